Context: an optimization exercise on an open-source flow, tuned for small area, a short achievable clock period and few clock cycles per item. The choices shown serve that exercise and are no tape-out recipe. Where RTL was checked, it was by simulation tests only, not by an equivalence proof against the original. Runs are listed by start time; runs that overlapped did not see each other's results, and the first one shown may already differ from the original design. The series may have gaps, and a smaller design here may also do less where the tests do not look. Function not checked in runs 1 to 4: the RTL went through the layout flow alone. Power figures rest on the tool's default switching activity, not on a simulated workload.

===== config.mk =====
export PLATFORM = sky130hd
export DESIGN_NAME = y86_cpu
export DESIGN_NICKNAME = y86_cpu
export VERILOG_FILES = /design/flow/design.v
export SDC_FILE = /design/flow/constraint.sdc
export NUM_CORES = 8
export LEC_CHECK = 0
export ABC_CLOCK_PERIOD_IN_PS = 30000
export CAP_MARGIN = 20
export CORE_MARGIN = 2
export CORE_UTILIZATION = 30
export SETUP_SLACK_MARGIN = 3
export SLEW_MARGIN = 20
export SYNTH_HIERARCHICAL = 1

===== constraint.sdc =====
create_clock -name core_clock -period 50.0 [get_ports {clk}]
set_input_delay 10.0000 -clock core_clock [delete_from_list [all_inputs] [get_ports {clk}]]
set_output_delay 10.0000 -clock core_clock [all_outputs]
set_load 0.01 [all_outputs]

===== design.v =====
module rf_ao222n(input a, b, c, d, e, f, output y);
  assign y = ~((a & b) | (c & d) | (e & f));
endmodule
module rf_read(input [14:0] sel, input [959:0] r, output [63:0] q);
  genvar b, g;
  for (b = 0; b < 64; b = b + 1) begin : bits
    wire [4:0] t;
    for (g = 0; g < 5; g = g + 1) begin : grp
      rf_ao222n u(.a(sel[3*g]),   .b(r[64*(3*g)+b]),
                  .c(sel[3*g+1]), .d(r[64*(3*g+1)+b]),
                  .e(sel[3*g+2]), .f(r[64*(3*g+2)+b]), .y(t[g]));
    end
    assign q[b] = ~(&t);
  end
endmodule
module y86_cpu(
    input         clk,
    input         rst,
    output [63:0] imem_addr,
    input  [79:0] imem_data,
    output [63:0] dmem_addr,
    output [63:0] dmem_wdata,
    output        dmem_we,
    input  [63:0] dmem_rdata,
    input  [3:0]  dbg_reg,
    output [63:0] dbg_val,
    output        halted,
    output [1:0]  stat
);
  reg  [63:0] PC;
  reg  [2:0]  CC;           
  reg         halted_r;
  reg  [1:0]  stat_r;
  reg         s2_we;        
  reg         s2_ret;
  reg         s2_isM;       
  reg  [3:0]  s2_dst;       
  reg  [63:0] s2_val;       
  reg  [63:0] s2_wdata;
  reg  [63:0] R [0:14];
  wire [63:0] fpc = s2_ret ? dmem_rdata : PC;
  assign imem_addr = fpc;
  wire [3:0]  icode = imem_data[79:76];
  wire [3:0]  ifun  = imem_data[75:72];
  wire [3:0]  rA    = imem_data[71:68];
  wire [3:0]  rB    = imem_data[67:64];
  wire [63:0] cimm  = imem_data[63:0];
  wire [63:0] dest  = imem_data[71:8];
  wire i_halt = (icode == 4'h0);
  wire i_cmov = (icode == 4'h2);
  wire i_irm  = (icode == 4'h3);
  wire i_rm   = (icode == 4'h4);
  wire i_mr   = (icode == 4'h5);
  wire i_op   = (icode == 4'h6);
  wire i_jxx  = (icode == 4'h7);
  wire i_call = (icode == 4'h8);
  wire i_ret  = (icode == 4'h9);
  wire i_push = (icode == 4'hA);
  wire i_pop  = (icode == 4'hB);
  wire i_bad  = (icode[3:2] == 2'b11);
  wire stk    = i_call | i_ret | i_push | i_pop;
  wire run = ~halted_r & ~i_halt & ~i_bad;
  reg [3:0] len;
  always @* begin
    case (icode)
      4'h2, 4'h6, 4'hA, 4'hB: len = 4'd2;
      4'h3, 4'h4, 4'h5:       len = 4'd10;
      4'h7, 4'h8:             len = 4'd9;
      default:                len = 4'd1;
    endcase
  end
  wire [63:0] valP = fpc + {60'd0, len};
  wire [63:0] W = s2_isM ? dmem_rdata : s2_val;    
  wire [959:0] rflat;
  genvar g;
  for (g = 0; g < 15; g = g + 1) begin : fl
    assign rflat[64*g +: 64] = R[g];
  end
  wire [3:0] idxA = halted_r ? dbg_reg : rA;
  wire [3:0] idxB = stk ? 4'd4 : rB;
  wire [14:0] selA, selB;
  for (g = 0; g < 15; g = g + 1) begin : sl
    assign selA[g] = (idxA == g);
    assign selB[g] = (idxB == g);
  end
  wire [63:0] portA, portB;
  rf_read rdA(.sel(selA), .r(rflat), .q(portA));
  rf_read rdB(.sel(selB), .r(rflat), .q(portB));
  assign dbg_val = portA;
  wire fwdA = (s2_dst != 4'hF) & (s2_dst == rA);
  wire fwdB = (s2_dst != 4'hF) & (s2_dst == idxB);
  wire [63:0] valA = fwdA ? W : portA;
  wire [63:0] valB = fwdB ? W : portB;
  wire ZF = CC[0], SF = CC[1], OF = CC[2];
  reg cnd;
  always @* begin
    case (ifun)
      4'h0: cnd = 1'b1;
      4'h1: cnd = (SF ^ OF) | ZF;
      4'h2: cnd = SF ^ OF;
      4'h3: cnd = ZF;
      4'h4: cnd = ~ZF;
      4'h5: cnd = ~(SF ^ OF);
      4'h6: cnd = ~(SF ^ OF) & ~ZF;
      default: cnd = 1'b0;
    endcase
  end
  wire op_sub = i_op & (ifun[1:0] == 2'd1);
  wire op_and = i_op & (ifun[1:0] == 2'd2);
  wire op_xor = i_op & (ifun[1:0] == 2'd3);
  wire [63:0] Y = i_op ? (op_sub ? ~valA : valA) :
                  (i_rm | i_mr) ? cimm :
                  (i_call | i_push) ? 64'hFFFF_FFFF_FFFF_FFF8 : 64'd8;
  wire [63:0] sum = valB + Y + {63'd0, op_sub};
  wire [63:0] valE = i_irm  ? cimm :
                     i_cmov ? valA :
                     op_and ? (valB & valA) :
                     op_xor ? (valB ^ valA) : sum;
  wire addOF = (valB[63] == Y[63]) & (sum[63] != valB[63]);
  wire newOF = (op_and | op_xor) ? 1'b0 : addOF;
  reg [3:0] dst;
  always @* begin
    dst = 4'hF;
    if (i_cmov)            dst = cnd ? rB : 4'hF;
    else if (i_irm | i_op) dst = rB;
    else if (i_mr | i_pop) dst = rA;
  end
  always @(posedge clk) begin
    if (rst) begin
      PC <= 64'd64;
      CC <= 3'b001;
      halted_r <= 1'b0;
      stat_r <= 2'b01;
      s2_we <= 1'b0;
      s2_ret <= 1'b0;
      s2_dst <= 4'hF;
    end else begin
      s2_we  <= run & (i_rm | i_call | i_push);
      s2_ret <= run & i_ret;
      s2_dst <= run ? dst : 4'hF;
      if (run) begin
        PC <= ((i_jxx & cnd) | i_call) ? dest : valP;
        if (i_op) CC <= {newOF, valE[63], valE == 64'd0};
      end
      if (~halted_r & (i_halt | i_bad)) begin
        halted_r <= 1'b1;
        stat_r <= i_halt ? 2'b10 : 2'b00;
      end
    end
    s2_isM   <= i_mr | i_pop;
    s2_val   <= (i_ret | i_pop) ? valB : valE;
    s2_wdata <= i_call ? valP : valA;
  end
  wire [63:0] Wz = rst ? 64'd0 : W;
  wire stkw = run & stk & ~rst;
  integer i;
  always @(posedge clk) begin
    for (i = 0; i < 15; i = i + 1) begin
      if (i == 4) begin
        if (stkw)
          R[i] <= valE;
        else if (rst | (s2_dst == i[3:0]))
          R[i] <= Wz;
      end else if (rst | (s2_dst == i[3:0]))
        R[i] <= Wz;
    end
  end
  assign dmem_addr  = s2_val;
  assign dmem_wdata = s2_wdata;
  assign dmem_we    = s2_we;
  assign halted     = halted_r;
  assign stat       = stat_r;
endmodule

===== run.sh =====
#!/bin/bash
# synth_recipe.tcl (not shown) runs the flow's synth.tcl, then flattens the netlist and writes it again
# the make line also repeats each setting of config.mk as NAME=value (left out here)
make -C /OpenROAD-flow-scripts/flow DESIGN_CONFIG=/design/flow/config.mk WORK_HOME=/design/flow/orfs CLKGATE_MAP_FILE= SYNTH_SCRIPT=/design/flow/synth_recipe.tcl finish

==> run summary, run 1 <==
status=no timing/DRC/antenna violations; Synth Flop Type=edfxtp_1; Syn Inst Count=5,051; Tot Pwr=0.00318 W; Least-Margin Pin Slew=1.28 ns; register area=32,900 um^2; WP data arrival=14.13 ns; Synth-to-Final Area Change=20.4%; post_cts resized=0; vias in the first global route=51,263; num ports=410; yosys warns=8; vias per cell=6.75; Synth async-reset ratio=0%; final worst setup slack=25.87 ns; Initial Utilization=30.1%; Root Driver=clkbuf_16; initial antenna violation count=41; placed cell areas=66,600 um^2; Placed Instances=7,936; DRT iter0 DRCs=13,475; Final Critical Period=24.13 ns; drt wl/cell=38.8 um; Final HPWL DP=213,000 um; Peak supply drop=0.0329 mV; Final Wtd Congestion=1.06; combined area of the multi-input logic cells=24,800 um^2; Setup-failing EPs final=0; # H-tree levels=3; layout cells sized above 1=9.73%; Yosys cell types=97; Avg Synthesized Cell Area=11.6 um^2; RSZ-0062 raised after global routing=false; first-pass GRT wire length=421,000 um; worst path required time=40.00 ns; syn nets=5,333; core area=194,000 um^2; CTS tree=built; number of buffers added for setup after CTS=0; gr usage total=30.5%; fmax=41.4 MHz; FF+latch count, synth=1,165; fin area=70,500 um^2; max-cap viol count=0; endpoint class of the critical path=primary output; FILL cells=18,926; leak pwr=24.4 nW; largest net degree at the start of global routing=74; full die area=199,000 um^2; Clock transition at path regs=0.07 ns; Syn Std Cell Area=58,500 um^2; Clock Latency Late Sink=0.84 ns; Worst Setup Path Type=in -> out; Non-Filler Instances=8,171; Rows=162; Hold Fails Final Rpt=0; cts bufs inserted=116; first-pass iteration count of the detailed router=17; DRC=0; Die H=446 um; EDFF count, synth=960; DR vias=55,152; commonest non-fill, non-tap cell in the layout=edfxtp_1; CTS max path bufs=3; PortBufs=409; period utilization=48.3%; Nets=5,795; CTS sink cnt=1,165; Setup TNS Final=0 ns; total gr overflow=0; worst hold path type=reg -> reg; Chip Width=446 um; Slew headroom=14.0%; Seq/Total Area, Yosys=56.2%; Antenna Violating Nets Remaining=0; WL final=317,000 um; Max FO, Critical Path=34; Slew Limit Fails=0; Max Clock Skew=0.0702 ns; crit path launch type=primary input; Pwr Density=45.1 nW/um^2; CTS Hold Buffers Added=0; commonest cells after routing, fill and taps aside=edfxtp_1 (960), a222oi_1 (651), o21ai_0 (459); pre-CTS setup slack=26.04 ns
-- through the flow --
stage                     utilization [%]  hold slack [ns]
after detailed placement             34.2            0.444
after CTS                            36.2            0.465
after global placement               34.2            0.437
after floorplan                         -            0.429
after global routing                 36.3            0.490
final                                36.3            0.463
-- per-module statistics from Yosys (local to each module, per instance) --
module,times used,area [um^2],cells
rf_ao222n,640,10.0,1
y86_cpu,1,50700,4155
rf_read,2,721,128
-- synthesized netlist by cell type (33+ instances only) --
cell type / count / area, um^2
edfxtp_1: 960 / 28800
a222oi_1: 651 / 6520
o21ai_0: 465 / 2330
nand2_1: 447 / 1680
nor2_1: 415 / 1560
a21oi_1: 223 / 1120
dfxtp_1: 205 / 4100
clkbuf_1: 179 / 672
nand3_1: 178 / 891
and3_1: 144 / 901
ha_1: 129 / 1610
mux2i_1: 126 / 1260
mux2_2: 87 / 980
a22oi_1: 67 / 503
nor3_1: 67 / 335
xnor2_1: 64 / 561
a211oi_1: 57 / 428
inv_1: 56 / 210
xor2_1: 45 / 394
nand4_1: 36 / 225
o211ai_1: 35 / 263
a21o_1: 33 / 248
-- final cells by class --
| cell class | instances | area share, % |
|---|---|---|
| Clock buffer | 153 | 4.44 |
| Antenna cell | 15 | 0.0532 |
| Tap cell | 2542 | 4.51 |
| Inverter | 57 | 0.303 |
| Timing Repair Buffer | 590 | 7.72 |
| Sequential cell | 1165 | 46.7 |
| Clock inverter | 66 | 1.08 |
| Multi-Input combinational cell | 3583 | 35.2 |
-- routing by layer --
metal,GRT usage (%),up-vias,part of all wire [%],wire (um)
met5,0,-,0.096,303
li1,-,21984,-,-
met4,21.9,46,8.6,27200
met2,44.4,5149,42,132000
met3,10.8,1154,14,45900
met1,37.2,26819,35,111000
-- cells by family (layout without fill, tap and decap cells) --
group	count (synthesis)	in the layout	share of synthesized area, %
adder cells (fa/ha/maj)	132	132	2.86
multiplexers	213	213	3.83
AND/OR/NAND/NOR	1407	1407	11.1
AO/OA/AOI/OAI	1721	1721	22.2
flip-flops	1165	1165	56.2
other	0	15	0
buffers and inverters	303	866	2.16
XOR/XNOR	110	110	1.66
-- path summary, 6_finish.rpt --
| path | start | end | slack (ns) | cells after the start |
|---|---|---|---|---|
| min | PC[3] | PC[3] | 0.46 | 2 |
| max reg2reg | halted_r | CC[0] | 39.23 | 25 |
| max | imem_data[70] | dbg_val[26] | 25.87 | 10 |
| min reg2reg | PC[3] | PC[3] | 0.46 | 2 |
-- sequential cells by signal, summed over array words and instances, names as in the netlist --
register	cells
R	960
PC	64
s2_val	64
s2_wdata	64
s2_dst	4
CC	3
stat_r	2
halted_r	1
s2_isM	1
s2_ret	1
s2_we	1
-- critical path: stages --
cell and delay, ns:
clkdlybuf4s50_1 0.71, inv_1 0.08, o32a_1 0.50, nor2_4 0.12, buf_4 0.48, buf_4 0.77, a222oi_1 0.20, and3_1 0.21
nand3_1 0.20, clkdlybuf4s50_1 0.81
-- report_power, final --
part	internal (W)	leakage [nW]	switching, W
Clock	0.000514	1.88	0.000404
Sequential	0.00127	11.5	0.000109
Combinational	0.000288	11.0	0.000593
==> run 2: changes to the inputs <==
--- a/design.v
+++ b/design.v
@@ -1,2 +1,61 @@
+module alu_pg(input gh, ph, gl, pl, output g, p);
+  assign g = gh | (ph & gl);
+  assign p = ph & pl;
+endmodule
+module bk_carry64(input [63:0] g, input [63:0] p, input cin, output [63:0] c);
+  wire [63:0] G [0:6];
+  wire [63:0] P [0:6];
+  assign G[0] = {g[63:1], g[0] | (p[0] & cin)};
+  assign P[0] = p;
+  genvar l, i;
+  for (l = 1; l <= 6; l = l + 1) begin : up
+    for (i = 0; i < 64; i = i + 1) begin : b
+      if ((i + 1) % (1 << l) == 0) begin : n
+        alu_pg u(.gh(G[l-1][i]), .ph(P[l-1][i]),
+                 .gl(G[l-1][i-(1<<(l-1))]), .pl(P[l-1][i-(1<<(l-1))]),
+                 .g(G[l][i]), .p(P[l][i]));
+      end else begin : k
+        assign G[l][i] = G[l-1][i];
+        assign P[l][i] = P[l-1][i];
+      end
+    end
+  end
+  wire [63:0] GD [1:6];
+  wire [63:0] PD [1:6];
+  assign GD[6] = G[6];
+  assign PD[6] = P[6];
+  for (l = 5; l >= 1; l = l - 1) begin : dn
+    for (i = 0; i < 64; i = i + 1) begin : b
+      if ((i + 1) % (1 << l) == (1 << (l - 1)) && i >= (1 << l)) begin : n
+        alu_pg u(.gh(GD[l+1][i]), .ph(PD[l+1][i]),
+                 .gl(GD[l+1][i-(1<<(l-1))]), .pl(PD[l+1][i-(1<<(l-1))]),
+                 .g(GD[l][i]), .p(PD[l][i]));
+      end else begin : k
+        assign GD[l][i] = GD[l+1][i];
+        assign PD[l][i] = PD[l+1][i];
+      end
+    end
+  end
+  assign c = {GD[1][62:0], cin};
+endmodule
+module alu64(
+    input  [63:0] A,
+    input  [63:0] X,
+    input  [63:0] C,
+    input         yA, yAn, yC, kneg, kany, killg, cin, selS, selX, selAnd,
+    output [63:0] sum,
+    output [63:0] out,
+    output        ovf
+);
+  wire [63:0] k = {{60{kneg}}, kany, 3'b000};
+  wire [63:0] Y = ({64{yA}} & A) | ({64{yAn}} & ~A) | ({64{yC}} & C) | k;
+  wire [63:0] p = X ^ Y;
+  wire [63:0] g = X & Y & {64{~killg}};
+  wire [63:0] c;
+  bk_carry64 bk(.g(g), .p(p), .cin(cin), .c(c));
+  assign sum = p ^ c;
+  assign out = ({64{selS}} & sum) | ({64{selX}} & X) | ({64{selAnd}} & g);
+  assign ovf = (X[63] == Y[63]) & (sum[63] != X[63]);
+endmodule
 module rf_ao222n(input a, b, c, d, e, f, output y);
   assign y = ~((a & b) | (c & d) | (e & f));
@@ -12,4 +71,16 @@
     end
     assign q[b] = ~(&t);
+  end
+endmodule
+module rf_readf(input [14:0] sel, input fsel, input [63:0] f, input [959:0] r, output [63:0] q);
+  genvar b, g;
+  for (b = 0; b < 64; b = b + 1) begin : bits
+    wire [4:0] t;
+    for (g = 0; g < 5; g = g + 1) begin : grp
+      rf_ao222n u(.a(sel[3*g]),   .b(r[64*(3*g)+b]),
+                  .c(sel[3*g+1]), .d(r[64*(3*g+1)+b]),
+                  .e(sel[3*g+2]), .f(r[64*(3*g+2)+b]), .y(t[g]));
+    end
+    assign q[b] = ~(&t) | (fsel & f[b]);
   end
 endmodule
@@ -70,6 +141,10 @@
     endcase
   end
-  wire [63:0] valP = fpc + {60'd0, len};
-  wire [63:0] W = s2_isM ? dmem_rdata : s2_val;    
+  wire [4:0]  lo   = {1'b0, fpc[3:0]} + {1'b0, len};
+  wire [59:0] hi   = fpc[63:4] + {59'd0, lo[4]};
+  wire [63:0] valP = {hi, lo[3:0]};
+  wire wM = s2_isM & ~rst;
+  wire wV = ~s2_isM & ~rst;
+  wire [63:0] Wz = ({64{wM}} & dmem_rdata) | ({64{wV}} & s2_val);
   wire [959:0] rflat;
   genvar g;
@@ -78,18 +153,22 @@
   end
   wire [3:0] idxA = halted_r ? dbg_reg : rA;
-  wire [3:0] idxB = stk ? 4'd4 : rB;
-  wire [14:0] selA, selB;
-  for (g = 0; g < 15; g = g + 1) begin : sl
+  wire [14:0] selA;
+  for (g = 0; g < 15; g = g + 1) begin : sla
     assign selA[g] = (idxA == g);
-    assign selB[g] = (idxB == g);
-  end
-  wire [63:0] portA, portB;
+  end
+  wire [63:0] portA;
   rf_read rdA(.sel(selA), .r(rflat), .q(portA));
-  rf_read rdB(.sel(selB), .r(rflat), .q(portB));
   assign dbg_val = portA;
   wire fwdA = (s2_dst != 4'hF) & (s2_dst == rA);
-  wire fwdB = (s2_dst != 4'hF) & (s2_dst == idxB);
-  wire [63:0] valA = fwdA ? W : portA;
-  wire [63:0] valB = fwdB ? W : portB;
+  wire [63:0] A = fwdA ? Wz : portA;
+  wire zB = i_irm | i_cmov;
+  wire [3:0] idxB = stk ? 4'd4 : rB;
+  wire fwdB = (s2_dst != 4'hF) & (s2_dst == idxB) & ~zB;
+  wire [14:0] selB;
+  for (g = 0; g < 15; g = g + 1) begin : slb
+    assign selB[g] = (idxB == g) & ~fwdB & ~zB;
+  end
+  wire [63:0] X;
+  rf_readf rdB(.sel(selB), .fsel(fwdB), .f(Wz), .r(rflat), .q(X));
   wire ZF = CC[0], SF = CC[1], OF = CC[2];
   reg cnd;
@@ -109,14 +188,12 @@
   wire op_and = i_op & (ifun[1:0] == 2'd2);
   wire op_xor = i_op & (ifun[1:0] == 2'd3);
-  wire [63:0] Y = i_op ? (op_sub ? ~valA : valA) :
-                  (i_rm | i_mr) ? cimm :
-                  (i_call | i_push) ? 64'hFFFF_FFFF_FFFF_FFF8 : 64'd8;
-  wire [63:0] sum = valB + Y + {63'd0, op_sub};
-  wire [63:0] valE = i_irm  ? cimm :
-                     i_cmov ? valA :
-                     op_and ? (valB & valA) :
-                     op_xor ? (valB ^ valA) : sum;
-  wire addOF = (valB[63] == Y[63]) & (sum[63] != valB[63]);
-  wire newOF = (op_and | op_xor) ? 1'b0 : addOF;
+  wire popret = i_pop | i_ret;
+  wire [63:0] sum, out;
+  wire ovf;
+  alu64 alu(.A(A), .X(X), .C(cimm),
+            .yA((i_op & ~op_sub) | i_cmov), .yAn(op_sub), .yC(i_irm | i_rm | i_mr),
+            .kneg(i_push | i_call), .kany(stk), .killg(op_xor), .cin(op_sub),
+            .selS(~(popret | op_and)), .selX(popret), .selAnd(op_and),
+            .sum(sum), .out(out), .ovf(ovf));
   reg [3:0] dst;
   always @* begin
@@ -128,5 +205,4 @@
   always @(posedge clk) begin
     if (rst) begin
-      PC <= 64'd64;
       CC <= 3'b001;
       halted_r <= 1'b0;
@@ -139,8 +215,6 @@
       s2_ret <= run & i_ret;
       s2_dst <= run ? dst : 4'hF;
-      if (run) begin
-        PC <= ((i_jxx & cnd) | i_call) ? dest : valP;
-        if (i_op) CC <= {newOF, valE[63], valE == 64'd0};
-      end
+      if (run & i_op)
+        CC <= {~ifun[1] & ovf, out[63], out == 64'd0};
       if (~halted_r & (i_halt | i_bad)) begin
         halted_r <= 1'b1;
@@ -148,9 +222,9 @@
       end
     end
+    PC <= rst ? 64'd64 : ((i_jxx & cnd) | i_call) ? dest : valP;
     s2_isM   <= i_mr | i_pop;
-    s2_val   <= (i_ret | i_pop) ? valB : valE;
-    s2_wdata <= i_call ? valP : valA;
-  end
-  wire [63:0] Wz = rst ? 64'd0 : W;
+    s2_val   <= out;
+    s2_wdata <= i_call ? valP : A;
+  end
   wire stkw = run & stk & ~rst;
   integer i;
@@ -158,8 +232,6 @@
     for (i = 0; i < 15; i = i + 1) begin
       if (i == 4) begin
-        if (stkw)
-          R[i] <= valE;
-        else if (rst | (s2_dst == i[3:0]))
-          R[i] <= Wz;
+        if (stkw | rst | (s2_dst == i[3:0]))
+          R[i] <= stkw ? sum : Wz;
       end else if (rst | (s2_dst == i[3:0]))
         R[i] <= Wz;
==> flow/run.sh (new file) <==
#!/bin/bash
# Layout flow: the standard ORFS flow (standard.sh), unchanged synthesis,
# with two changes for the layout steps:
#  - the port buffers are plain buffers (sky130_fd_sc_hd__buf_2) rather than
#    the delay cells buffer_ports picks by default;
#  - timing repair aims at a setup slack of REPAIR_MARGIN ns at the design's
#    clock period (the SDC is unchanged), so the resizer works on the paths
#    that set the achieved period.
# Each step's full output goes to a log file in this folder.
set -euo pipefail
REPAIR_MARGIN=${REPAIR_MARGIN:-28.5}
bash standard.sh synth > synth.log 2>&1
bash standard.sh "BUFFER_PORTS_ARGS=-buffer_cell sky130_fd_sc_hd__buf_2" \
  "SETUP_SLACK_MARGIN=$REPAIR_MARGIN" finish > layout.log 2>&1
==> standard.sh (new file) <==
#!/bin/bash
# synth_recipe.tcl (not shown) runs the flow's synth.tcl, then flattens the netlist and writes it again
# the make line also repeats each setting of config.mk as NAME=value (left out here)
make -C /OpenROAD-flow-scripts/flow DESIGN_CONFIG=/design/flow/config.mk WORK_HOME=/design/flow/orfs CLKGATE_MAP_FILE= SYNTH_SCRIPT=/design/flow/synth_recipe.tcl "${@:-finish}"
--- a/config.mk
+++ b/config.mk
@@ -9,5 +9,6 @@
 export CAP_MARGIN = 20
 export CORE_MARGIN = 2
-export CORE_UTILIZATION = 30
+export CORE_UTILIZATION = 50
+export CTS_BUF_LIST = sky130_fd_sc_hd__clkbuf_4 sky130_fd_sc_hd__clkbuf_8
 export SETUP_SLACK_MARGIN = 3
 export SLEW_MARGIN = 20
removed: run.sh
==> run 2 against run 1 <==
Sequential share of layout area rose by 2.2 points. Still clean. Clock-buffer cell count rose by 125. Critical endpoint is now dbg_val[36]. Global-route usage rose by 16 points. Largest power group unchanged. Combinational power is 29% lower. Largest cell class unchanged. Power is 8.5% lower. Via count is 7.6% lower.
==> run summary, run 2 <==
status=no timing/DRC/antenna violations; first-pass iteration count of the detailed router=17 (unchanged); crit-path cells=buf_6 -> and3_4 -> a31oi_4 -> buf_6 -> nor2_4 -> buf_12 -> buf_12 -> a222oi_1 -> and3_1 -> nand3_2 -> buf_2; fmax=45.3 MHz (+9.2%); Setup-failing EPs final=0 (unchanged); Syn Inst Count=4,243 (-16%); num ports=410 (unchanged); drt wl/cell=41.9 um (+8.0%); Max Used Layer=met5; met3 routed WL=54,400 um (+19%); period utilization=44.2% (-4.1 points); vias in the first global route=46,216 (-9.8%); total gr overflow=0 (unchanged); CTS tree=built; final core occ=61.0% (+25 points); RSZ-0062 raised after global routing=true; max-cap viol count=0 (unchanged); met2 WL=107,000 um (-19%); Chip Width=337 um (-24%); Least-Margin Pin Slew=1.32 ns (+0.0458 ns); Clock transition at path regs=0.05 ns (-0.02 ns); leak pwr=26.1 nW (+6.8%); Nets=5,147 (-11%); slowest CP cell=a222oi_1; endpoint class of the critical path=primary output; combined area of the multi-input logic cells=22,500 um^2 (-9.3%); DRT iter0 DRCs=13,534 (+0.44%); CTS max path bufs=3 (unchanged); Slew headroom=11.1% (-3.0 points); Final Critical Period=22.09 ns (-2.04 ns); Tot Pwr=0.00291 W (-8.5%); commonest cells after routing, fill and taps aside=edfxtp_1 (960), a222oi_1 (646), buf_2 (354); Pwr Density=43.2 nW/um^2 (-4.2%); commonest non-fill, non-tap cell in the layout=edfxtp_1; worst path required time=40.00 ns (about the same); WL final=276,000 um (-13%); Max Clock Skew=0.0428 ns (-0.0274 ns); most flop-heavy register=R; syn nets=4,464 (-16%); cts bufs inserted=193 (+66%); Worst Setup Path Type=in -> out; Hold Fails Final Rpt=0 (unchanged); DRC=0 (unchanged); CP max stage delay=0.44 ns (-0.37 ns); PortBufs=409 (unchanged); crit path launch type=primary input; initial antenna violation count=22 (-46%); yosys warns=9 (+1); Critical path buffers and inverters=5 (unchanged); Die H=337 um (-24%); Rows=122 (-25%); first-pass GRT wire length=362,000 um (-14%); Initial Utilization=50.3% (+20 points); Setup TNS Final=0 ns (unchanged); vias per cell=7.73 (+15%); Root Driver=clkbuf_8; Final Wtd Congestion=0.977 (-7.7%); Synth-to-Final Area Change=21.2%; # H-tree levels=4 (+1); DR vias=50,986 (-7.6%); Top Family by Delay on Critical Path=buffers and inverters; Final HPWL DP=153,000 um (-28%); Slew Limit Fails=0 (unchanged); FILL cells=8,738 (-54%); Clock Latency Late Sink=0.92 ns (+0.08 ns); full die area=114,000 um^2 (-43%); CTS sink cnt=1,165 (unchanged); worst hold path type=reg -> reg; layout cells sized above 1=25.7% (+16 points); Peak supply drop=0.0265 mV (-19%); Largest register FFs=960 (unchanged); core area=111,000 um^2 (-43%); Avg Synthesized Cell Area=13.1 um^2 (+13%); register area=32,900 um^2 (about the same); met1 wire length=93,700 um (-16%); gr usage total=46.2% (+16 points); FF-to-FF setup slack=40.77 ns (+1.54 ns); Antenna Violating Nets Remaining=0 (unchanged); largest net degree at the start of global routing=66 (-11%); Max FO, Critical Path=14 (-59%); WP data arrival=12.09 ns (-2.04 ns); Syn Std Cell Area=55,600 um^2 (-5.1%)
==> run 2: final timing paths <==
check             start           to  cells after the start
min           stat_r[0]    stat_r[0]                      2
max reg2reg   s2_dst[0]        CC[0]                     27
max          dbg_reg[1]  dbg_val[36]                     11
min reg2reg   stat_r[0]    stat_r[0]                      2
==> run 2: final cells by class <==
class,instances,share of cell area [%]
antenna,14,0.0520
clock buffer,278,5.13
clock inverter,85,1.02
inverter,48,0.269
multi-input combinational,2853,33.4
sequential,1165,48.9
tap,1488,2.76
timing repair buffer,665,8.47
==> run 2: per-stage QoR <==
| stage | setup WS (ns) | instance area, um^2 | hold WS [ns] | instances |
|---|---|---|---|---|
| floorplan | 28.23 | 55700 | 0.461 | 4243 |
| global placement | 26.84 | 60000 | 0.476 | 6083 |
| detailed placement | 26.79 | 60100 | 0.474 | 6086 |
| CTS | 28.05 | 66700 | 0.484 | 6547 |
| global route | 27.91 | 67300 | 0.525 | 6586 |
| finish | 27.91 | 67400 | 0.481 | 6596 |
==> run 2: repair_timing <==
item | in CTS | in global routing
hold buffers | 0 | 0
gates cloned | 29 | 10
buffers inserted | 69 | 25
setup endpoints to repair | 64 | 64
pin swaps | 172 | 93
resized for setup | 244 | 20
==> run 2: worst register-to-register path: cells and delay by family (launching register included) <==
family          cells  cell delay (ns)
compound gates     13             3.36
xor+xnor            1             0.15
fa+ha+maj           1             0.28
buf+inv             2             1.43
flops               1             0.68
simple gates       10             3.25
==> run 2: metal layers <==
| metal | vias up | global-route usage (%) |
|---|---|---|
| met5 | - | 1.57 |
| met4 | 26 | 27.6 |
| li1 | 19540 | - |
| met2 | 5680 | 61.6 |
| met1 | 24510 | 59.9 |
| met3 | 1230 | 22.8 |
==> run 2: power by group <==
| part | internal, W | switching (W) |
|---|---|---|
| Clock | 0.000498 | 0.000414 |
| Combinational | 0.000226 | 0.000402 |
| Sequential | 0.00127 | 0.000101 |
==> run 3: changes to the inputs <==
==> run.sh (new file) <==
#!/bin/bash
# synth_recipe.tcl (not shown) runs the flow's synth.tcl, then flattens the netlist and writes it again
# the make line also repeats each setting of config.mk as NAME=value (left out here)
make -C /OpenROAD-flow-scripts/flow DESIGN_CONFIG=/design/flow/config.mk WORK_HOME=/design/flow/orfs CLKGATE_MAP_FILE= SYNTH_SCRIPT=/design/flow/synth_recipe.tcl finish
removed: flow/run.sh
removed: standard.sh
==> run 3 against run 2 <==
Critical path type unchanged. Non-clock buffer count fell by 110. Routed wire length fell by 6.0%. Via count fell by 3.2%. Sequential share of layout area rose by 0.79 points. Combinational power barely moved. Synthesized area did not move. First-iteration DRC count fell by 12%. Synthesized cell count did not move. Largest cell class unchanged. Highest routed layer unchanged. Still clean on timing, DRC and antenna. Critical endpoint is now dbg_val[49]. Fmax fell by 10%.
==> run summary, run 3 <==
PortBufs=409 (unchanged); # H-tree levels=4 (unchanged); commonest non-fill, non-tap cell in the layout=edfxtp_1; initial antenna violation count=10 (-55%); Placed Instances=6,104 (+0.30%); FILL cells=9,022 (+3.3%); Nets=5,032 (-2.2%); Chip Width=337 um (unchanged); number of buffers added for setup after CTS=0 (-100%); Top Family by Delay on Critical Path=buffers and inverters; Worst Setup Path Type=in -> out; most flop-heavy register=R; Critical path buffers and inverters=4 (-1); CTS Hold Buffers Added=0 (unchanged); Die H=337 um (unchanged); Avg Synthesized Cell Area=13.1 um^2 (unchanged); vias in the first global route=46,427 (+0.46%); Slew Limit Fails=0 (unchanged); crit-path cells=clkdlybuf4s50_1 -> inv_1 -> o32a_1 -> nor2_4 -> buf_4 -> a222oi_1 -> nand3_1 -> clkdlybuf4s50_1; endpoint class of the critical path=primary output; Clock transition at path regs=0.06 ns (about the same); fin area=66,300 um^2 (-1.6%); Syn Std Cell Area=55,600 um^2 (unchanged); Largest register FFs=960 (unchanged); Non-Filler Instances=6,477 (-1.8%); slowest CP cell=nor2_4; drt wl/cell=40.1 um (-4.3%); DR vias=49,378 (-3.2%); Syn Inst Count=4,243 (unchanged); WL final=260,000 um (-6.0%); first-pass iteration count of the detailed router=13 (-4); Pwr Density=43.8 nW/um^2 (+1.6%); Final Critical Period=24.60 ns (+2.51 ns); leak pwr=24.5 nW (-6.3%); RSZ-0062 raised after global routing=false; Final HPWL DP=160,000 um (+4.8%); max-cap viol count=0 (unchanged); Slew headroom=14.8% (+3.7 points); Synth-to-Final Area Change=19.3%; Peak supply drop=0.0298 mV (+12%); CTS tree=built; Max Clock Skew=0.0408 ns (-0.00198 ns); DRC=0 (unchanged); Tot Pwr=0.00291 W (about the same); Setup TNS Final=0 ns (unchanged); Least-Margin Pin Slew=1.28 ns (-0.0431 ns); Root Driver=clkbuf_8; worst path required time=40.00 ns (about the same); Sw Ratio=30.9% (-0.66 points); register area=32,900 um^2 (about the same); Rows=122 (unchanged); Max FO, Critical Path=40 (+26); Final Wtd Congestion=1.00 (+2.8%); Antenna Violating Nets Remaining=0 (unchanged); clock share of power=31.2% (about the same); placed cell areas=62,100 um^2 (+3.4%); num ports=410 (unchanged); post_cts resized=0 (-100%); CTS sink cnt=1,165 (unchanged); Setup-failing EPs final=0 (unchanged); Seq pwr share=47.1% (about the same); yosys warns=9 (unchanged); fmax=40.6 MHz (-10%); combinational fraction of design power=21.7% (about the same); Initial Utilization=50.3% (unchanged); first-pass GRT wire length=351,000 um (-2.9%); CP max stage delay=0.97 ns (+0.53 ns); syn nets=4,464 (unchanged); layout cells sized above 1=14.5% (-11 points); combined area of the multi-input logic cells=22,000 um^2 (-2.4%); vias per cell=7.62 (-1.4%); CTS max path bufs=3 (unchanged); DRT iter0 DRCs=11,847 (-12%); full die area=114,000 um^2 (unchanged); worst hold path type=reg -> reg; status=no timing/DRC/antenna violations; commonest cells after routing, fill and taps aside=edfxtp_1 (960), a222oi_1 (646), clkdlybuf4s50_1 (408); crit path launch type=primary input; P_sw=0.000897 W (-2.1%); period utilization=49.2% (+5.0 points); WP data arrival=14.60 ns (+2.51 ns); Hold Fails Final Rpt=0 (unchanged); Int Power=0.00201 W (+0.91%); Clock Latency Late Sink=0.92 ns (about the same); core area=111,000 um^2 (unchanged); total gr overflow=0 (unchanged); gr usage total=44.3% (-1.9 points); cts bufs inserted=193 (unchanged); largest net degree at the start of global routing=73 (+11%); most used cell, CP=clkdlybuf4s50_1
run 3: routing by layer:
| layer | global-route usage, % | routed length [um] | share of wire [%] |
|---|---|---|---|
| met5 | 0.340 | 68 | 0.026 |
| met2 | 63.2 | 107000 | 41 |
| met3 | 17.1 | 43700 | 17 |
| met4 | 25.2 | 17500 | 6.7 |
| met1 | 57.6 | 91600 | 35 |
run 3: final cells by class:
cell class / instances / area share (%)
inverter: 48 / 0.274
timing repair buffer: 555 / 7.84
tap: 1488 / 2.81
sequential: 1165 / 49.7
antenna: 6 / 0.0226
multi-input combinational: 2848 / 33.1
clock buffer: 287 / 5.36
clock inverter: 80 / 0.881
run 3: worst reg2reg max path: cells and delay by family, from the launching register on:
kind | cells | cell delay [ns]
and+or+nand+nor | 9 | 2.83
muxes | 1 | 0.21
buffers and inverters | 1 | 0.92
adders and majority gates | 1 | 0.20
DFF | 1 | 0.61
AOI/OAI and AO/OA | 15 | 4.69
xor gates and xnor gates | 1 | 0.19
run 3: path summary, 6_finish.rpt:
check	slack [ns]	cells past startpoint	endpoint	startpoint
max	25.40	8	dbg_val[49]	imem_data[70]
min reg2reg	0.47	2	stat_r[0]	stat_r[0]
min	0.47	2	stat_r[0]	stat_r[0]
max reg2reg	40.28	28	CC[0]	halted_r
run 3: power by group through the flow:
stage               clock, W  sequential [W]  combinational, W
floorplan                  0         0.00136          0.000292
global placement           0         0.00138          0.000605
detailed placement         0         0.00138          0.000607
CTS                 0.000903         0.00136          0.000610
global route        0.000947         0.00138          0.000653
finish              0.000907         0.00137          0.000631
run 3: through the flow:
stage	utilization [%]	setup WS [ns]	hold WS, ns
after detailed placement	56.2	25.78	0.467
after global placement	56.2	25.85	0.453
after global routing	60.0	25.59	0.496
after floorplan	-	26.89	0.461
after CTS	60.0	25.77	0.477
final	60.0	25.40	0.475
==> run 4: changes to the inputs <==
--- a/design.v
+++ b/design.v
@@ -84,4 +84,10 @@
     assign q[b] = ~(&t) | (fsel & f[b]);
   end
+endmodule
+module mx22(input s, sn, a, b, output y);
+  assign y = (sn & a) | (s & b);
+endmodule
+module mx33(input a, b, c, d, e, f, output y);
+  assign y = (a & b) | (c & d) | (e & f);
 endmodule
 module y86_cpu(
@@ -110,5 +116,9 @@
   reg  [63:0] s2_wdata;
   reg  [63:0] R [0:14];
-  wire [63:0] fpc = s2_ret ? dmem_rdata : PC;
+  wire [63:0] fpc;
+  genvar g;
+  for (g = 0; g < 64; g = g + 1) begin : fm
+    mx22 u(.s(s2_ret), .sn(~s2_ret), .a(PC[g]), .b(dmem_rdata[g]), .y(fpc[g]));
+  end
   assign imem_addr = fpc;
   wire [3:0]  icode = imem_data[79:76];
@@ -148,5 +158,4 @@
   wire [63:0] Wz = ({64{wM}} & dmem_rdata) | ({64{wV}} & s2_val);
   wire [959:0] rflat;
-  genvar g;
   for (g = 0; g < 15; g = g + 1) begin : fl
     assign rflat[64*g +: 64] = R[g];
@@ -161,5 +170,8 @@
   assign dbg_val = portA;
   wire fwdA = (s2_dst != 4'hF) & (s2_dst == rA);
-  wire [63:0] A = fwdA ? Wz : portA;
+  wire [63:0] A;
+  for (g = 0; g < 64; g = g + 1) begin : am
+    mx22 u(.s(fwdA), .sn(~fwdA), .a(portA[g]), .b(Wz[g]), .y(A[g]));
+  end
   wire zB = i_irm | i_cmov;
   wire [3:0] idxB = stk ? 4'd4 : rB;
@@ -203,4 +215,13 @@
     else if (i_mr | i_pop) dst = rA;
   end
+  wire taken = (i_jxx & cnd) | i_call;
+  wire pc_t = taken & ~rst, pc_n = ~taken & ~rst;
+  wire [63:0] pcM, pcD, wdD;
+  wire stkw = run & stk & ~rst;
+  for (g = 0; g < 64; g = g + 1) begin : nm
+    mx22 up(.s(pc_t), .sn(pc_n), .a(valP[g]), .b(dest[g]), .y(pcM[g]));
+    mx22 uw(.s(i_call), .sn(~i_call), .a(A[g]), .b(valP[g]), .y(wdD[g]));
+  end
+  assign pcD = pcM | {57'd0, rst, 6'd0};
   always @(posedge clk) begin
     if (rst) begin
@@ -222,20 +243,31 @@
       end
     end
-    PC <= rst ? 64'd64 : ((i_jxx & cnd) | i_call) ? dest : valP;
+    PC <= pcD;
     s2_isM   <= i_mr | i_pop;
     s2_val   <= out;
-    s2_wdata <= i_call ? valP : A;
-  end
-  wire stkw = run & stk & ~rst;
+    s2_wdata <= wdD;
+  end
+  wire [14:0] rwe;
+  wire [63:0] rD [0:14];
+  for (g = 0; g < 15; g = g + 1) begin : rw
+    assign rwe[g] = rst | (s2_dst == g);
+    if (g == 4) begin : sp
+      wire w4 = rwe[g] & ~stkw;
+      wire h4 = ~rwe[g] & ~stkw;
+      genvar b;
+      for (b = 0; b < 64; b = b + 1) begin : bt
+        mx33 u(.a(stkw), .b(sum[b]), .c(w4), .d(Wz[b]), .e(h4), .f(R[g][b]), .y(rD[g][b]));
+      end
+    end else begin : o
+      genvar b;
+      for (b = 0; b < 64; b = b + 1) begin : bt
+        mx22 u(.s(rwe[g]), .sn(~rwe[g]), .a(R[g][b]), .b(Wz[b]), .y(rD[g][b]));
+      end
+    end
+  end
   integer i;
-  always @(posedge clk) begin
-    for (i = 0; i < 15; i = i + 1) begin
-      if (i == 4) begin
-        if (stkw | rst | (s2_dst == i[3:0]))
-          R[i] <= stkw ? sum : Wz;
-      end else if (rst | (s2_dst == i[3:0]))
-        R[i] <= Wz;
-    end
-  end
+  always @(posedge clk)
+    for (i = 0; i < 15; i = i + 1)
+      R[i] <= rD[i];
   assign dmem_addr  = s2_val;
   assign dmem_wdata = s2_wdata;
==> flow/run.sh (new file) <==
#!/bin/bash
# Layout flow: the standard ORFS flow (standard.sh) with the standard
# synthesis, and two changes for the layout steps:
#  - the port buffers are plain buffers (sky130_fd_sc_hd__buf_1, which timing
#    repair may upsize) rather than the delay cells buffer_ports picks by
#    default;
#  - timing repair aims at a setup slack of REPAIR_MARGIN ns at the design's
#    clock period (the SDC is unchanged), so the resizer works on the paths
#    that set the achieved period.
# Each step's full output goes to a log file in this folder.
set -euo pipefail
REPAIR_MARGIN=${REPAIR_MARGIN:-28.0}
bash standard.sh synth > synth.log 2>&1
bash standard.sh "BUFFER_PORTS_ARGS=-buffer_cell sky130_fd_sc_hd__buf_1" \
  "SETUP_SLACK_MARGIN=$REPAIR_MARGIN" finish > layout.log 2>&1
==> standard.sh (new file) <==
#!/bin/bash
# synth_recipe.tcl (not shown) runs the flow's synth.tcl, then flattens the netlist and writes it again
# the make line also repeats each setting of config.mk as NAME=value (left out here)
make -C /OpenROAD-flow-scripts/flow DESIGN_CONFIG=/design/flow/config.mk WORK_HOME=/design/flow/orfs CLKGATE_MAP_FILE= SYNTH_SCRIPT=/design/flow/synth_recipe.tcl "${@:-finish}"
--- a/config.mk
+++ b/config.mk
@@ -10,5 +10,7 @@
 export CORE_MARGIN = 2
 export CORE_UTILIZATION = 50
-export CTS_BUF_LIST = sky130_fd_sc_hd__clkbuf_4 sky130_fd_sc_hd__clkbuf_8
+export CTS_BUF_LIST = sky130_fd_sc_hd__clkbuf_8
+export CTS_CLUSTER_DIAMETER = 60
+export CTS_CLUSTER_SIZE = 16
 export SETUP_SLACK_MARGIN = 3
 export SLEW_MARGIN = 20
removed: run.sh
==> run 4 against run 3 <==
Still clean on timing, DRC and antenna. Cell count grew 6.5%. Clock power shrank 27%. Sequential power shrank 8%. Utilization shrank 1.3 points. Fmax grew 11%. Highest routed layer unchanged. Clock-buffer cell count shrank 171. Synthesized cell count grew 12%. Routed wire length grew 15%.
==> run summary, run 4 <==
status=no timing/DRC/antenna violations; crit path launch type=primary input; vias in the first global route=52,849 (+14%); vias per cell=8.36 (+9.6%); Setup TNS Final=0 ns (unchanged); PortBufs=409 (unchanged); Root Driver=clkbuf_8; leak pwr=24.4 nW (-0.15%); Hold Fails Final Rpt=0 (unchanged); Pwr Density=43.1 nW/um^2 (-1.6%); Setup-failing EPs final=0 (unchanged); Final HPWL DP=167,000 um (+4.6%); Reg-to-Reg End=CC[0]; slowest CP cell=a222oi_1; Antenna Violating Nets Remaining=0 (unchanged); Avg Synthesized Cell Area=10.9 um^2 (-17%); Largest register FFs=960 (unchanged); worst path required time=40.00 ns (about the same); first-pass iteration count of the detailed router=17 (+4); Nets=5,643 (+12%); largest net degree at the start of global routing=68 (-6.8%); CP max stage delay=0.43 ns (-0.54 ns); hold endpoint=stat_r[0]; WP data arrival=12.17 ns (-2.43 ns); Initial Utilization=50.3% (about the same); worst hold path type=reg -> reg; commonest non-fill, non-tap cell in the layout=dfxtp_1; CTS Hold Buffers Added=0 (unchanged); Hold Startpoint=stat_r[0]; initial antenna violation count=17 (+7); drt wl/cell=43.2 um (+7.7%); core area=103,000 um^2 (-6.6%); WL final=298,000 um (+15%); Max FO, Critical Path=9 (-78%); # H-tree levels=3 (-1); Slew headroom=10.3% (-4.4 points); Clock transition at path regs=0.10 ns (+0.04 ns); RSZ-0062 raised after global routing=true; Fin Hold WS=0.506 ns (+0.0312 ns); Die H=326 um (-3.3%); Clock Latency Late Sink=0.89 ns (-0.03 ns); DRC=0 (unchanged); Syn Inst Count=4,768 (+12%); Least-Margin Pin Slew=1.34 ns (+0.0639 ns); first-pass GRT wire length=402,000 um (+14%); CTS tree=built; Final Wtd Congestion=0.940 (-6.4%); FF-to-FF Start=halted_r; commonest cells after routing, fill and taps aside=dfxtp_1 (1,163), a22o_1 (1,153), a222oi_1 (705); gr usage total=52.1% (+7.8 points); max-cap viol count=0 (unchanged); Slew Limit Fails=0 (unchanged); DRT iter0 DRCs=14,675 (+24%); cts bufs inserted=106 (-45%); Rows=118 (-3.3%); endpoint class of the critical path=primary output; period utilization=44.3% (-4.9 points); yosys warns=10 (+1); Synth-to-Final Area Change=16.7%; total gr overflow=0 (unchanged); Peak supply drop=0.0304 mV (+1.9%); Worst Setup Path Type=in -> out; full die area=106,000 um^2 (-6.6%); fmax=45.1 MHz (+11%); worst-case reg-to-reg path depth=29 (+3.6%); most flop-heavy register=R; crit-path cells=buf_1 -> and3_1 -> a31oi_4 -> buf_4 -> nor2_4 -> buf_4 -> a222oi_1 -> nand3_1 -> buf_1; layout cells sized above 1=11.0% (-3.5 points); Final Critical Period=22.17 ns (-2.43 ns); syn nets=4,988 (+12%); Worst Hold Depth=2 (unchanged); CTS max path bufs=3 (unchanged); Max Clock Skew=0.0606 ns (+0.0198 ns); Syn Std Cell Area=51,900 um^2 (-6.6%); DR vias=57,622 (+17%); Chip Width=326 um (-3.3%); CTS sink cnt=1,165 (unchanged); FF-to-FF setup slack=40.51 ns (+0.23 ns); num ports=410 (unchanged)
==> run 4: per-stage QoR <==
step / utilization [%] / setup WS [ns] / power [W] / instances / cell area [um^2]
2_1_floorplan: - / 28.04 / 0.00161 / 4768 / 52000
3_3_place_gp: 54.8 / 26.57 / 0.00189 / 6645 / 56600
3_5_place_dp: 54.8 / 26.54 / 0.00189 / 6646 / 56600
4_1_cts: 57.9 / 27.98 / 0.00254 / 6863 / 59800
5_1_grt: 58.6 / 27.84 / 0.00267 / 6885 / 60500
6_report: 58.6 / 27.83 / 0.00261 / 6896 / 60500
==> run 4: how the worst max path moves through the flow <==
stage                  endpoint  depth (start not counted)  slack, ns           from
floorplan            dbg_val[0]                          7      28.04  imem_data[69]
finish              dbg_val[48]                          9      27.83     dbg_reg[3]
CTS                 dbg_val[41]                          9      27.98     dbg_reg[1]
detailed placement  dbg_val[50]                          9      26.54  imem_data[69]
global placement    dbg_val[31]                          9      26.57  imem_data[69]
global route        dbg_val[33]                         10      27.84  imem_data[68]
==> run 4: repair_timing <==
| action | in CTS | in global routing |
|---|---|---|
| setup buffers | 24 | 8 |
| endpoints found under the hold margin | 0 | 0 |
| pin swaps | 40 | 74 |
| setup endpoints to repair | 64 | 64 |
| gates cloned | 5 | 11 |
| resized for setup | 115 | 98 |
==> run 4: power breakdown <==
| group | internal (W) | switching [W] |
|---|---|---|
| logic | 0.000269 | 0.000419 |
| registers | 0.00111 | 0.000148 |
| clock network | 0.000279 | 0.000384 |
==> run 4: area by class of cell <==
type / count / area (um^2)
Fill cell: 9037 / 42700
Multi-Input combinational cell: 3389 / 28400
Sequential cell: 1165 / 23300
Timing Repair Buffer: 658 / 4210
Tap cell: 1380 / 1730
Clock buffer: 116 / 1600
Clock inverter: 72 / 816
Inverter: 103 / 400
Antenna cell: 13 / 32.5
==> run 4: per-layer routing <==
metal	global-route usage, %	wire, um
met5	0.0444	247
met4	36.9	27200
met1	65.2	103000
met2	69.6	113000
met3	24.8	53500
==> run 4: critical path: cells and delay by family <==
kind	cells	cell delay [ns]
buf+inv	4	0.81
simple gates	3	0.63
compound gates	2	0.71
==> run 5: changes to the inputs <==
--- a/design.v
+++ b/design.v
@@ -43,5 +43,5 @@
     input  [63:0] X,
     input  [63:0] C,
-    input         yA, yAn, yC, kneg, kany, killg, cin, selS, selX, selAnd,
+    input         yA, yAn, yC, kneg, kany, cin, selS, selAnd, selP, selP3, selX3,
     output [63:0] sum,
     output [63:0] out,
@@ -51,9 +51,14 @@
   wire [63:0] Y = ({64{yA}} & A) | ({64{yAn}} & ~A) | ({64{yC}} & C) | k;
   wire [63:0] p = X ^ Y;
-  wire [63:0] g = X & Y & {64{~killg}};
+  wire [63:0] g = X & Y;
   wire [63:0] c;
   bk_carry64 bk(.g(g), .p(p), .cin(cin), .c(c));
   assign sum = p ^ c;
-  assign out = ({64{selS}} & sum) | ({64{selX}} & X) | ({64{selAnd}} & g);
+  wire [63:0] o;
+  genvar i;
+  for (i = 0; i < 64; i = i + 1) begin : om
+    mx33 u(.a(selS), .b(sum[i]), .c(selAnd), .d(g[i]), .e(i == 3 ? selP3 : selP), .f(p[i]), .y(o[i]));
+  end
+  assign out = {o[63:4], o[3] | (selX3 & X[3]), o[2:0]};
   assign ovf = (X[63] == Y[63]) & (sum[63] != X[63]);
 endmodule
@@ -116,6 +121,6 @@
   reg  [63:0] s2_wdata;
   reg  [63:0] R [0:14];
+  genvar g;
   wire [63:0] fpc;
-  genvar g;
   for (g = 0; g < 64; g = g + 1) begin : fm
     mx22 u(.s(s2_ret), .sn(~s2_ret), .a(PC[g]), .b(dmem_rdata[g]), .y(fpc[g]));
@@ -156,5 +161,8 @@
   wire wM = s2_isM & ~rst;
   wire wV = ~s2_isM & ~rst;
-  wire [63:0] Wz = ({64{wM}} & dmem_rdata) | ({64{wV}} & s2_val);
+  wire [63:0] Wz;
+  for (g = 0; g < 64; g = g + 1) begin : wz
+    mx22 u(.s(wM), .sn(wV), .a(s2_val[g]), .b(dmem_rdata[g]), .y(Wz[g]));
+  end
   wire [959:0] rflat;
   for (g = 0; g < 15; g = g + 1) begin : fl
@@ -205,6 +213,7 @@
   alu64 alu(.A(A), .X(X), .C(cimm),
             .yA((i_op & ~op_sub) | i_cmov), .yAn(op_sub), .yC(i_irm | i_rm | i_mr),
-            .kneg(i_push | i_call), .kany(stk), .killg(op_xor), .cin(op_sub),
-            .selS(~(popret | op_and)), .selX(popret), .selAnd(op_and),
+            .kneg(i_push | i_call), .kany(stk), .cin(op_sub),
+            .selS(~(popret | op_and | op_xor)), .selAnd(op_and), .selP(popret | op_xor),
+            .selP3(op_xor), .selX3(popret),
             .sum(sum), .out(out), .ovf(ovf));
   reg [3:0] dst;
@@ -272,5 +281,5 @@
   assign dmem_addr  = s2_val;
   assign dmem_wdata = s2_wdata;
-  assign dmem_we    = s2_we;
+  assign dmem_we    = s2_we & ~rst;
   assign halted     = halted_r;
   assign stat       = stat_r;
==> flow/run.sh (replaced) <==
#!/bin/bash
# Layout flow: the standard ORFS flow (standard.sh) with the standard
# synthesis, and these changes for the layout steps:
#  - the port buffers are plain buffers (sky130_fd_sc_hd__buf_1, which timing
#    repair may upsize) rather than the delay cells buffer_ports picks by
#    default;
#  - timing repair aims at a setup slack of REPAIR_MARGIN ns at the design's
#    clock period (the SDC is unchanged), so the resizer works on the paths
#    that set the achieved period;
set -euo pipefail
REPAIR_MARGIN=${REPAIR_MARGIN:-28.0}
CTS="-sink_clustering_enable -repair_clock_nets -sink_clustering_size 16"
CTS="$CTS -sink_clustering_max_diameter 60 -buf_list sky130_fd_sc_hd__clkbuf_8 -dont_use_dummy_load"
bash standard.sh synth > synth.log 2>&1
bash standard.sh "BUFFER_PORTS_ARGS=-buffer_cell sky130_fd_sc_hd__buf_1" \
  "SETUP_SLACK_MARGIN=$REPAIR_MARGIN" "CTS_ARGS=$CTS" finish > layout.log 2>&1
--- a/config.mk
+++ b/config.mk
@@ -9,5 +9,5 @@
 export CAP_MARGIN = 20
 export CORE_MARGIN = 2
-export CORE_UTILIZATION = 50
+export CORE_UTILIZATION = 55
 export CTS_BUF_LIST = sky130_fd_sc_hd__clkbuf_8
 export CTS_CLUSTER_DIAMETER = 60
==> run 5 against run 4 <==
Still clean on timing, DRC and antenna. Clock skew is 0.0091 ns higher. Worst setup slack better by 0.045 ns. Sequential share of layout area is 1.2 points higher. Cell count is 5.6% lower. Die area is 9.9% lower. Register-to-register slack worse by 1.3 ns. Clock power is 24% lower. Sequential cell count stayed put. Global-route usage is 3.7 points higher. Routed wire length is 1.4% lower. Critical path depth is 1 lower. Worst hold slack worse by 0.012 ns.
==> run summary, run 5 <==
largest net degree at the start of global routing=52 (-24%); Clock transition at path regs=0.10 ns (about the same); FF-to-FF Start=halted_r; WL final=294,000 um (-1.4%); Syn Std Cell Area=51,300 um^2 (-1.1%); period utilization=44.2% (-0.089 points); Antenna Violating Nets Remaining=0 (unchanged); DRT iter0 DRCs=15,721 (+7.1%); crit path launch=imem_data[70]; Setup-failing EPs final=0 (unchanged); fin area=58,600 um^2 (-3.2%); WP data arrival=12.12 ns (-0.05 ns); max-cap viol count=0 (unchanged); Setup TNS Final=0 ns (unchanged); gr usage total=55.9% (+3.7 points); Pwr Density=42.0 nW/um^2 (-2.6%); worst path required time=40.00 ns (about the same); initial antenna violation count=25 (+8); commonest cells after routing, fill and taps aside=a22o_1 (1,217), dfxtp_1 (1,164), a222oi_1 (768); Final HPWL DP=154,000 um (-7.9%); PortBufs=409 (unchanged); placed cell areas=54,900 um^2 (-2.9%); Syn Inst Count=4,652 (-2.4%); layout cells sized above 1=9.69% (-1.3 points); FILL cells=7,710 (-15%); Largest register FFs=960 (unchanged); full die area=95,800 um^2 (-9.9%); Least-Margin Pin Slew=1.28 ns (-0.0612 ns); Initial Utilization=55.2% (+5.0 points); cts bufs inserted=98 (-7.5%); RSZ-0062 raised after global routing=true; Final Critical Period=22.12 ns (-0.0447 ns); CTS Hold Buffers Added=0 (unchanged); vias in the first global route=51,864 (-1.9%); Slew Limit Fails=0 (unchanged); Chip Width=309 um (-5.1%); core area=92,900 um^2 (-10%); Peak supply drop=0.0267 mV (-12%); crit path launch type=primary input; CTS sink cnt=1,165 (unchanged); first-pass GRT wire length=385,000 um (-4.1%); Worst Setup Path Type=in -> out; # H-tree levels=3 (unchanged); Hold Fails Final Rpt=0 (unchanged); Final Wtd Congestion=0.959 (+2.0%); num ports=410 (unchanged); Rows=112 (-5.1%); status=no timing/DRC/antenna violations; Nets=5,464 (-3.2%); leak pwr=23.8 nW (-2.5%); vias per cell=8.86 (+6.0%); CTS max path bufs=3 (unchanged); most flop-heavy register=R; yosys warns=10 (unchanged); syn nets=4,872 (-2.3%); Die H=309 um (-5.1%); Hold Startpoint=stat_r[0]; drt wl/cell=45.1 um (+4.4%); Max FO, Critical Path=22 (+13); Max Clock Skew=0.0697 ns (+0.00913 ns); Root Driver=clkbuf_8; commonest non-fill, non-tap cell in the layout=a22o_1; worst hold path type=reg -> reg; first-pass iteration count of the detailed router=22 (+5); fmax=45.2 MHz (+0.20%); DR vias=57,688 (+0.11%); Slew headroom=14.6% (+4.3 points); endpoint class of the critical path=primary output; DRC=0 (unchanged); CTS tree=built; Avg Synthesized Cell Area=11.0 um^2 (+1.4%); Clock Latency Late Sink=0.86 ns (-0.03 ns); Synth-to-Final Area Change=14.2%; total gr overflow=0 (unchanged)
==> run 5: stage by stage <==
stage          worst slack (ns)  cells  power [W]  hold WS (ns)  utilization, %
5_1_grt                   27.91   6501    0.00250         0.518            63.1
6_report                  27.88   6513    0.00246         0.494            63.1
3_5_place_dp              26.70   6315    0.00189         0.476            59.1
2_1_floorplan             28.20   4652    0.00166         0.467               -
3_3_place_gp              26.77   6315    0.00188         0.468            59.1
4_1_cts                   27.96   6447    0.00237         0.494            61.7
==> run 5: layout make-up <==
class                           count  area (um^2)  share of cell area [%]
Multi-Input combinational cell   3190        27300                    46.6
Clock buffer                       98         1350                    2.30
Tap cell                         1254         1570                    2.68
Timing Repair Buffer              624         4390                    7.48
Sequential cell                  1165        23300                    39.8
Antenna cell                       17         42.5                  0.0726
Inverter                          165          624                    1.07
==> run 5: timing repair <==
action / in CTS / in global routing
gates resized for setup: 157 / 120
buffers inserted: 22 / 18
pin swaps: 42 / 107
setup endpoints to repair: 64 / 64
cloned: 12 / 29
hold endpoints to repair: 0 / 0
==> run 5: power by group <==
group	internal [W]	switching [W]
clock network	0.000174	0.000330
registers	0.00112	0.000149
logic	0.000266	0.000426
total	0.00156	0.000905
==> run 5: critical path, stage by stage <==
cell	delay (ns)
buf_6	0.11
inv_1	0.08
o32a_4	0.51
nor2_4	0.46
buf_8	0.43
a222oi_1	0.15
nand3_2	0.17
buf_1	0.17
==> run 5: routing by layer <==
layer | track usage (%) | vias to the layer above | share of wire, %
li1 | - | 21450 | -
met1 | 67.0 | 27031 | 32
met2 | 75.0 | 6923 | 37
met3 | 27.1 | 2259 | 19
met4 | 44.9 | 25 | 11
met5 | 1.37 | - | 0.13
==> run 5: path summary, 6_finish.rpt <==
check / cells past startpoint / endpoint / slack (ns)
max: 8 / dbg_val[22] / 27.88
min: 2 / stat_r[0] / 0.49
max reg2reg: 31 / CC[0] / 39.22
min reg2reg: 2 / stat_r[0] / 0.49
Testbench counts for the RTL of run 5, summed over its fixed seeds: cycles 90,757, instrs 90,437.
==> run 6: changes to the inputs <==
--- a/config.mk
+++ b/config.mk
@@ -9,5 +9,5 @@
 export CAP_MARGIN = 20
 export CORE_MARGIN = 2
-export CORE_UTILIZATION = 55
+export CORE_UTILIZATION = 50
 export CTS_BUF_LIST = sky130_fd_sc_hd__clkbuf_8
 export CTS_CLUSTER_DIAMETER = 60
==> run 6 against run 5 <==
Sequential power about the same. Non-clock buffer count increased by 66. First-iteration DRC count fell by 1.5%. Sequential cell count unchanged. Synthesized cell count unchanged. Final area is 2.7% higher. Critical path type unchanged. Critical endpoint is now dbg_val[21]. Largest power group unchanged.
==> run summary, run 6 <==
Rows=117 (+4.5%); CTS max path bufs=3 (unchanged); WL final=306,000 um (+4.2%); CTS Hold Buffers Added=0 (unchanged); endpoint class of the critical path=primary output; most flop-heavy register=R; FILL cells=8,684 (+13%); vias in the first global route=51,843 (-0.040%); slowest CP cell=a222oi_1; num ports=410 (unchanged); Hold Fails Final Rpt=0 (unchanged); drt wl/cell=45.7 um (+1.2%); Clock Latency Late Sink=0.88 ns (+0.02 ns); largest net degree at the start of global routing=67 (+29%); Syn Std Cell Area=51,300 um^2 (unchanged); vias per cell=8.64 (-2.5%); full die area=105,000 um^2 (+9.9%); DRT iter0 DRCs=15,478 (-1.5%); gr usage total=53.0% (-2.8 points); WP data arrival=12.15 ns (+0.03 ns); Largest register FFs=960 (unchanged); Pwr Density=41.5 nW/um^2 (-1.1%); Max Clock Skew=0.0858 ns (+0.0161 ns); CTS sink cnt=1,165 (unchanged); Worst Setup Path Type=in -> out; layout cells sized above 1=11.2% (+1.5 points); register area=23,300 um^2 (unchanged); RSZ-0062 raised after global routing=true; worst hold path type=reg -> reg; Slew Limit Fails=0 (unchanged); Avg Synthesized Cell Area=11.0 um^2 (unchanged); core area=102,000 um^2 (+9.5%); CP max stage delay=0.46 ns (-0.05 ns); Peak supply drop=0.0256 mV (-4.0%); Final Wtd Congestion=0.941 (-1.9%); Least-Margin Pin Slew=1.32 ns (+0.0421 ns); crit-path cells=buf_12 -> nor2_1 -> a21oi_4 -> buf_6 -> nor2_4 -> buf_12 -> buf_12 -> a222oi_1 -> and3_1 -> nand3_2 -> buf_6; combined area of the multi-input logic cells=27,400 um^2 (+0.28%); Antenna Violating Nets Remaining=0 (unchanged); leak pwr=24.5 nW (+2.9%); # H-tree levels=3 (unchanged); final worst setup slack=27.85 ns (-0.0273 ns); Final HPWL DP=162,000 um (+4.8%); total gr overflow=0 (unchanged); Chip Width=324 um (+4.8%); commonest cells after routing, fill and taps aside=a22o_1 (1,217), dfxtp_1 (1,164), a222oi_1 (768); DR vias=57,914 (+0.39%); Initial Utilization=50.4% (-4.8 points); pre-CTS setup slack=26.73 ns (+0.0274 ns); Setup-failing EPs final=0 (unchanged); Tot Pwr=0.00250 W (+1.5%); first-pass iteration count of the detailed router=19 (-14%); period utilization=44.3% (+0.055 points); Clock transition at path regs=0.07 ns (-0.03 ns); crit path launch type=primary input; Slew headroom=11.8% (-2.8 points); DRC=0 (unchanged); most used cell, CP=buf_12; syn nets=4,872 (unchanged); Final Critical Period=22.15 ns (+0.0273 ns); Max FO, Critical Path=11 (-50%); status=no timing/DRC/antenna violations; commonest non-fill, non-tap cell in the layout=a22o_1; Syn Inst Count=4,652 (unchanged); worst path required time=40.00 ns (about the same); fmax=45.1 MHz (-0.12%); Critical path buffers and inverters=5 (+1); CTS tree=built; initial antenna violation count=24 (-4.0%); yosys warns=10 (unchanged); first-pass GRT wire length=404,000 um (+4.9%); Nets=5,533 (+1.3%); cts bufs inserted=102 (+4.1%); Root Driver=clkbuf_8; Die H=324 um (+4.8%); Setup TNS Final=0 ns (unchanged); Top Family by Delay on Critical Path=compound AO/OA/AOI/OAI gates; max-cap viol count=0 (unchanged); PortBufs=409 (unchanged); Synth-to-Final Area Change=17.3%
## run 6: changes by cell type in the layout (fill, tap and decap cells not counted), sizes merged
cell    change
nor2        -1
clkbuf      -6
bufbuf      +6
buf        +70
diode       +7
## run 6: area by class of cell
type | count | share of cell area (%)
antenna | 24 | 0.0998
clock buffer | 102 | 2.33
inverter | 165 | 1.05
multi-input combinational | 3189 | 45.5
sequential | 1165 | 38.8
tap | 1368 | 2.84
timing repair buffer | 690 | 9.39
## run 6: worst paths after layout
kind                                     from           to  slack (ns)  cells after the start
worst min register to register      stat_r[0]    stat_r[0]        0.47                      2
worst max register to register       halted_r        CC[0]       39.73                     29
worst max-delay path            imem_data[69]  dbg_val[21]       27.85                     11
worst min-delay path                stat_r[0]    stat_r[0]        0.47                      2
## run 6: power breakdown
group	leakage, nW	internal, W	switching [W]	total (W)
logic	14.2	0.000280	0.000434	0.000714
clock network	0.733	0.000181	0.000331	0.000512
registers	9.59	0.00112	0.000156	0.00127
## run 6: timing repair
action                                  4_1_cts  5_1_grt
resized for setup                           218      140
endpoints found under the setup margin       64       64
buffers inserted                             35       62
pin swaps                                    91      160
cloned                                       25       23
## run 6: through the flow
stage | hold WS (ns) | std cells | utilization, % | area, um^2
final | 0.471 | 6703 | 59.2 | 60200
after floorplan | 0.467 | 4652 | - | 51400
after global routing | 0.508 | 6680 | 59.1 | 60100
after detailed placement | 0.462 | 6431 | 54.3 | 55200
after global placement | 0.455 | 6430 | 54.2 | 55200
after CTS | 0.471 | 6593 | 57.6 | 58600
## run 6: layer usage
layer	vias up	track usage, %	part of all wire [%]
met1	27739	66.4	34
met4	28	37.2	10
met5	-	0.589	0.096
met3	1932	24.8	19
met2	6602	71.2	37
li1	21613	-	-
## run 6: worst register-to-register path: cells and delay by family (launching register included)
kind            cells  cell delay (ns)
simple gates        6             2.13
xor+xnor            1             0.21
flops               1             1.20
compound gates     16             4.97
fa+ha+maj           1             0.34
buf+inv             5             1.31
==> run 7: changes to the inputs <==
--- a/design.v
+++ b/design.v
@@ -92,4 +92,13 @@
 module mx22(input s, sn, a, b, output y);
   assign y = (sn & a) | (s & b);
+endmodule
+module mx22n(input s, sn, a, b, output y);
+  assign y = ~((sn & a) | (s & b));
+endmodule
+module nor2m(input a, b, output y);
+  assign y = ~(a | b);
+endmodule
+module and2m(input a, b, output y);
+  assign y = a & b;
 endmodule
 module mx33(input a, b, c, d, e, f, output y);
@@ -169,8 +178,17 @@
     assign rflat[64*g +: 64] = R[g];
   end
-  wire [3:0] idxA = halted_r ? dbg_reg : rA;
+  wire [3:0] mp, mn;
+  for (g = 0; g < 4; g = g + 1) begin : sam
+    mx22  up(.s(halted_r), .sn(~halted_r), .a(rA[g]), .b(dbg_reg[g]), .y(mp[g]));
+    mx22n un(.s(halted_r), .sn(~halted_r), .a(rA[g]), .b(dbg_reg[g]), .y(mn[g]));
+  end
+  wire [3:0] plo, phi;
+  for (g = 0; g < 4; g = g + 1) begin : sap
+    nor2m ul(.a(g[0] ? mn[0] : mp[0]), .b(g[1] ? mn[1] : mp[1]), .y(plo[g]));
+    nor2m uh(.a(g[0] ? mn[2] : mp[2]), .b(g[1] ? mn[3] : mp[3]), .y(phi[g]));
+  end
   wire [14:0] selA;
   for (g = 0; g < 15; g = g + 1) begin : sla
-    assign selA[g] = (idxA == g);
+    and2m u(.a(plo[g % 4]), .b(phi[g / 4]), .y(selA[g]));
   end
   wire [63:0] portA;
--- a/config.mk
+++ b/config.mk
@@ -9,5 +9,5 @@
 export CAP_MARGIN = 20
 export CORE_MARGIN = 2
-export CORE_UTILIZATION = 50
+export CORE_UTILIZATION = 55
 export CTS_BUF_LIST = sky130_fd_sc_hd__clkbuf_8
 export CTS_CLUSTER_DIAMETER = 60
==> run 7 against run 6 <==
Still clean on timing, DRC and antenna. Power increased by 0.14%. Routed wire length decreased by 5.0%. Clock power decreased by 1%. Synthesized cell count increased by 0.15%. Global-route usage increased by 3.1 points. Die area decreased by 8.7%. First-iteration DRC count increased by 16%. Critical path type unchanged. Largest power group unchanged. Highest routed layer unchanged.
==> run summary, run 7 <==
status=no timing/DRC/antenna violations; crit path launch type=primary input; syn nets=4,879 (+0.14%); crit-path cells=buf_8 -> a22oi_2 -> nor2_4 -> and2_4 -> buf_8 -> a222oi_1 -> and3_1 -> nand3_2 -> buf_6; slowest CP cell=a222oi_1; Critical path buffers and inverters=3 (-2); Max FO, Critical Path=6 (-5); CTS tree=built; Worst Setup Path Type=in -> out; placed cell areas=55,000 um^2 (-0.34%); Synth-to-Final Area Change=12.8%; fin area=58,100 um^2 (-3.5%); Final Wtd Congestion=0.985 (+4.7%); fmax=45.2 MHz (about the same); leak pwr=23.5 nW (-4.2%); final core occ=62.4% (+3.2 points); Chip Width=310 um (-4.5%); Slew headroom=9.27% (-2.5 points); max-cap viol count=0 (unchanged); DRT iter0 DRCs=17,897 (+16%); largest net degree at the start of global routing=65 (-3.0%); Max Clock Skew=0.0752 ns (-0.0106 ns); Largest register FFs=960 (unchanged); initial antenna violation count=25 (+4.2%); DR vias=58,015 (+0.17%); Hold Fails Final Rpt=0 (unchanged); vias in the first global route=51,612 (-0.45%); CTS sink cnt=1,165 (unchanged); first-pass iteration count of the detailed router=17 (-2); full die area=96,000 um^2 (-8.7%); Final HPWL DP=157,000 um (-2.6%); endpoint class of the critical path=primary output; layout cells sized above 1=8.43% (-2.8 points); Clock transition at path regs=0.09 ns (+0.02 ns); first-pass GRT wire length=389,000 um (-3.9%); RSZ-0062 raised after global routing=true; worst path required time=40.00 ns (about the same); combined area of the multi-input logic cells=27,300 um^2 (-0.43%); total gr overflow=0 (unchanged); CTS max path bufs=3 (unchanged); Top Family by Delay on Critical Path=compound AO/OA/AOI/OAI gates; WP data arrival=12.15 ns (about the same); WL final=291,000 um (-5.0%); drt wl/cell=44.8 um (-2.0%); period utilization=44.3% (about the same); most used cell, CP=buf_8; Slew Limit Fails=0 (unchanged); Syn Inst Count=4,659 (+0.15%); Root Driver=clkbuf_8; Die H=310 um (-4.5%); num ports=410 (unchanged); PortBufs=409 (unchanged); Final Critical Period=22.15 ns (-0.00420 ns); Rows=112 (-4.3%); vias per cell=8.93 (+3.3%); core area=93,000 um^2 (-8.5%); most flop-heavy register=R; worst hold path type=reg -> reg; commonest cells after routing, fill and taps aside=a22o_1 (1,217), dfxtp_1 (1,164), a222oi_1 (768); gr usage total=56.1% (+3.1 points); yosys warns=10 (unchanged); # H-tree levels=3 (unchanged); DRC=0 (unchanged); Clock Latency Late Sink=0.90 ns (+0.02 ns); commonest non-fill, non-tap cell in the layout=a22o_1; Avg Synthesized Cell Area=11.0 um^2 (+0.13%); FILL cells=7,821 (-9.9%); cts bufs inserted=99 (-2.9%); Nets=5,440 (-1.7%); Pwr Density=43.1 nW/um^2 (+3.8%); CP max stage delay=0.62 ns (+0.16 ns); register area=23,300 um^2 (unchanged); Least-Margin Pin Slew=1.36 ns (+0.0375 ns); Initial Utilization=55.3% (+4.9 points); Setup-failing EPs final=0 (unchanged); Peak supply drop=0.0283 mV (+11%); Antenna Violating Nets Remaining=0 (unchanged); Setup TNS Final=0 ns (unchanged); Syn Std Cell Area=51,500 um^2 (+0.28%)
==> run 7: worst paths after layout <==
kind,start,end,slack [ns],cells after the start
max,imem_data[68],dbg_val[13],27.85,9
min,stat_r[0],stat_r[0],0.48,2
min reg2reg,stat_r[0],stat_r[0],0.48,2
max reg2reg,s2_dst[3],CC[0],39.65,26
==> run 7: layout make-up <==
type,instances,share of cell area [%]
Antenna cell,28,0.121
Clock buffer,99,2.35
Inverter,158,1.03
Multi-Input combinational cell,3204,47.0
Sequential cell,1165,40.2
Tap cell,1254,2.70
Timing Repair Buffer,592,6.64
==> run 7: routing by layer <==
metal,GRT usage (%),part of all wire (%)
met1,69.0,33
met2,71.4,36
met3,31.4,20
met4,42.4,10
met5,2.02,0.23
==> run 7: worst reg2reg max path, stage by stage, from the launching register on <==
cell and delay (ns):
dfxtp_1 0.48, and4_1 0.36, nor3_1 0.35, nand3_4 0.59
clkinv_2 0.69, buf_4 0.38, buf_4 0.66, a22o_1 0.55
nor2b_1 0.09, a221o_1 0.29, ha_1 0.35, and2_1 0.15
a21o_1 0.31, a21o_1 0.34, a21o_1 0.51, a21o_1 0.51
a21o_1 0.46, a21o_1 0.37, a21o_1 0.21, a21o_1 0.13
xor2_1 0.08, a222oi_1 0.31, inv_1 0.16, nor4_1 0.65
nand4_1 0.40, or4_1 0.75, o21ai_0 0.19
==> run 7: report_power, final <==
group,internal (W),switching (W)
clock,0.000176,0.000331
combinational,0.000274,0.000448
sequential,0.00112,0.000154
total,0.00157,0.000933
==> run 7: stage by stage <==
stage | worst slack [ns] | std cells | hold slack (ns) | total power, W
3_5_place_dp | 26.85 | 6307 | 0.473 | 0.00192
3_3_place_gp | 26.95 | 6307 | 0.454 | 0.00192
2_1_floorplan | 28.01 | 4659 | 0.467 | 0.00168
6_report | 27.85 | 6500 | 0.483 | 0.00250
5_1_grt | 27.90 | 6476 | 0.521 | 0.00255
4_1_cts | 27.98 | 6443 | 0.486 | 0.00241
==> run 7: what timing repair did <==
item,4_1_cts,5_1_grt
hold endpoints to repair,0,0
pin swaps,26,58
gates resized for setup,96,62
cloned,15,16
buffers inserted,22,12
hold buffers,0,0
endpoints found under the setup margin,64,64
Testbench counts for the RTL of run 7, summed over its fixed seeds: cycles 90,757, instrs 90,437.
==> run 8: changes to the inputs <==
--- a/config.mk
+++ b/config.mk
@@ -9,5 +9,5 @@
 export CAP_MARGIN = 20
 export CORE_MARGIN = 2
-export CORE_UTILIZATION = 55
+export CORE_UTILIZATION = 58
 export CTS_BUF_LIST = sky130_fd_sc_hd__clkbuf_8
 export CTS_CLUSTER_DIAMETER = 60
==> run 8 against run 7 <==
Still clean on timing, DRC and antenna. Die area decreased by 5.1%. Utilization grew 3.4 points. Final area is 0.20% lower. Worst hold slack better by 0.025 ns. Register-to-register slack worse by 0.54 ns. Synthesized area stayed put. Critical endpoint is now dbg_val[36].
==> run summary, run 8 <==
drt wl/cell=45.0 um (+0.61%); yosys warns=10 (unchanged); initial antenna violation count=20 (-20%); CTS tree=built; worst-case reg-to-reg path depth=27 (+3.8%); DR vias=57,934 (-0.14%); max-cap viol count=0 (unchanged); DRC=0 (unchanged); Reg-to-Reg End=CC[0]; Syn Std Cell Area=51,500 um^2 (unchanged); full die area=91,100 um^2 (-5.1%); worst hold path type=reg -> reg; Final Critical Period=22.19 ns (+0.0441 ns); Max FO, Critical Path=8 (+2); Antenna Violating Nets Remaining=0 (unchanged); CTS sink cnt=1,165 (unchanged); Slew headroom=8.91% (-0.36 points); WL final=288,000 um (-1.0%); # H-tree levels=3 (unchanged); num ports=410 (unchanged); Least-Margin Pin Slew=1.36 ns (+0.00340 ns); Max Clock Skew=0.104 ns (+0.0290 ns); gr usage total=59.0% (+2.9 points); Hold Fails Final Rpt=0 (unchanged); Tot Pwr=0.00251 W (+0.27%); Setup TNS Final=0 ns (unchanged); fmax=45.1 MHz (-0.20%); Peak supply drop=0.0322 mV (+13%); Final HPWL DP=154,000 um (-1.9%); Slew Limit Fails=0 (unchanged); period utilization=44.4% (+0.088 points); Syn Inst Count=4,659 (unchanged); commonest cells after routing, fill and taps aside=a22o_1 (1,217), dfxtp_1 (1,164), a222oi_1 (768); Final Wtd Congestion=0.983 (-0.24%); syn nets=4,879 (unchanged); Chip Width=302 um (-2.6%); first-pass iteration count of the detailed router=17 (unchanged); vias per cell=9.06 (+1.5%); Synth-to-Final Area Change=12.6%; layout cells sized above 1=8.62% (+0.19 points); Largest register FFs=960 (unchanged); endpoint class of the critical path=primary output; Nets=5,431 (-0.17%); first-pass GRT wire length=390,000 um (+0.33%); leak pwr=23.5 nW (+0.27%); PortBufs=409 (unchanged); crit path launch=imem_data[71]; RSZ-0062 raised after global routing=true; vias in the first global route=52,659 (+2.0%); total gr overflow=0 (unchanged); crit path launch type=primary input; FF-to-FF Start=s2_dst[0]; CTS max path bufs=3 (unchanged); core area=88,100 um^2 (-5.3%); CTS Hold Buffers Added=0 (unchanged); Setup-failing EPs final=0 (unchanged); Initial Utilization=58.4% (+3.1 points); Pwr Density=43.3 nW/um^2 (+0.47%); Clock transition at path regs=0.10 ns (about the same); Worst Setup Path Type=in -> out; most flop-heavy register=R; Die H=302 um (-2.6%); cts bufs inserted=100 (+1.0%); worst path required time=40.00 ns (about the same); commonest non-fill, non-tap cell in the layout=a22o_1; Root Driver=clkbuf_8; Clock Latency Late Sink=0.85 ns (-0.05 ns); Avg Synthesized Cell Area=11.0 um^2 (unchanged); DRT iter0 DRCs=17,293 (-3.4%); capture point of the worst path=dbg_val[36]; FF-to-FF setup slack=39.11 ns (-0.54 ns); WP data arrival=12.19 ns (+0.04 ns); largest net degree at the start of global routing=65 (unchanged); Rows=109 (-2.7%); status=no timing/DRC/antenna violations
==> run 8: how the worst min path moves through the flow <==
stage,slack [ns],cells past startpoint,startpoint,end
3_3_place_gp,0.48,2,stat_r[1],stat_r[1]
3_5_place_dp,0.49,2,stat_r[1],stat_r[1]
2_1_floorplan,0.47,2,CC[0],CC[0]
4_1_cts,0.50,2,stat_r[1],stat_r[1]
5_1_grt,0.53,1,R[14][35],R[14][35]
6_report,0.51,2,stat_r[1],stat_r[1]
==> run 8: worst max-delay path: stages <==
cell and delay, ns:
buf_6 0.11, a22oi_2 0.26, buf_4 0.17, nor2_4 0.06, and2_4 0.29, buf_12 0.22
a222oi_1 0.59, nand3_2 0.27, buf_6 0.19
==> run 8: layer usage <==
| metal | GRT usage, % | up-vias | part of all wire (%) |
|---|---|---|---|
| met5 | 2.54 | - | 0.10 |
| met4 | 47.1 | 20 | 11 |
| met3 | 33.5 | 2314 | 20 |
| met2 | 75.1 | 7084 | 36 |
| met1 | 71.3 | 27096 | 32 |
| li1 | - | 21420 | - |
==> run 8: metrics by stage <==
stage                     hold WS [ns]  area (um^2)  std cells  setup WS, ns  utilization (%)
after floorplan                  0.467        51500       4659         28.01                -
after CTS                        0.504        57200       6346         28.00             64.9
after detailed placement         0.488        54800       6206         26.88             62.2
after global placement           0.478        54800       6206         26.94             62.2
after global routing             0.525        57900       6381         27.86             65.7
final                            0.509        57900       6393         27.81             65.8
==> run 8: final cells by class <==
type	count	area, um^2
repair buffers	581	3850
fillers	7186	30200
multi-input cells	3205	27300
diodes	19	47.5
flip-flops and latches	1165	23300
inverters	158	602
well taps	1165	1460
clock buffers	100	1380
==> run 8: where the power goes <==
group	total [W]	internal [W]	switching, W
Sequential	0.00128	0.00112	0.000159
Clock	0.000508	0.000178	0.000330
Combinational	0.000722	0.000276	0.000446
==> run 8: timing repair <==
action / CTS / global route
buffers inserted: 28 / 11
setup endpoints to repair: 64 / 63
gates cloned: 12 / 17
pin swaps: 42 / 58
gates resized for setup: 129 / 64

==> what the ideal ports hide <==
The results above use ideal ports. As a check the final layouts listed here were re-extracted and re-timed, cells and wires unchanged. Step 1 assumes that a clkbuf_16 drives the clock port and a buf_2 every other input. Step 2 times the ports against the registers' clock, not the clock port: input delays grow and output delays shrink by t, the midpoint of the rising clock arrivals with the driver on. a / b / c = ideal / step 1 / step 2; a / b = the first two.
run	t, ns	setup slack, ns	hold slack, ns	worst register clock-pin slew, ns	worst slew at a driven data input, ns
run 1	0.891	25.870 / 25.812 / 25.812	0.463 / 0.463 / 0.463	0.09 / 0.09	0.28
run 2	0.976	27.909 / 27.855 / 27.855	0.481 / 0.481 / 0.481	0.08 / 0.08	0.17
run 3	0.976	25.399 / 25.371 / 25.371	0.475 / 0.475 / 0.475	0.07 / 0.07	0.10
run 4	0.934	27.831 / 27.698 / 27.698	0.506 / 0.506 / 0.506	0.11 / 0.11	0.22
run 5	0.905	27.876 / 27.835 / 27.835	0.494 / 0.494 / 0.494	0.12 / 0.12	0.19
run 6	0.914	27.849 / 27.778 / 27.778	0.471 / 0.471 / 0.471	0.11 / 0.11	0.07
run 7	0.941	27.853 / 27.811 / 27.811	0.483 / 0.483 / 0.483	0.11 / 0.11	0.06
run 8	0.874	27.809 / 27.755 / 27.755	0.509 / 0.509 / 0.509	0.11 / 0.11	0.15
After both steps setup and hold are still met in every run listed. For run 4, which loses most, drivers alone change the setup slack by -0.133 ns; drivers and shift together by -0.133 ns.
